Background: an optimization exercise with open tools, aiming at a short achievable clock period and few clock cycles. Do not read the settings as production practice. Function was checked by simulation only, so behaviour that the tests miss may differ from the original. Order is by start time. A run may have started before the one above it ended, and the first run may already hold edits. Not every run is shown, and edits may drop behaviour that the tests do not exercise. Power figures rest on the tool's default switching activity, not on a simulated workload.

==> flow/config.mk <==
export PLATFORM = sky130hd
export DESIGN_NAME = rv32i
export DESIGN_NICKNAME = rv32i
export VERILOG_FILES = /design/flow/design.v
export SDC_FILE = /design/flow/constraint.sdc
export NUM_CORES = 4
export LEC_CHECK = 0
export CAP_MARGIN = 20
export CORE_MARGIN = 2
export CORE_UTILIZATION = 40
export SLEW_MARGIN = 20
==> flow/constraint.sdc <==
create_clock -name core_clock -period 8.0 [get_ports {clk}]
set_input_delay 1.6000 -clock core_clock [delete_from_list [all_inputs] [get_ports {clk}]]
set_output_delay 1.6000 -clock core_clock [all_outputs]
set_load 0.01 [all_outputs]
==> flow/design.v <==
module rfile #(
    parameter REG_W = -1,
    parameter REG_S = -1,
    parameter DATA_W = -1
)(
    input wire  clk,
    input wire [REG_W-1:0] a1,a2,a3,
    output wire [DATA_W-1:0] rd1,rd2,
    input wire [DATA_W-1:0] wd,
    input wire              we
);
    reg [DATA_W-1:0] rf [0:REG_S-1];
    wire [DATA_W-1:0] x1;
    assign x1 = rf[1];
    assign rd1 = (a1 == 0) ? {DATA_W{1'b0}} : rf[a1];
    assign rd2 = (a2 == 0) ? {DATA_W{1'b0}} : rf[a2];
    always @(posedge clk) begin
        if (we && (a3 != 0)) begin
            rf[a3] <= wd;
        end
    end
endmodule
module alu #(
    parameter DATA_W =32,
    parameter SHAMT_W = 5,
    parameter OP =3
)(
    input wire [DATA_W-1:0] a,
    input wire [DATA_W-1:0] b,
    input wire [OP-1:0]     s,
    input wire              ext,
    output reg [DATA_W-1:0] y
);
    wire [SHAMT_W-1:0] shamt = b[SHAMT_W-1:0];  
    always @(*) begin
        case (s)
        3'b000: y= ext ? (a-b) : (a+b);  
        3'b111: y= a & b;                
        3'b110: y= a | b;                
        3'b100: y= a ^ b;                
        3'b001: y= a << shamt;           
        3'b010: y= {{(DATA_W-1){1'b0}}, ($signed(a) < $signed(b))};  
        3'b011: y= {{(DATA_W-1){1'b0}}, (a < b)};                    
        3'b101:  begin
            if (ext)
                y = $signed(a) >>> shamt;  
            else
                y = a >> shamt;          
        end
        default: y=0;
     endcase
    end
endmodule
module rv32i #(
    parameter   MEMORY_S    =   2**8,
    parameter   OPCODE_W    =   7,
    parameter   SHAMT_W     =   5,
    parameter   OP          =   3,
    parameter   PC_W        =   10,
    parameter   REG_W       =   5,
    parameter   DATA_W      =   32,
    parameter   REG_S       =   32,
    parameter   FUNCT3      =   3,
    parameter   FUNCT7      =   7,
    parameter   IMM         =   32,
    parameter   BYTE        =   8,
    parameter   HALF        =   2*BYTE,
    parameter   WORD        =   4*BYTE,
    parameter   STORE_M     =   2
)(
    input wire                  clk,
    input wire                  n_rst,
    input wire  [DATA_W-1:0]    instruction,
    output wire [PC_W-1:0]      pc,
    input wire  [DATA_W-1:0]    d_in,
    output wire                 wr_en,
    output wire [STORE_M-1:0]   mode,
    output wire [PC_W-1:0]      wr_addr,
    output wire [PC_W-1:0]      rd_addr,
    output wire [DATA_W-1:0]    d_out
);
    reg [PC_W - 1:0]        pc_reg;
    reg [DATA_W - 1:0]      inst;
    reg [PC_W-1:0]          pc_D;     
    wire                    r_we;
    wire [PC_W-1:0]         pc_next;
    reg                     valid_D, valid_E, valid_M, valid_W;
    wire                    pc_write_en;
    wire                    ifid_write_en;
    wire                    stall_pipeline;
    wire                    flush_pipeline;
    assign pc    = pc_reg;
    always @(posedge clk or negedge n_rst) begin
        if (!n_rst) begin
            pc_reg <= 0;
        end else if (pc_write_en) begin
            pc_reg <= pc_next;
        end else begin
            pc_reg <= pc_reg;  
        end
    end
    always @(posedge clk or negedge n_rst) begin
        if (!n_rst) begin
            inst <= 0;
            valid_D <= 0;
            pc_D <= 0;
        end else if (flush_pipeline) begin
            valid_D <= 0;
            inst <= inst;  
            pc_D <= pc_D;  
        end else if (ifid_write_en) begin
            inst <= instruction;
            pc_D <= pc_reg;    
            valid_D <= 1;
        end else begin
            inst <= inst;  
            pc_D <= pc_D;  
            valid_D <= valid_D;
        end
    end
    wire    [REG_W-1:0]     rs1,rs2,rd;
    wire    [DATA_W-1:0]    rdata1,rdata2;
    wire                    aluop;
    wire    [OPCODE_W-1:0]  opcode;
    wire    [FUNCT3-1:0]    funct3;
    wire    [FUNCT7-1:0]    funct7;
    wire    [DATA_W-1:0]    imm_i, imm_s, imm_b, imm_j, imm_u;
    wire    [DATA_W-1:0]    imm_sel;
    reg     [REG_W-1:0]     rd_E;
    reg     [REG_W-1:0]     rs1_E, rs2_E;
    reg     [DATA_W-1:0]    rdata_E1,rdata_E2;
    reg                     aluop_E;
    reg     [OP-1:0]        funct3_E;
    reg     [IMM-1:0]       imm_E;
    reg     [OPCODE_W-1:0]  opcode_E;
    reg     [PC_W-1:0]      pc_E;
    assign funct7   = inst[31:25];
    assign rs2      = inst[24:20];
    assign rs1      = inst[19:15];
    assign funct3   = inst[14:12];
    assign rd       = inst[11:7];
    assign opcode   = inst[6:0];
    assign aluop    = inst[30] && ((opcode == 7'b0110011) ||
                                   (opcode == 7'b0010011 && funct3 == 3'b101));
    assign imm_i = {{20{inst[31]}}, inst[31:20]};
    assign imm_s = {{20{inst[31]}}, inst[31:25], inst[11:7]};
    assign imm_b = {{19{inst[31]}}, inst[31], inst[7], inst[30:25], inst[11:8], 1'b0};
    assign imm_j = {{11{inst[31]}}, inst[31], inst[19:12], inst[20], inst[30:21], 1'b0};
    assign imm_u = {inst[31:12], 12'b0};
    assign imm_sel = (opcode == 7'b0000011   || opcode == 7'b0010011   || opcode == 7'b1100111) ? imm_i :
                     (opcode == 7'b0100011)   ? imm_s :
                     (opcode == 7'b1100011)  ? imm_b :
                     (opcode == 7'b1101111)     ? imm_j :
                     (opcode == 7'b0110111 || opcode == 7'b0010111) ? imm_u :
                     imm_i;
    wire                    id_rs2_used;
    assign id_rs2_used = (opcode == 7'b0110011) || (opcode == 7'b0100011) || (opcode == 7'b1100011);
    wire                    id_writes_rd;
    assign id_writes_rd = (opcode == 7'b0000011) || (opcode == 7'b0110011)  ||
                          (opcode == 7'b0010011)  || (opcode == 7'b1101111) ||
                          (opcode == 7'b1100111) || (opcode == 7'b0110111) ||
                          (opcode == 7'b0010111);
    wire    [DATA_W-1:0]    rdata1_byp, rdata2_byp;
    assign rdata1_byp = (r_we && rd_W != 0 && rd_W == rs1) ? wd : rdata1;
    assign rdata2_byp = (r_we && rd_W != 0 && rd_W == rs2) ? wd : rdata2;
    rfile #(
        .REG_W(REG_W),
        .DATA_W(DATA_W),
        .REG_S(REG_S)
    )rfile(
        .clk(clk),
        .a1(rs1),        
        .a2(rs2),        
        .a3(rd_W),       
        .rd1(rdata1),    
        .rd2(rdata2),    
        .wd(wd),         
        .we(r_we)        
    );
    always @(posedge clk or negedge n_rst) begin
        if (!n_rst) begin
            rdata_E1    <= 0;
            rdata_E2    <= 0;
            rd_E        <= 0;
            rs1_E       <= 0;
            rs2_E       <= 0;
            funct3_E    <= 0;
            aluop_E     <= 0;
            opcode_E    <= 0;
            imm_E       <= 0;
            pc_E        <= 0;
            valid_E     <= 0;
        end else if (flush_pipeline) begin
            rdata_E1    <= 0;
            rdata_E2    <= 0;
            rd_E        <= 0;
            rs1_E       <= 0;
            rs2_E       <= 0;
            funct3_E    <= 0;
            aluop_E     <= 0;
            opcode_E    <= 0;
            imm_E       <= 0;
            pc_E        <= 0;
            valid_E     <= 0;
        end else if (stall_pipeline) begin
            rdata_E1    <= 0;
            rdata_E2    <= 0;
            rd_E        <= 0;
            rs1_E       <= 0;
            rs2_E       <= 0;
            funct3_E    <= 0;
            aluop_E     <= 0;
            opcode_E    <= 0;
            imm_E       <= 0;
            pc_E        <= pc_E;  
            valid_E     <= 0;
        end else begin
            rdata_E1    <= rdata1_byp;
            rdata_E2    <= rdata2_byp;
            rd_E        <= (valid_D && id_writes_rd) ? rd : {REG_W{1'b0}};
            rs1_E       <= rs1;
            rs2_E       <= rs2;
            funct3_E    <= funct3;
            aluop_E     <= aluop;
            opcode_E    <= valid_D ? opcode : {OPCODE_W{1'b0}};
            imm_E       <= imm_sel;
            pc_E        <= pc_D;    
            valid_E     <= valid_D;
        end
    end
    reg     [DATA_W-1:0]    alu_res_M;
    reg     [REG_W-1:0]     rd_M;
    reg     [FUNCT3-1:0]    funct3_M;
    reg     [DATA_W-1:0]    rdata_M1,rdata_M2;
    reg     [OPCODE_W-1:0]  opcode_M;
    reg     [PC_W-1:0]      pc_M;
    wire    [DATA_W-1:0]    alu_res;
    wire    [DATA_W-1:0]    in_a, in_b;
    wire    [DATA_W-1:0]    rs1_fwd, rs2_fwd;
    wire    [FUNCT3-1:0]    s;
    wire                    branch_taken_E;
    wire    [PC_W-1:0]      pc_plus4;
    wire    [PC_W-1:0]      branch_target;
    wire    [PC_W-1:0]      jal_target;
    wire    [PC_W-1:0]      jalr_target;
    wire                    use_imm_E;
    reg     [PC_W-1:0]      pc_next_r;
    wire    [DATA_W-1:0]    branch_sum;
    wire    [DATA_W-1:0]    jal_sum;
    wire    [DATA_W-1:0]    jalr_sum;
    wire                    is_jal_E, is_jalr_E;
    assign s        = (opcode_E == 7'b0110011 || opcode_E == 7'b0010011) ? funct3_E : 0;
    assign use_imm_E= (opcode_E == 7'b0000011)  || (opcode_E == 7'b0100011) ||
                      (opcode_E == 7'b0010011)   || (opcode_E == 7'b1101111)   ||
                      (opcode_E == 7'b1100111)  || (opcode_E == 7'b0110111)   ||
                      (opcode_E == 7'b0010111);
    wire [DATA_W-1:0] wb_result = (opcode_W == 7'b0000011) ? rd_data_W : alu_res_W;
    assign rs1_fwd = (rd_M != 0 && rd_M == rs1_E) ? alu_res_M :
                     (rd_W != 0 && rd_W == rs1_E) ? wb_result : rdata_E1;
    assign rs2_fwd = (rd_M != 0 && rd_M == rs2_E) ? alu_res_M :
                     (rd_W != 0 && rd_W == rs2_E) ? wb_result : rdata_E2;
    assign in_a     = (opcode_E == 7'b0010111) ? pc_E : (opcode_E == 7'b0110111 ? {DATA_W{1'b0}} : rs1_fwd);
    assign in_b     = use_imm_E ? imm_E : rs2_fwd;
    reg                     br_cond_E;
    always @(*) begin
        case (funct3_E)
            3'b000 : br_cond_E = (rs1_fwd == rs2_fwd);
            3'b001 : br_cond_E = (rs1_fwd != rs2_fwd);
            3'b100 : br_cond_E = ($signed(rs1_fwd) <  $signed(rs2_fwd));
            3'b101 : br_cond_E = ($signed(rs1_fwd) >= $signed(rs2_fwd));
            3'b110: br_cond_E = (rs1_fwd <  rs2_fwd);
            3'b111: br_cond_E = (rs1_fwd >= rs2_fwd);
            default : br_cond_E = 1'b0;
        endcase
    end
    assign branch_taken_E = (opcode_E == 7'b1100011) && br_cond_E;
    assign pc_plus4       = pc_reg + 4;
    assign branch_sum     = pc_E + imm_E;
    assign branch_target  = branch_sum[PC_W-1:0];
    assign is_jal_E       = (opcode_E == 7'b1101111);
    assign is_jalr_E      = (opcode_E == 7'b1100111);
    assign jal_sum        = pc_E + imm_E;
    assign jalr_sum       = rs1_fwd + imm_E;
    assign jal_target     = jal_sum[PC_W-1:0];
    assign jalr_target    = {jalr_sum[PC_W-1:1], 1'b0};
    always @(*) begin
        pc_next_r = pc_plus4;
        if (branch_taken_E)  pc_next_r = branch_target;
        else if (is_jal_E)   pc_next_r = jal_target;
        else if (is_jalr_E)  pc_next_r = jalr_target;
    end
    assign pc_next = pc_next_r;
    alu #(
        .DATA_W(DATA_W),
        .SHAMT_W(SHAMT_W),
        .OP(OP)
    )alu(
        .a(in_a),
        .b(in_b),
        .s(s),  
        .ext(aluop_E),
        .y(alu_res)
    );
    wire [DATA_W-1:0] link_E = {{(DATA_W-PC_W){1'b0}}, pc_E} + 4;
    reg [DATA_W-1:0] store_data_M;
    always @(posedge clk or negedge n_rst)begin
        if (!n_rst) begin
            alu_res_M   <= 0;
            rd_M        <= 0;
            funct3_M    <= 0;
            opcode_M    <= 0;
            rdata_M1    <= 0;
            rdata_M2    <= 0;
            pc_M        <= 0;
            valid_M     <= 0;
            store_data_M<= 0;
        end else begin
            alu_res_M   <= (is_jal_E || is_jalr_E) ? link_E : alu_res;
            rd_M        <= rd_E;
            funct3_M    <= funct3_E;
            opcode_M    <= opcode_E;
            rdata_M1    <= rdata_E1;
            rdata_M2    <= rdata_E2;
            pc_M        <= pc_E;
            valid_M     <= valid_E;
            store_data_M<= rs2_fwd;
        end
    end
    wire    [DATA_W-1:0]    rd_data;
    reg     [OPCODE_W-1:0]  opcode_W;
    reg     [DATA_W-1:0]    rd_data_W;
    reg     [DATA_W-1:0]    alu_res_W;
    reg     [REG_W-1:0]     rd_W;
    reg     [PC_W-1:0]      pc_W;
    assign rd_addr  = alu_res_M;
    assign rd_data  = rd_data_sel(funct3_M,d_in);
    function [DATA_W-1:0] rd_data_sel(
        input [FUNCT3-1:0] funct,
        input [DATA_W-1:0] data
    );
        case(funct)
            3'b000 : rd_data_sel = (data[7]) ? {24'hFFFFFF,data[7:0]}:{24'h0,data[7:0]};
            3'b001 : rd_data_sel = (data[15]) ? {16'hFFFF,data[15:0]}:{16'h0,data[15:0]};
            3'b010 : rd_data_sel = data;
            3'b100 : rd_data_sel = {24'h0,data[7:0]};
            3'b101 : rd_data_sel = {16'h0,data[15:0]};
            default: rd_data_sel = 32'h0;
        endcase
    endfunction
    always @(posedge clk or negedge n_rst) begin
        if (!n_rst) begin
            opcode_W    <= 0;
            rd_data_W   <= 0;
            rd_W        <= 0;
            alu_res_W   <= 0;
            pc_W        <= 0;
            valid_W     <= 0;
        end else begin
            opcode_W    <= opcode_M;
            rd_data_W   <= rd_data;
            rd_W        <= rd_M;
            alu_res_W   <= alu_res_M;
            pc_W        <= pc_M;
            valid_W     <= valid_M;
        end
    end
    wire [DATA_W-1:0]   wd;
    wire [DATA_W-1:0]   jal_link;
    assign jal_link  = alu_res_W;
    assign wd        = (opcode_W == 7'b0000011) ? rd_data_W : alu_res_W;
    assign r_we     = valid_W && (
                      (opcode_W == 7'b0000011)  || (opcode_W == 7'b0110011)   ||
                      (opcode_W == 7'b0010011)   || (opcode_W == 7'b1101111)  ||
                      (opcode_W == 7'b1100111)  || (opcode_W == 7'b0110111)  ||
                      (opcode_W == 7'b0010111));
    assign wr_en    = valid_M && (opcode_M == 7'b0100011);
    assign mode     = funct3_M[1:0];
    assign wr_addr  = alu_res_M;
    assign d_out    = store_data_M;
    wire ex_is_load = (opcode_E == 7'b0000011);
    assign stall_pipeline = ex_is_load && (rd_E != 0) &&
                            ( (rd_E == rs1) || (id_rs2_used && (rd_E == rs2)) ) && valid_D;
    assign flush_pipeline = branch_taken_E || is_jal_E || is_jalr_E;
    assign pc_write_en    = ~stall_pipeline;
    assign ifid_write_en  = ~stall_pipeline;
endmodule
==> flow/run.sh <==
#!/bin/bash
# synth_recipe.tcl (not shown) runs the flow's synth.tcl, then flattens the netlist and writes it again
# the make line also repeats each setting of config.mk as NAME=value (left out here)
make -C /OpenROAD-flow-scripts/flow DESIGN_CONFIG=/design/flow/config.mk WORK_HOME=/design/flow/orfs CLKGATE_MAP_FILE= SYNTH_SCRIPT=/design/flow/synth_recipe.tcl finish
==> results of run 1 <==
final timing paths:
check / start / to / slack, ns / depth (start not counted)
min in group asynchronous: n_rst / store_data_M[19] / 0.75 / 1
worst max-delay path: opcode_W[5] / rdata_E1[17] / 0.45 / 20
worst min register to register: valid_E / valid_M / 0.35 / 0
max in group asynchronous: n_rst / inst[16] / 5.70 / 3
worst max register to register: opcode_W[5] / rdata_E1[17] / 0.45 / 20
worst min-delay path: valid_E / valid_M / 0.35 / 0
Yosys cell counts, types with 12 or more instances:
| master | n | area, um^2 |
|---|---|---|
| nand2b_1 | 16 | 100 |
| edfxtp_1 | 1024 | 30700 |
| mux2i_1 | 355 | 3550 |
| o21ai_0 | 174 | 871 |
| o22a_1 | 50 | 438 |
| buf_1 | 70 | 263 |
| a31oi_1 | 27 | 169 |
| o22ai_1 | 27 | 169 |
| and3_1 | 38 | 238 |
| dfrtp_1 | 343 | 8580 |
| o221ai_1 | 33 | 289 |
| nand2_1 | 354 | 1330 |
| xnor2_1 | 57 | 499 |
| inv_1 | 175 | 657 |
| and2_1 | 17 | 106 |
| a221oi_1 | 57 | 499 |
| nand4_1 | 17 | 106 |
| nor2b_1 | 27 | 169 |
| nor3_1 | 63 | 315 |
| clkbuf_1 | 241 | 905 |
| buf_2 | 40 | 200 |
| buf_4 | 27 | 203 |
| mux4_2 | 583 | 13100 |
| ha_1 | 148 | 1850 |
| or3_1 | 12 | 75.1 |
| o211ai_1 | 19 | 143 |
| mux2_2 | 26 | 293 |
| a21o_1 | 58 | 435 |
| nor2_1 | 312 | 1170 |
| nand3_1 | 51 | 255 |
| o21ai_1 | 23 | 115 |
| a21oi_1 | 200 | 1000 |
| xor2_1 | 32 | 280 |
| a22oi_1 | 25 | 188 |
| a211oi_1 | 81 | 608 |
layer usage:
| layer | GRT usage [%] | part of all wire (%) | vias up |
|---|---|---|---|
| li1 | - | - | 19825 |
| met1 | 35.1 | 39 | 24827 |
| met2 | 43.3 | 48 | 2362 |
| met3 | 4.77 | 7.9 | 500 |
| met4 | 13.2 | 5.5 | 2 |
| met5 | 0 | 0.0053 | - |
final cells by class:
cell class                 instances  area (um^2)
multi-input combinational       3099        30600
inverter                         182          698
clock inverter                    68          762
tap                             2355         2950
timing repair inverter             1         5.00
antenna                            1         2.50
sequential                      1367        39400
timing repair buffer             283         2730
clock buffer                     195         4030
fill                           15583        97300
timing repair:
item / CTS / global route
setup endpoints to repair: 0 / 125
setup buffers: 0 / 1
hold buffers: 0 / 0
resized for setup: 0 / 5
power by group through the flow:
stage / clock network, mW / logic, mW / registers, mW
floorplan: 0 / 3.58 / 9.26
global placement: 0 / 5.49 / 9.60
detailed placement: 0 / 5.52 / 9.59
CTS: 6.98 / 5.55 / 9.46
global route: 7.25 / 6.13 / 9.50
finish: 6.89 / 5.72 / 9.47
worst max-delay path: cells and delay by family (launching register included):
kind | cells | cell delay, ns
buffers and inverters | 4 | 1.92
AOI/OAI and AO/OA | 6 | 1.60
and+or+nand+nor | 7 | 1.97
DFF | 1 | 0.37
adders and majority gates | 1 | 0.34
muxes | 2 | 1.11
logic make-up (layout without fill, tap and decap cells):
| kind of cell | Yosys count | count (layout) | share of synthesized area (%) |
|---|---|---|---|
| xor+xnor | 90 | 90 | 1.12 |
| buf+inv | 569 | 729 | 3.27 |
| simple gates | 967 | 967 | 6.09 |
| mux | 964 | 964 | 23.7 |
| flops | 1367 | 1367 | 54.8 |
| other cells | 1 | 33 | 0.00523 |
| compound gates | 894 | 894 | 8.34 |
| fa+ha+maj | 152 | 152 | 2.69 |
cells in the final DEF (no fill, tap or decap), drive strengths merged, types with 25 or more instances in the layout:
cell / synthesis / final
clkdlybuf4s50: 0 / 129
nor3: 66 / 66
a31oi: 27 / 27
o22ai: 27 / 27
and3: 38 / 38
a211oi: 81 / 81
inv: 182 / 185
a221oi: 58 / 58
ha: 148 / 148
xor2: 32 / 32
edfxtp: 1024 / 1024
nand3: 51 / 51
conb: 1 / 32
a21o: 58 / 58
dfrtp: 343 / 343
clkbuf: 242 / 195
buf: 145 / 154
nand2: 354 / 354
xnor2: 57 / 57
a22oi: 25 / 25
a21oi: 200 / 200
clkinv: 0 / 44
o22a: 50 / 50
mux2i: 355 / 355
nor2: 317 / 317
mux2: 26 / 26
o21ai: 203 / 203
nor2b: 27 / 27
o221ai: 33 / 33
mux4: 583 / 583
==> flow_summary.json, run 1 <==
{
  "antenna_found_initial": 5,
  "grt-ovfl-total": 0,
  "regMostFlops": "rfile.rf",
  "fmax_ghz": 0.132,
  "critPathLaunchType": "register",
  "crit_arrival_ns": 8.25,
  "vias": 47516,
  "die_area_mm2": 0.183,
  "synth_cell_types": 98,
  "htreeDepth": 4,
  "via_per_inst": 6.29,
  "outcome": "finished clean",
  "placed_area_mm2": 0.0762,
  "whs_ns": 0.347,
  "cts_made_buffers": 146,
  "port_buffers": 130,
  "io_pins": 131,
  "gr-usage-all-layers_pct": 26.8,
  "setup_viol": 0,
  "clk_pin_slew_ns": 0.06,
  "finalHoldViolCount": 0,
  "timing.slew.headroom_pct": 18.7,
  "p_clk_share_pct": 31.2,
  "syn_avg_cell_area_um2": 14.3,
  "leakage_nw": 29.1,
  "placed_cells_incl_taps": 7281,
  "wirelength_um": 246000,
  "postLayoutCoreUtil_pct": 45.5,
  "drv_cap": 0,
  "rsz0062_at_grt": "false",
  "critPathKind": "register to register",
  "largest_reg_flops": 1024,
  "fin_area_mm2": 0.0811,
  "post_drt_wl_per_cell_um": 32.6,
  "worstPathCellList": "and4bb_2 > nand3b_2 > mux2i_1 > clkinvlp_4 > mux2i_1 > o21ai_0 > ha_1 > a21o_1 > a21o_1 > a21oi_1 > nor3_1 > o31ai_1 > a32o_1 > nor4_1 > or3_1 > buf_4 > inv_1 > nand2_8 > buf_12 > nor2_1",
  "worst_path_largest_cell_delay_ns": 0.67,
  "min_period_ns": 7.55,
  "fin_nets": 5298,
  "drtPass1Iterations": 6,
  "synth_enable_flop_cells": 1024,
  "synth_seq_cells": 1367,
  "seq_power_share_pct": 42.9,
  "critPathSlowestCell": "clkinvlp_4",
  "tritoncts": "done",
  "synthCells": 5004,
  "async_flop_share_pct": 25.1,
  "ys_warn_count": 3,
  "cts.sinks": 1367,
  "hold_class": "register to register",
  "tightest_slew_ns": 1.19,
  "powerDensity_mw_per_mm2": 272,
  "grt_pass1_vias": 47401,
  "chipWidth_um": 428,
  "cp.required_ns": 8.71,
  "synth_area_mm2": 0.0717,
  "row_count": 155,
  "post-dp-hpwl_um": 157000,
  "switching_power_mw": 7.16,
  "p_int_mw": 14.9,
  "fin_ws_ns": 0.452,
  "final.period_utilization_pct": 94.3,
  "area_growth_pct": 13.0,
  "coreArea_mm2": 0.178,
  "p_comb_share_pct": 25.9,
  "grt_pass1_wl_um": 350000,
  "drtAntennaViolNets": 0,
  "drt_iter0_drc": 6339,
  "final_cells": 7551,
  "clock_tree.root_cell": "clkbuf_16",
  "path_max_fanout": 75,
  "finalPower_mw": 22.1,
  "start_util_pct": 40.2,
  "drc": 0,
  "vdd_ir_drop_max_mv": 0.242,
  "final.setup.tns_ns": 0,
  "clock_latency_ns": 0.81,
  "synth_seq_area_share_pct": 54.8,
  "drv_slew": 0,
  "drive_gt1_share_pct": 20.8,
  "clk_path_buf_depth": 3,
  "cp-end-kind": "register",
  "die_y_um": 428,
  "synth_ff_type": "edfxtp_1",
  "grt_max_degree": 172,
  "swShare_pct": 32.4,
  "finalClockSkew_ns": 0.0329,
  "dp_worst_setup_slack_ns": 0.576,
  "place_congestion": 0.985
}
Testbench counts, summed over its fixed seeds: cycles 87,957.
==> run 2: changes to the inputs <==
==> flow/design.v (replaced) <==
module rfile (
    input  wire        clk,
    input  wire [4:0]  a1, a2,
    output wire [31:0] rd1, rd2,
    input  wire [4:0]  a3,
    input  wire [31:0] wd,
    input  wire        we
);
    reg [31:0] rf [1:31];
    assign rd1 = (a1 == 5'd0) ? 32'd0 : rf[a1];
    assign rd2 = (a2 == 5'd0) ? 32'd0 : rf[a2];
    integer k;
    always @(posedge clk) begin
        for (k = 1; k < 32; k = k + 1)
            if (we && a3 == k[4:0]) rf[k] <= wd;
    end
endmodule
module alu (
    input  wire [31:0] a,
    input  wire [31:0] b,
    input  wire        r_add, r_sub, r_sll, r_slt, r_sltu,
    input  wire        r_xor, r_srl, r_sra, r_or, r_and,
    output wire [31:0] y,
    output wire        eq, lt, ltu
);
    wire [31:0] sum  = a + b;
    wire [32:0] diff = {1'b0, a} - {1'b0, b};
    wire [4:0]  sh   = b[4:0];
    assign eq  = (a == b);
    assign ltu = diff[32];
    assign lt  = (a[31] ^ b[31]) ? a[31] : diff[31];
    wire [31:0] y_sll = a << sh;
    wire [31:0] y_srl = a >> sh;
    wire [31:0] y_sra = $signed(a) >>> sh;
    assign y = ({32{r_add}}  & sum)
             | ({32{r_sub}}  & diff[31:0])
             | ({32{r_sll}}  & y_sll)
             | ({32{r_slt}}  & {31'd0, lt})
             | ({32{r_sltu}} & {31'd0, ltu})
             | ({32{r_xor}}  & (a ^ b))
             | ({32{r_srl}}  & y_srl)
             | ({32{r_sra}}  & y_sra)
             | ({32{r_or}}   & (a | b))
             | ({32{r_and}}  & (a & b));
endmodule
module rv32i (
    input  wire        clk,
    input  wire        n_rst,
    input  wire [31:0] instruction,
    output wire [9:0]  pc,
    input  wire [31:0] d_in,
    output wire        wr_en,
    output wire [1:0]  mode,
    output wire [9:0]  wr_addr,
    output wire [9:0]  rd_addr,
    output wire [31:0] d_out
);
    reg  [9:0]  pc_r;
    reg         br_E, jalrnf_E, auipc_E, load_E, store_E, wr_E, pred_E;
    reg         beq_E, bne_E, blt_E, bge_E, bltu_E, bgeu_E;
    reg         r_add_E, r_sub_E, r_sll_E, r_slt_E, r_sltu_E;
    reg         r_xor_E, r_srl_E, r_sra_E, r_or_E, r_and_E, r_pass_E;
    reg         faM_E, faW_E, faR_E;
    reg         fbM_E, fbW_E, fbR_E, fbI_E;
    reg         fsM_E, fsW_E, fsR_E;
    reg  [4:0]  rd_E;
    reg  [2:0]  f3_E;
    reg  [9:0]  alt_E;
    reg  [31:0] pass_E, rfa_E, rfb_E, imm_E;
    reg         wr_M, load_M;
    reg         ldb_M, ldh_M, ldw_M, lds_M;
    reg  [4:0]  rd_M;
    reg  [31:0] res_M;
    reg  [9:0]  rd_addr_r, wr_addr_r;
    reg  [1:0]  mode_r;
    reg         wr_en_r;
    reg  [31:0] d_out_r;
    reg  [31:0] res_W;
    assign pc      = pc_r;
    assign rd_addr = rd_addr_r;
    assign wr_addr = wr_addr_r;
    assign mode    = mode_r;
    assign wr_en   = wr_en_r;
    assign d_out   = d_out_r;
    wire [31:0] i   = instruction;
    wire [4:0]  opc = i[6:2];
    wire [4:0]  rs1 = i[19:15];
    wire [4:0]  rs2 = i[24:20];
    wire [4:0]  rd  = i[11:7];
    wire [2:0]  f3  = i[14:12];
    wire is_lui   = (opc == 5'b01101);
    wire is_auipc = (opc == 5'b00101);
    wire is_jal   = (opc == 5'b11011);
    wire is_jalr  = (opc == 5'b11001);
    wire is_br    = (opc == 5'b11000);
    wire is_load  = (opc == 5'b00000);
    wire is_store = (opc == 5'b01000);
    wire is_opimm = (opc == 5'b00100);
    wire is_op    = (opc == 5'b01100);
    wire use_rs1  = ~(is_lui | is_auipc | is_jal);
    wire use_rs2  = is_op | is_store | is_br;
    wire writes   = (is_lui | is_auipc | is_jal | is_jalr | is_load | is_opimm | is_op)
                    & (rd != 5'd0);
    wire [31:0] imm_i = {{20{i[31]}}, i[31:20]};
    wire [31:0] imm_s = {{20{i[31]}}, i[31:25], i[11:7]};
    wire [31:0] imm_u = {i[31:12], 12'd0};
    wire [31:0] rf_a, rf_b;
    wire [31:0] wd;
    rfile rfile (
        .clk(clk),
        .a1(rs1), .a2(rs2),
        .rd1(rf_a), .rd2(rf_b),
        .a3(rd_M), .wd(wd), .we(wr_M)
    );
    wire a_hitE = wr_E & (rd_E == rs1);
    wire a_hitM = wr_M & (rd_M == rs1);
    wire b_hitE = wr_E & (rd_E == rs2);
    wire b_hitM = wr_M & (rd_M == rs2);
    wire stall = load_E & wr_E & ((use_rs1 & (rd_E == rs1)) | (use_rs2 & (rd_E == rs2)));
    wire is_alu  = is_op | is_opimm;
    wire sub_sra = i[30] & (is_op | (f3 == 3'b101));
    wire f_add   = (is_alu & (f3 == 3'b000) & ~(is_op & i[30])) | is_load | is_store;
    wire f_sub   = is_op & (f3 == 3'b000) & i[30];
    wire f_sll   = is_alu & (f3 == 3'b001);
    wire f_slt   = is_alu & (f3 == 3'b010);
    wire f_sltu  = is_alu & (f3 == 3'b011);
    wire f_xor   = is_alu & (f3 == 3'b100);
    wire f_srl   = is_alu & (f3 == 3'b101) & ~sub_sra;
    wire f_sra   = is_alu & (f3 == 3'b101) & sub_sra;
    wire f_or    = is_alu & (f3 == 3'b110);
    wire f_and   = is_alu & (f3 == 3'b111);
    wire f_pass  = is_lui | is_auipc | is_jal | is_jalr;
    wire [9:0]  pc_plus4 = pc_r + 10'd4;
    wire [10:0] link     = {1'b0, pc_r} + 11'd4;
    wire [9:0]  imm_jb   = is_jal ? {i[29:21], 1'b0} : {i[29:25], i[11:8], 1'b0};
    wire [9:0]  t_jb     = pc_r + imm_jb;
    wire        fuse     = is_jalr & auipc_E & (rd_E == rs1);
    wire [9:0]  t_jr_sum = pass_E[9:0] + i[29:20];
    wire [9:0]  t_jr     = {t_jr_sum[9:1], 1'b0};
    wire        pred_tk  = is_br & i[31];
    wire        jump     = is_jal | pred_tk | fuse;
    wire [31:0] a = ({32{faM_E}} & res_M) | ({32{faW_E}} & res_W) | ({32{faR_E}} & rfa_E);
    wire [31:0] b = ({32{fbM_E}} & res_M) | ({32{fbW_E}} & res_W) | ({32{fbR_E}} & rfb_E)
                  | ({32{fbI_E}} & imm_E);
    wire [31:0] sdata = ({32{fsM_E}} & res_M) | ({32{fsW_E}} & res_W) | ({32{fsR_E}} & rfb_E);
    wire [31:0] alu_y;
    wire        eq, lt, ltu;
    alu alu (
        .a(a), .b(b),
        .r_add(r_add_E), .r_sub(r_sub_E), .r_sll(r_sll_E), .r_slt(r_slt_E), .r_sltu(r_sltu_E),
        .r_xor(r_xor_E), .r_srl(r_srl_E), .r_sra(r_sra_E), .r_or(r_or_E), .r_and(r_and_E),
        .y(alu_y), .eq(eq), .lt(lt), .ltu(ltu)
    );
    wire [31:0] res_E = alu_y | ({32{r_pass_E}} & pass_E);
    wire [9:0]  addr_E = a[9:0] + b[9:0];
    wire taken = (beq_E & eq) | (bne_E & ~eq) | (blt_E & lt) | (bge_E & ~lt)
               | (bltu_E & ltu) | (bgeu_E & ~ltu);
    wire mis   = (br_E & (taken ^ pred_E)) | jalrnf_E;
    wire [9:0] fix = jalrnf_E ? {addr_E[9:1], 1'b0} : alt_E;
    wire [31:0] ld_val = ({32{ldb_M}} & {{24{lds_M & d_in[7]}},  d_in[7:0]})
                       | ({32{ldh_M}} & {{16{lds_M & d_in[15]}}, d_in[15:0]})
                       | ({32{ldw_M}} & d_in);
    assign wd = load_M ? ld_val : res_M;
    wire go = ~mis & ~stall;    
    always @(posedge clk or negedge n_rst) begin
        if (!n_rst) begin
            pc_r <= 10'd0;
        end else if (mis) begin
            pc_r <= fix;
        end else if (!stall) begin
            pc_r <= jump ? (fuse ? t_jr : t_jb) : pc_plus4;
        end
    end
    always @(posedge clk or negedge n_rst) begin
        if (!n_rst) begin
            br_E <= 1'b0; jalrnf_E <= 1'b0; auipc_E <= 1'b0; load_E <= 1'b0;
            store_E <= 1'b0; wr_E <= 1'b0; pred_E <= 1'b0;
            beq_E <= 1'b0; bne_E <= 1'b0; blt_E <= 1'b0; bge_E <= 1'b0;
            bltu_E <= 1'b0; bgeu_E <= 1'b0;
            r_add_E <= 1'b0; r_sub_E <= 1'b0; r_sll_E <= 1'b0; r_slt_E <= 1'b0;
            r_sltu_E <= 1'b0; r_xor_E <= 1'b0; r_srl_E <= 1'b0; r_sra_E <= 1'b0;
            r_or_E <= 1'b0; r_and_E <= 1'b0; r_pass_E <= 1'b0;
            faM_E <= 1'b0; faW_E <= 1'b0; faR_E <= 1'b0;
            fbM_E <= 1'b0; fbW_E <= 1'b0; fbR_E <= 1'b0; fbI_E <= 1'b0;
            fsM_E <= 1'b0; fsW_E <= 1'b0; fsR_E <= 1'b0;
        end else begin
            br_E     <= go & is_br;
            jalrnf_E <= go & is_jalr & ~fuse;
            auipc_E  <= go & is_auipc & (rd != 5'd0);
            load_E   <= go & is_load;
            store_E  <= go & is_store;
            wr_E     <= go & writes;
            pred_E   <= pred_tk;
            beq_E    <= go & is_br & (f3 == 3'b000);
            bne_E    <= go & is_br & (f3 == 3'b001);
            blt_E    <= go & is_br & (f3 == 3'b100);
            bge_E    <= go & is_br & (f3 == 3'b101);
            bltu_E   <= go & is_br & (f3 == 3'b110);
            bgeu_E   <= go & is_br & (f3 == 3'b111);
            r_add_E  <= f_add;
            r_sub_E  <= f_sub;
            r_sll_E  <= f_sll;
            r_slt_E  <= f_slt;
            r_sltu_E <= f_sltu;
            r_xor_E  <= f_xor;
            r_srl_E  <= f_srl;
            r_sra_E  <= f_sra;
            r_or_E   <= f_or;
            r_and_E  <= f_and;
            r_pass_E <= f_pass;
            faM_E    <= a_hitE;
            faW_E    <= ~a_hitE & a_hitM;
            faR_E    <= ~a_hitE & ~a_hitM;
            fbM_E    <= ~(is_opimm | is_load | is_store | is_jalr) & b_hitE;
            fbW_E    <= ~(is_opimm | is_load | is_store | is_jalr) & ~b_hitE & b_hitM;
            fbR_E    <= ~(is_opimm | is_load | is_store | is_jalr) & ~b_hitE & ~b_hitM;
            fbI_E    <= is_opimm | is_load | is_store;
            fsM_E    <= b_hitE;
            fsW_E    <= ~b_hitE & b_hitM;
            fsR_E    <= ~b_hitE & ~b_hitM;
        end
    end
    always @(posedge clk) begin
        rd_E   <= rd;
        f3_E   <= f3;
        alt_E  <= pred_tk ? pc_plus4 : t_jb;
        pass_E <= is_lui   ? imm_u :
                  is_auipc ? {i[31:12], 2'b00, pc_r} :
                             {21'd0, link};
        rfa_E  <= rf_a;
        rfb_E  <= rf_b;
        imm_E  <= is_store ? imm_s : imm_i;
    end
    always @(posedge clk or negedge n_rst) begin
        if (!n_rst) begin
            wr_M    <= 1'b0;
            load_M  <= 1'b0;
            wr_en_r <= 1'b0;
        end else begin
            wr_M    <= wr_E;
            load_M  <= load_E;
            wr_en_r <= store_E;
        end
    end
    always @(posedge clk) begin
        rd_M      <= rd_E;
        res_M     <= res_E;
        ldb_M     <= (f3_E[1:0] == 2'b00);
        ldh_M     <= (f3_E[1:0] == 2'b01);
        ldw_M     <= (f3_E[1:0] == 2'b10);
        lds_M     <= ~f3_E[2];
        rd_addr_r <= addr_E;
        wr_addr_r <= addr_E;
        mode_r    <= f3_E[1:0];
        d_out_r   <= sdata;
        res_W     <= wd;
    end
endmodule
==> run 2 against run 1 <==
- still clean
- non-clock buffer count grew 58
- via count grew 14%
- cell area shrank 14%
- global-route usage grew 10 points
- critical path type unchanged
- critical endpoint is now jalrnf_E
==> flow_summary.json, run 2 <==
{
  "outcome": "finished clean",
  "post_drt_wl_per_cell_um": 40.2,
  "die_area_mm2": 0.154,
  "powerDensity_mw_per_mm2": 263,
  "worstPathCellList": "a222oi_1 > inv_1 > ha_1 > or2_2 > a221oi_1 > o41ai_1 > a21oi_2 > a211oi_1 > buf_4 > o221ai_1 > a21oi_1 > o21bai_1 > a31oi_1 > fa_1 > mux2_2 > a211oi_2 > o31a_2 > a21boi_4 > o31ai_2 > a2111oi_2",
  "drv_slew": 0,
  "cts_resized": 0,
  "ys_warn_count": 35,
  "grt_max_degree": 68,
  "critPathTopFamily": "compound AO/OA/AOI/OAI gates",
  "crit_arrival_ns": 7.37,
  "finalPower_mw": 18.3,
  "grt-ovfl-total": 0,
  "hold_end": "wr_en_r",
  "clock_latency_ns": 0.82,
  "hold_buffers": 0,
  "cp.required_ns": 8.65,
  "post-dp-hpwl_um": 176000,
  "drive_gt1_share_pct": 12.1,
  "vias": 54318,
  "io_pins": 131,
  "drtPass1Iterations": 10,
  "largest_reg_flops": 992,
  "hold_start": "store_E",
  "cts.sinks": 1281,
  "grt_pass1_wl_um": 399000,
  "critPathSlowestCell": "a222oi_1",
  "n_fill_cell": 13640,
  "clk_path_buf_depth": 3,
  "netlist_top_cells_count": "edfxtp_1, a22oi_1, nand2_1",
  "antenna_found_initial": 18,
  "r2r_slack_ns": 1.28,
  "coreArea_mm2": 0.150,
  "final.period_utilization_pct": 84.0,
  "synthCells": 5105,
  "tritoncts": "done",
  "start_util_pct": 40.3,
  "cts_made_buffers": 136,
  "gr-usage-all-layers_pct": 37.0,
  "path_max_fanout": 6,
  "hold_class": "register to register",
  "fmax_ghz": 0.149,
  "r2r_start": "faW_E",
  "row_count": 142,
  "cp-startpoint": "faW_E",
  "synth_area_leaders": "edfxtp_1, dfxtp_1, a22oi_1",
  "rsz0062_at_grt": "false",
  "wirelength_um": 295000,
  "timing.slew.headroom_pct": 4.33,
  "synth.most_common_cell": "edfxtp_1",
  "r2r-end": "jalrnf_E",
  "regMostFlops": "rfile.rf",
  "synth_seq_cells": 1281,
  "critPathLaunchType": "register",
  "critical_path_buf_inv_count": 2,
  "cp-end-kind": "register",
  "critPathKind": "register to register",
  "synth_area_mm2": 0.0605,
  "final.setup.tns_ns": 0,
  "syn_avg_cell_area_um2": 11.8,
  "worst_path_largest_cell_delay_ns": 0.73,
  "finalHoldViolCount": 0,
  "synth_cell_types": 96,
  "reg2reg_depth": 20,
  "die_y_um": 393,
  "post_cts_buffers": 0,
  "clock_tree.root_cell": "clkbuf_16",
  "min_period_ns": 6.72,
  "drt_iter0_drc": 12841,
  "drc": 0,
  "yosysTopAreaCellShare_pct": 49.3,
  "place_congestion": 0.990,
  "yosysTopAreaCell": "edfxtp_1",
  "drtAntennaViolNets": 0,
  "vdd_ir_drop_max_mv": 0.209,
  "clk_pin_slew_ns": 0.06,
  "synth_ff_type": "edfxtp_1",
  "area_growth_pct": 15.4,
  "synth_seq_area_share_pct": 59.2,
  "async_flop_share_pct": 3.67,
  "grt_pass1_vias": 50326,
  "hold_depth": 0,
  "chipWidth_um": 393,
  "synth_enable_flop_cells": 992,
  "fin_nets": 5383,
  "tightest_slew_ns": 1.42,
  "port_buffers": 128,
  "setup_viol": 0,
  "finalClockSkew_ns": 0.0350,
  "mostFrequentLayoutCells": "edfxtp_1, a22oi_1, nand2_1",
  "htreeDepth": 4,
  "via_per_inst": 7.41,
  "layout_commonest_cell": "edfxtp_1",
  "leakage_nw": 24.1,
  "drv_cap": 0
}
run 2: changes by cell type in the layout (fill, tap and decap cells not counted), sizes merged, moves of 55 or more:
cell,change
a211oi,-55
a21oi,+89
a221oi,+208
a222oi,+123
a22o,+248
a22oi,+368
buf,+60
dfrtp,-296
dfxtp,+242
mux2i,-296
mux4,-582
nand3,+114
nand4,+135
nor2,-69
run 2: cell families (layout without fill, tap and decap cells):
logic type	after synthesis	in the layout	share of synthesized area [%]
flops	1281	1281	59.2
xor+xnor	71	71	1.03
fa+ha+maj	120	120	2.55
compound gates	1832	1832	22.9
buf+inv	538	739	3.52
mux	84	84	1.47
other cells	0	13	0
simple gates	1179	1179	9.26
run 2: routing by layer:
layer / vias to the layer above / wire length [um] / global-route usage [%]
met5: - / 620 / 0.861
met4: 24 / 23800 / 22.5
met3: 1560 / 48200 / 16.0
met2: 5639 / 122000 / 53.6
met1: 26286 / 100000 / 45.4
li1: 20809 / - / -
run 2: cell type report:
cell class / instances / area [um^2] / area share (%)
diodes: 13 / 32.5 / 0.0466
flip-flops and latches: 1281 / 35800 / 51.3
clock inverters: 84 / 782 / 1.12
well taps: 2016 / 2520 / 3.62
inverters: 151 / 567 / 0.812
clock buffers: 163 / 3620 / 5.19
multi-input cells: 3286 / 23400 / 33.6
repair buffers: 341 / 3000 / 4.30
run 2: per-stage QoR:
| stage | setup WS (ns) | instance area, um^2 | hold WS [ns] | utilization [%] | std cells |
|---|---|---|---|---|---|
| after floorplan | 2.45 | 60500 | 0.331 | - | 5105 |
| after global placement | 1.54 | 65200 | 0.352 | 43.5 | 7071 |
| after detailed placement | 1.54 | 65200 | 0.355 | 43.5 | 7072 |
| after CTS | 1.52 | 69600 | 0.369 | 46.4 | 7319 |
| after global routing | 0.965 | 69700 | 0.376 | 46.5 | 7324 |
| final | 1.28 | 69800 | 0.365 | 46.5 | 7335 |
run 2: power by group:
part	switching, mW	total (mW)	internal [mW]
Sequential	0.254	7.94	7.68
Clock	2.83	6.35	3.53
Combinational	2.71	4.03	1.32
Total	5.79	18.3	12.5
run 2: worst max path at each step:
| stage | endpoint | slack (ns) | depth (start not counted) |
|---|---|---|---|
| 2_1_floorplan | pc_r[7] | 2.45 | 24 |
| 3_3_place_gp | jalrnf_E | 1.54 | 22 |
| 3_5_place_dp | pc_r[7] | 1.54 | 20 |
| 4_1_cts | jalrnf_E | 1.52 | 18 |
| 5_1_grt | pc_r[7] | 0.97 | 20 |
| 6_report | jalrnf_E | 1.28 | 20 |
Testbench counts for the RTL of run 2, summed over its fixed seeds: cycles 70,019.
==> run 3: changes to the inputs <==
--- a/flow/config.mk
+++ b/flow/config.mk
@@ -7,2 +7,3 @@
 export LEC_CHECK = 0
+export ABC_CLOCK_PERIOD_IN_PS = 2500
 export CAP_MARGIN = 20
@@ -10,2 +11,3 @@
 export CORE_UTILIZATION = 40
+export SETUP_SLACK_MARGIN = 5.0
 export SLEW_MARGIN = 20
==> run 3 against run 2 <==
- hold slack got worse by 0.010 ns
- non-clock buffer count increased by 492
- setup slack improved by 1.3 ns
- synthesized cell count unchanged
- final cell count increased by 6.9%
- combinational power increased by 32%
- first-iteration DRC count decreased by 2.9%
- maximum frequency increased by 25%
- critical path depth increased by 2
- sequential cell count unchanged
- clock power increased by 6.3%
==> flow_summary.json, run 3 <==
{
  "synth_area_leaders": "edfxtp_1, dfxtp_1, a22oi_1",
  "synth_mux_area_share_pct": 1.47,
  "row_count": 142,
  "rsz0062_at_grt": "true",
  "met1_usage_pct": 47.2,
  "drc": 0,
  "critPathSlowestCell": "dfrtp_4",
  "yosys.area_share.simple_pct": 9.26,
  "drv_cap": 0,
  "antenna_found_initial": 15,
  "use_met2_pct": 59.1,
  "powerDensity_mw_per_mm2": 251,
  "fin_nets": 5883,
  "grt_pass1_vias": 53045,
  "finalHoldViolCount": 0,
  "finalClockSkew_ns": 0.0510,
  "clock_latency_ns": 0.81,
  "post_drt_wl_per_cell_um": 41.9,
  "hold_class": "register to register",
  "fmax_ghz": 0.186,
  "grt-ovfl-total": 0,
  "wirelength_um": 328000,
  "worst_path_largest_cell_delay_ns": 0.51,
  "yosysTopAreaCell": "edfxtp_1",
  "port_buffers": 128,
  "tightest_slew_ns": 1.27,
  "synth_top_family_by_area": "compound AO/OA/AOI/OAI gates",
  "netlist_top_cells_count": "edfxtp_1, a22oi_1, nand2_1",
  "whs_ns": 0.355,
  "synth_seq_cells": 1281,
  "final.setup.tns_ns": 0,
  "area_growth_pct": 31.6,
  "path_max_fanout": 8,
  "place_congestion": 1.02,
  "coreArea_mm2": 0.150,
  "drtAntennaViolNets": 0,
  "drtPass1Iterations": 14,
  "layout_commonest_cell": "edfxtp_1",
  "synth_ff_type": "edfxtp_1",
  "critPathLaunchType": "register",
  "crit_arrival_ns": 6.07,
  "post-dp-hpwl_um": 181000,
  "critPathKind": "register to register",
  "drt_iter0_drc": 12473,
  "synth.most_common_cell": "edfxtp_1",
  "synthXorXnorAreaFrac_pct": 1.03,
  "vias": 58120,
  "cp-end-kind": "register",
  "start_util_pct": 40.3,
  "die_y_um": 393,
  "vdd_ir_drop_max_mv": 0.223,
  "synth_fa_ha_area_share_pct": 2.55,
  "regMostFlops": "rfile.rf",
  "fin_area_mm2": 0.0796,
  "syn_avg_cell_area_um2": 11.8,
  "ys_warn_count": 35,
  "synth_seq_area_share_pct": 59.2,
  "postLayoutCoreUtil_pct": 53.1,
  "grt_use_met3_pct": 17.1,
  "drive_gt1_share_pct": 28.9,
  "leakage_nw": 28.5,
  "synth_cell_types": 96,
  "cts_made_buffers": 138,
  "worstPathCellList": "buf_6 > a222oi_1 > buf_4 > inv_2 > ha_4 > nand2b_4 > a21oi_4 > o41ai_4 > a21oi_4 > a211oi_4 > o221ai_4 > a21oi_2 > o21bai_1 > a31oi_2 > fa_2 > mux2_4 > a211oi_4 > o31a_4 > and3b_4 > o31ai_4 > buf_6 > o211a_1",
  "grt_pass1_wl_um": 431000,
  "chipWidth_um": 393,
  "largest_reg_flops": 992,
  "mostFrequentLayoutCells": "edfxtp_1, buf_4, a22oi_1",
  "outcome": "finished clean",
  "final.period_utilization_pct": 67.4,
  "timing.slew.headroom_pct": 15.2,
  "via_per_inst": 7.41,
  "top_usage_layer": "met2",
  "cts.sinks": 1281,
  "grt_max_degree": 67,
  "die_area_mm2": 0.154,
  "drv_slew": 0,
  "critical_path_buf_inv_count": 4,
  "synthCells": 5105,
  "async_flop_share_pct": 3.67,
  "io_pins": 131,
  "critPathTopFamily": "compound AO/OA/AOI/OAI gates",
  "setup_viol": 0,
  "cp.required_ns": 8.68,
  "synth_area_mm2": 0.0605,
  "tritoncts": "done",
  "clk_path_buf_depth": 3,
  "yosysTopAreaCellShare_pct": 49.3,
  "placed_area_mm2": 0.0665,
  "clock_tree.root_cell": "clkbuf_16",
  "gr-usage-all-layers_pct": 40.4,
  "min_period_ns": 5.39,
  "clk_pin_slew_ns": 0.06,
  "htreeDepth": 4,
  "synth_enable_flop_cells": 992,
  "synth-compound-area-share_pct": 22.9
}
[run 3: worst paths after layout]
path                       cells after the start  startpoint       to  slack, ns
setup / recovery                              22       faM_E  pc_r[1]       2.61
hold / removal                                 0     store_E  wr_en_r       0.36
setup reg to reg                              22       faM_E  pc_r[1]       2.61
hold reg to reg                                0     store_E  wr_en_r       0.36
max in group asynchronous                      2       n_rst    faM_E       6.56
min in group asynchronous                      2       n_rst  r_and_E       0.91
[run 3: layer usage]
metal | part of all wire [%] | up-vias
met1 | 32 | 28009
met5 | 0.14 | -
met3 | 17 | 1965
li1 | - | 21830
met4 | 10 | 20
met2 | 41 | 6296
[run 3: where the power goes]
group          total (mW)  leakage [nW]  switching, mW  internal, mW
Sequential           7.89          11.7          0.201          7.69
Combinational        5.32          14.5           3.34          1.99
Clock                6.75          2.29           2.91          3.84
Total                20.0          28.5           6.45          13.5
[run 3: cell families (layout without fill, tap and decap cells)]
logic type | Yosys count | in the layout
xor gates and xnor gates | 71 | 71
and+or+nand+nor | 1179 | 1181
adders and majority gates | 120 | 120
other | 0 | 15
buffers and inverters | 538 | 1237
DFF | 1281 | 1281
AOI/OAI and AO/OA | 1832 | 1836
muxes | 84 | 84
[run 3: what timing repair did]
item / 4_1_cts / 5_1_grt
gates cloned: 15 / 11
pin swaps: 156 / 241
buffers inserted: 276 / 185
hold buffers: 0 / 0
endpoints found under the setup margin: 990 / 317
gates resized for setup: 600 / 425
[run 3: area by class of cell]
type / count / area (um^2)
flip-flops and latches: 1281 / 35800
diodes: 15 / 37.5
clock buffers: 170 / 3640
well taps: 2016 / 2520
multi-input cells: 3292 / 27200
inverters: 151 / 593
repair buffers: 833 / 8680
fillers: 12578 / 70400
clock inverters: 83 / 1060
[run 3: metrics by stage]
stage / setup slack (ns) / power, mW / instances
floorplan: 3.04 / 10.5 / 5105
global placement: 1.64 / 12.1 / 7086
detailed placement: 1.60 / 12.1 / 7086
CTS: 2.71 / 19.2 / 7630
global route: 2.48 / 20.4 / 7827
finish: 2.61 / 20.0 / 7841
[run 3: worst reg2reg max path, delay by kind of cell, from the launching register on]
kind            cells  cell delay (ns)
compound gates     13             2.77
simple gates        2             0.39
mux                 1             0.34
flops               1             0.51
fa+ha+maj           2             0.68
buf+inv             4             0.58
==> run 4: changes to the inputs <==
==> flow/design.v (replaced) <==
module rfile (
    input  wire        clk,
    input  wire [4:0]  a1, a2,
    output wire [31:0] rd1, rd2,
    input  wire [4:0]  a3,
    input  wire [31:0] wd,
    input  wire        we
);
    reg [31:0] rf [1:31];
    assign rd1 = (a1 == 5'd0) ? 32'd0 : rf[a1];
    assign rd2 = (a2 == 5'd0) ? 32'd0 : rf[a2];
    integer k;
    always @(posedge clk) begin
        for (k = 1; k < 32; k = k + 1)
            if (we && a3 == k[4:0]) rf[k] <= wd;
    end
endmodule
module alu (
    input  wire [31:0] a,
    input  wire [31:0] b,
    input  wire        sub,       
    input  wire        sgn,       
    input  wire        r_sll, r_srl, r_sra,
    input  wire        r_xor, r_or, r_and, r_pass,
    input  wire [31:0] pass,
    output wire [31:0] ar,        
    output wire        ltx,       
    output wire        eq,        
    output wire [31:0] ot         
);
    wire [31:0] bx  = b ^ {32{sub}};
    wire [32:0] d33 = {1'b0, a[31] ^ sgn, a[30:0]} + {1'b0, bx[31] ^ sgn, bx[30:0]}
                    + {32'd0, sub};
    assign ar  = d33[31:0];
    assign ltx = ~d33[32];
    assign eq  = (a == b);
    wire [4:0]  s     = b[4:0];
    wire [31:0] y_sll = a << s;
    wire [31:0] y_srl = a >> s;
    wire [31:0] y_sra = $signed(a) >>> s;
    assign ot = ({32{r_sll}}  & y_sll)
              | ({32{r_srl}}  & y_srl)
              | ({32{r_sra}}  & y_sra)
              | ({32{r_xor}}  & (a ^ b))
              | ({32{r_or}}   & (a | b))
              | ({32{r_and}}  & (a & b))
              | ({32{r_pass}} & pass);
endmodule
module rv32i (
    input  wire        clk,
    input  wire        n_rst,
    input  wire [31:0] instruction,
    output wire [9:0]  pc,
    input  wire [31:0] d_in,
    output wire        wr_en,
    output wire [1:0]  mode,
    output wire [9:0]  wr_addr,
    output wire [9:0]  rd_addr,
    output wire [31:0] d_out
);
    reg  [9:0]  pc_r;
    reg  [63:0] flip;        
    reg         br_E, jalrnf_E, auipc_E, load_E, store_E, wr_E;
    reg         pred_E, back_E;
    reg  [5:0]  idx_E;
    reg         beq_E, bne_E, blt_E, bge_E, bltu_E, bgeu_E;
    reg         r_sll_E, r_slt_E, r_sltu_E;
    reg         r_xor_E, r_srl_E, r_sra_E, r_or_E, r_and_E, r_pass_E;
    reg         g_ar_E, g_ot_E, g_slt_E;
    reg  [2:0]  fa_E, fb_E, fs_E;    
    reg         sub_E, sgn_E;
    reg  [4:0]  rd_E;
    reg  [2:0]  f3_E;
    reg  [9:0]  alt_E;
    reg  [31:0] pass_E, a_E, b_E, s_E;
    reg         wr_M, load_M, br_M, jalrnf_M;
    reg         pred_M, back_M, eq_M, ltx_M;
    reg         beq_M, bne_M, blt_M, bge_M;    
    reg  [5:0]  idx_M;
    reg  [9:0]  alt_M, addr_M;
    reg         ldb_M, ldh_M, ldw_M, lds_M;
    reg  [4:0]  rd_M;
    reg         g_ar_M, g_ot_M, g_slt_M;
    reg  [31:0] ar_M, ot_M;
    reg  [9:0]  rd_addr_r, wr_addr_r;
    reg  [1:0]  mode_r;
    reg         wr_en_r;
    reg  [31:0] d_out_r;
    assign pc      = pc_r;
    assign rd_addr = rd_addr_r;
    assign wr_addr = wr_addr_r;
    assign mode    = mode_r;
    assign wr_en   = wr_en_r;
    assign d_out   = d_out_r;
    wire [31:0] ld_val = ({32{ldb_M}} & {{24{lds_M & d_in[7]}},  d_in[7:0]})
                       | ({32{ldh_M}} & {{16{lds_M & d_in[15]}}, d_in[15:0]})
                       | ({32{ldw_M}} & d_in);
    wire [31:0] res_M = ({32{g_ar_M}} & ar_M)
                      | ({32{g_ot_M}} & ot_M)
                      | {31'd0, g_slt_M & ltx_M};
    wire [31:0] wd = load_M ? ld_val : res_M;
    wire taken = (beq_M & eq_M) | (bne_M & ~eq_M) | (blt_M & ltx_M) | (bge_M & ~ltx_M);
    wire mis   = (br_M & (taken ^ pred_M)) | jalrnf_M;
    wire [9:0] fix = jalrnf_M ? {addr_M[9:1], 1'b0} : alt_M;
    wire [31:0] i   = instruction;
    wire [4:0]  opc = i[6:2];
    wire [4:0]  rs1 = i[19:15];
    wire [4:0]  rs2 = i[24:20];
    wire [4:0]  rd  = i[11:7];
    wire [2:0]  f3  = i[14:12];
    wire is_lui   = (opc == 5'b01101);
    wire is_auipc = (opc == 5'b00101);
    wire is_jal   = (opc == 5'b11011);
    wire is_jalr  = (opc == 5'b11001);
    wire is_br    = (opc == 5'b11000);
    wire is_load  = (opc == 5'b00000);
    wire is_store = (opc == 5'b01000);
    wire is_opimm = (opc == 5'b00100);
    wire is_op    = (opc == 5'b01100);
    wire use_rs1  = ~(is_lui | is_auipc | is_jal);
    wire use_rs2  = is_op | is_store | is_br;
    wire use_imm  = is_opimm | is_load | is_store | is_jalr;
    wire writes   = (is_lui | is_auipc | is_jal | is_jalr | is_load | is_opimm | is_op)
                    & (rd != 5'd0);
    wire [31:0] imm_i = {{20{i[31]}}, i[31:20]};
    wire [31:0] imm_s = {{20{i[31]}}, i[31:25], i[11:7]};
    wire [31:0] imm_u = {i[31:12], 12'd0};
    wire [31:0] rf_a, rf_b;
    rfile rfile (
        .clk(clk),
        .a1(rs1), .a2(rs2),
        .rd1(rf_a), .rd2(rf_b),
        .a3(rd_M), .wd(wd), .we(wr_M)
    );
    wire a_hitE = wr_E & (rd_E == rs1);
    wire a_hitM = wr_M & (rd_M == rs1);
    wire b_hitE = wr_E & (rd_E == rs2);
    wire b_hitM = wr_M & (rd_M == rs2);
    wire [31:0] a_val = a_hitE ? 32'd0 : a_hitM ? wd : rf_a;
    wire [31:0] s_val = b_hitE ? 32'd0 : b_hitM ? wd : rf_b;
    wire stall = load_E & wr_E & ((use_rs1 & (rd_E == rs1)) | (use_rs2 & (rd_E == rs2)));
    wire is_alu  = is_op | is_opimm;
    wire sub_sra = i[30] & (is_op | (f3 == 3'b101));
    wire f_add   = is_alu & (f3 == 3'b000) & ~(is_op & i[30]);
    wire f_sub   = is_op & (f3 == 3'b000) & i[30];
    wire f_sll   = is_alu & (f3 == 3'b001);
    wire f_slt   = is_alu & (f3 == 3'b010);
    wire f_sltu  = is_alu & (f3 == 3'b011);
    wire f_xor   = is_alu & (f3 == 3'b100);
    wire f_srl   = is_alu & (f3 == 3'b101) & ~sub_sra;
    wire f_sra   = is_alu & (f3 == 3'b101) & sub_sra;
    wire f_or    = is_alu & (f3 == 3'b110);
    wire f_and   = is_alu & (f3 == 3'b111);
    wire f_pass  = is_lui | is_auipc | is_jal | is_jalr;
    wire [2:0] g_E = {g_slt_E, g_ot_E, g_ar_E};
    wire [9:0]  pc_plus4 = pc_r + 10'd4;
    wire [10:0] link     = {1'b0, pc_r} + 11'd4;
    wire [9:0]  t_j      = pc_r + {i[29:21], 1'b0};
    wire [9:0]  t_b      = pc_r + {i[29:25], i[11:8], 1'b0};
    wire        fuse     = is_jalr & auipc_E & (rd_E == rs1);
    wire [9:0]  t_jr_sum = pass_E[9:0] + i[29:20];
    wire [9:0]  t_jr     = {t_jr_sum[9:1], 1'b0};
    wire        flip_f   = flip[pc_r[7:2]];
    wire        pred_tk  = is_br & (i[31] ^ flip_f);
    wire        jump     = is_jal | pred_tk | fuse;
    wire [31:0] a     = ({32{fa_E[0]}} & ar_M) | ({32{fa_E[1]}} & ot_M)
                      | {31'd0, fa_E[2] & ltx_M} | a_E;
    wire [31:0] b     = ({32{fb_E[0]}} & ar_M) | ({32{fb_E[1]}} & ot_M)
                      | {31'd0, fb_E[2] & ltx_M} | b_E;
    wire [31:0] sdata = ({32{fs_E[0]}} & ar_M) | ({32{fs_E[1]}} & ot_M)
                      | {31'd0, fs_E[2] & ltx_M} | s_E;
    wire [31:0] ar_E, ot_E;
    wire        eq, ltx;
    alu alu (
        .a(a), .b(b), .sub(sub_E), .sgn(sgn_E),
        .r_sll(r_sll_E), .r_srl(r_srl_E), .r_sra(r_sra_E),
        .r_xor(r_xor_E), .r_or(r_or_E), .r_and(r_and_E), .r_pass(r_pass_E),
        .pass(pass_E),
        .ar(ar_E), .ltx(ltx), .eq(eq), .ot(ot_E)
    );
    wire [9:0]  addr_E = a[9:0] + b[9:0];
    wire go = ~mis & ~stall;      
    wire ok = ~mis;               
    always @(posedge clk or negedge n_rst) begin
        if (!n_rst) begin
            pc_r <= 10'd0;
        end else if (mis) begin
            pc_r <= fix;
        end else if (!stall) begin
            pc_r <= ({10{is_jal}}  & t_j)
                  | ({10{pred_tk}} & t_b)
                  | ({10{fuse}}    & t_jr)
                  | ({10{~jump}}   & pc_plus4);
        end
    end
    always @(posedge clk or negedge n_rst) begin
        if (!n_rst) begin
            br_E <= 1'b0; jalrnf_E <= 1'b0; auipc_E <= 1'b0; load_E <= 1'b0;
            store_E <= 1'b0; wr_E <= 1'b0;
        end else begin
            br_E     <= go & is_br;
            jalrnf_E <= go & is_jalr & ~fuse;
            auipc_E  <= go & is_auipc & (rd != 5'd0);
            load_E   <= go & is_load;
            store_E  <= go & is_store;
            wr_E     <= go & writes;
        end
    end
    always @(posedge clk) begin
        pred_E   <= pred_tk;
        back_E   <= i[31];
        idx_E    <= pc_r[7:2];
        beq_E    <= (f3 == 3'b000);
        bne_E    <= (f3 == 3'b001);
        blt_E    <= (f3 == 3'b100);
        bge_E    <= (f3 == 3'b101);
        bltu_E   <= (f3 == 3'b110);
        bgeu_E   <= (f3 == 3'b111);
        r_sll_E  <= f_sll;
        r_slt_E  <= f_slt;
        r_sltu_E <= f_sltu;
        r_xor_E  <= f_xor;
        r_srl_E  <= f_srl;
        r_sra_E  <= f_sra;
        r_or_E   <= f_or;
        r_and_E  <= f_and;
        r_pass_E <= f_pass;
        g_ar_E   <= f_add | f_sub;
        g_ot_E   <= f_sll | f_srl | f_sra | f_xor | f_or | f_and | f_pass;
        g_slt_E  <= f_slt | f_sltu;
        sub_E    <= f_sub | f_slt | f_sltu | is_br;
        sgn_E    <= f_slt | (is_br & ~f3[1]);
        fa_E     <= {3{a_hitE}} & g_E;
        fb_E     <= {3{~use_imm & b_hitE}} & g_E;
        fs_E     <= {3{b_hitE}} & g_E;
        rd_E     <= rd;
        f3_E     <= f3;
        alt_E    <= pred_tk ? pc_plus4 : t_b;
        pass_E   <= is_lui   ? imm_u :
                    is_auipc ? {i[31:12], 2'b00, pc_r} :
                               {21'd0, link};
        a_E      <= a_val;
        b_E      <= use_imm ? (is_store ? imm_s : imm_i) : s_val;
        s_E      <= s_val;
    end
    always @(posedge clk or negedge n_rst) begin
        if (!n_rst) begin
            wr_M     <= 1'b0;
            load_M   <= 1'b0;
            br_M     <= 1'b0;
            jalrnf_M <= 1'b0;
            wr_en_r  <= 1'b0;
        end else begin
            wr_M     <= ok & wr_E;
            load_M   <= ok & load_E;
            br_M     <= ok & br_E;
            jalrnf_M <= ok & jalrnf_E;
            wr_en_r  <= ok & store_E;
        end
    end
    always @(posedge clk) begin
        pred_M    <= pred_E;
        back_M    <= back_E;
        idx_M     <= idx_E;
        eq_M      <= eq;
        ltx_M     <= ltx;
        beq_M     <= beq_E;
        bne_M     <= bne_E;
        blt_M     <= blt_E | bltu_E;
        bge_M     <= bge_E | bgeu_E;
        alt_M     <= alt_E;
        addr_M    <= addr_E;
        rd_M      <= rd_E;
        g_ar_M    <= g_ar_E;
        g_ot_M    <= g_ot_E;
        g_slt_M   <= g_slt_E;
        ar_M      <= ar_E;
        ot_M      <= ot_E;
        ldb_M     <= (f3_E[1:0] == 2'b00);
        ldh_M     <= (f3_E[1:0] == 2'b01);
        ldw_M     <= (f3_E[1:0] == 2'b10);
        lds_M     <= ~f3_E[2];
        rd_addr_r <= addr_E;
        wr_addr_r <= addr_E;
        mode_r    <= f3_E[1:0];
        d_out_r   <= sdata;
    end
    always @(posedge clk or negedge n_rst) begin
        if (!n_rst) begin
            flip <= 64'd0;
        end else if (br_M) begin
            flip[idx_M] <= taken ^ back_M;
        end
    end
endmodule
==> run 4 against run 3 <==
- still clean on timing, DRC and antenna
- final cell count increased by 5.7%
- area after synthesis increased by 6.1%
- non-clock buffer count increased by 139
- critical path depth decreased by 12
- clock skew decreased by 0.0071 ns
==> flow_summary.json, run 4 <==
{
  "cts_made_buffers": 151,
  "area_growth_pct": 36.7,
  "gr-usage-all-layers_pct": 40.5,
  "clock_tree.root_cell": "clkbuf_16",
  "finalHoldViolCount": 0,
  "row_count": 146,
  "largest_reg_flops": 992,
  "synth_mux_area_share_pct": 3.29,
  "yosysTopAreaCell": "edfxtp_1",
  "regMostFlops": "rfile.rf",
  "fin_area_mm2": 0.0876,
  "synth.most_common_cell": "edfxtp_1",
  "final.period_utilization_pct": 46.5,
  "setup_viol": 0,
  "synth_area_mm2": 0.0641,
  "cp.required_ns": 8.65,
  "rsz0062_at_grt": "true",
  "synth_enable_flop_cells": 992,
  "cts.sinks": 1401,
  "cp-end-kind": "register",
  "drv_cap": 0,
  "synth_cell_types": 76,
  "netlist_top_cells_count": "edfxtp_1, a22oi_1, nand2_1",
  "start_util_pct": 40.4,
  "antenna_found_initial": 29,
  "drc": 0,
  "grt-ovfl-total": 0,
  "final_cells": 8285,
  "synth_area_leaders": "edfxtp_1, dfxtp_1, a22oi_1",
  "yosys.area_share.simple_pct": 8.43,
  "die_y_um": 404,
  "place_congestion": 0.978,
  "path_max_fanout": 32,
  "leakage_nw": 31.8,
  "synth_ff_type": "edfxtp_1",
  "drtAntennaViolNets": 0,
  "synthCells": 5327,
  "synth-compound-area-share_pct": 21.0,
  "outcome": "finished clean",
  "io_pins": 131,
  "htreeDepth": 4,
  "grt_pass1_wl_um": 459000,
  "die_area_mm2": 0.164,
  "coreArea_mm2": 0.159,
  "synth_fa_ha_area_share_pct": 2.52,
  "min_period_ns": 3.72,
  "async_flop_share_pct": 6.07,
  "clk_path_buf_depth": 3,
  "placed_cells_incl_taps": 7307,
  "clock_latency_ns": 0.86,
  "powerDensity_mw_per_mm2": 241,
  "grt_max_degree": 64,
  "post-dp-hpwl_um": 176000,
  "port_buffers": 128,
  "yosysTopAreaCellShare_pct": 46.5,
  "drtPass1Iterations": 22,
  "vias": 62787,
  "final.setup.tns_ns": 0,
  "crit_arrival_ns": 4.37,
  "drv_slew": 0,
  "timing.slew.headroom_pct": 10.1,
  "grt_pass1_vias": 56628,
  "wirelength_um": 354000,
  "synth_seq_cells": 1401,
  "chipWidth_um": 404,
  "tightest_slew_ns": 1.35,
  "post_drt_wl_per_cell_um": 42.7,
  "drt_iter0_drc": 14827,
  "layout_commonest_cell": "edfxtp_1",
  "finalClockSkew_ns": 0.0439,
  "synth_top_family_by_area": "compound AO/OA/AOI/OAI gates",
  "synthXorXnorAreaFrac_pct": 1.71,
  "via_per_inst": 7.58,
  "ys_warn_count": 35,
  "critPathKind": "register to register",
  "hold_class": "register to register",
  "fmax_ghz": 0.269,
  "vdd_ir_drop_max_mv": 0.213,
  "clk_pin_slew_ns": 0.06,
  "fin_nets": 6255,
  "critPathLaunchType": "register",
  "tritoncts": "done",
  "syn_avg_cell_area_um2": 12.0,
  "largest_registers": "rfile.rf x992, flip x64",
  "synth_seq_area_share_pct": 59.9,
  "drive_gt1_share_pct": 32.5,
  "mostFrequentLayoutCells": "edfxtp_1, buf_4, nand2_1",
  "placed_area_mm2": 0.0696
}
==> run 4: cell types whose count changed after synthesis, sizes merged, moves of 58 or more <==
| cell | change |
|---|---|
| a222oi | -58 |
| dfxtp | +82 |
| mux2i | +71 |
| nand2 | +62 |
| nand3 | -85 |
| o21ai | +80 |
==> run 4: power by group <==
group          switching [mW]  total [mW]  internal [mW]  leakage (nW)
Clock                    3.18        7.24           4.06          2.43
Sequential              0.377        8.55           8.18          13.1
Combinational            3.09        5.29           2.20          16.3
Total                    6.64        21.1           14.4          31.8
==> run 4: final timing paths <==
check	from	endpoint	slack, ns	depth (start not counted)
worst max-delay path	fa_E[0]	ltx_M	4.28	10
worst min-delay path	beq_E	beq_M	0.32	0
worst max register to register	fa_E[0]	ltx_M	4.28	10
worst min register to register	beq_E	beq_M	0.32	0
max in group asynchronous	n_rst	load_M	6.25	2
min in group asynchronous	n_rst	flip[49]	0.74	1
==> run 4: routing by layer <==
metal / up-vias / global-route usage (%) / wire length (um)
met4: 52 / 31.2 / 39300
met1: 29967 / 47.4 / 113000
li1: 22842 / - / -
met5: - / 3.78 / 1500
met2: 7362 / 55.5 / 136000
met3: 2564 / 20.8 / 63500
==> run 4: kinds of logic (layout without fill, tap and decap cells) <==
| family | Yosys count | after routing |
|---|---|---|
| compound gates | 1828 | 1835 |
| mux | 181 | 181 |
| simple gates | 1154 | 1162 |
| xor+xnor | 125 | 125 |
| fa+ha+maj | 126 | 126 |
| flops | 1401 | 1401 |
| buf+inv | 512 | 1358 |
| other cells | 0 | 25 |
==> run 4: area by class of cell <==
| class | count | area (um^2) |
|---|---|---|
| antenna | 25 | 62.6 |
| clock buffer | 193 | 4080 |
| clock inverter | 85 | 918 |
| fill | 12396 | 71100 |
| inverter | 104 | 432 |
| multi-input combinational | 3429 | 29100 |
| sequential | 1401 | 38400 |
| tap | 2072 | 2590 |
| timing repair buffer | 972 | 11900 |
| timing repair inverter | 4 | 50.0 |
==> run 4: through the flow <==
stage,hold slack (ns),worst slack [ns],util [%],power (mW)
finish,0.325,4.28,55.2,21.1
CTS,0.323,4.32,52.7,20.3
global route,0.332,4.23,55.2,21.5
floorplan,0.310,4.28,-,11.0
detailed placement,0.312,1.97,43.8,12.3
global placement,0.311,1.92,43.8,12.3
==> run 4: what timing repair did <==
action / in CTS / in global routing
gates resized for setup: 1025 / 514
hold buffers: 0 / 0
cloned: 55 / 13
endpoints found under the setup margin: 758 / 247
buffers inserted: 445 / 158
pin swaps: 337 / 361
==> run 4: worst max-delay path, cell delays in order, from the launching register on <==
cell and delay, ns:
dfxtp_1 0.31, buf_6 0.20, a221oi_1 0.75, inv_1 0.32, ha_1 0.45, a21o_1 0.20
o32ai_1 0.27, a21oi_2 0.10, a221oi_2 0.37, o211ai_1 0.13, o211ai_1 0.37
Testbench counts for the RTL of run 4, summed over its fixed seeds: cycles 70,183.
==> run 5: changes to the inputs <==
--- a/flow/design.v
+++ b/flow/design.v
@@ -61,6 +61,7 @@
     reg  [9:0]  pc_r;
-    reg  [63:0] flip;        
+    reg  [9:0]  pc_o;        
+    reg  [15:0] flip;        
     reg         br_E, jalrnf_E, auipc_E, load_E, store_E, wr_E;
     reg         pred_E, back_E;
-    reg  [5:0]  idx_E;
+    reg  [3:0]  idx_E;
     reg         beq_E, bne_E, blt_E, bge_E, bltu_E, bgeu_E;
@@ -69,3 +70,2 @@
     reg         g_ar_E, g_ot_E, g_slt_E;
-    reg  [2:0]  fa_E, fb_E, fs_E;    
     reg         sub_E, sgn_E;
@@ -78,3 +78,3 @@
     reg         beq_M, bne_M, blt_M, bge_M;    
-    reg  [5:0]  idx_M;
+    reg  [3:0]  idx_M;
     reg  [9:0]  alt_M, addr_M;
@@ -88,3 +88,3 @@
     reg  [31:0] d_out_r;
-    assign pc      = pc_r;
+    assign pc      = pc_o;
     assign rd_addr = rd_addr_r;
@@ -138,4 +138,4 @@
     wire b_hitM = wr_M & (rd_M == rs2);
-    wire [31:0] a_val = a_hitE ? 32'd0 : a_hitM ? wd : rf_a;
-    wire [31:0] s_val = b_hitE ? 32'd0 : b_hitM ? wd : rf_b;
+    wire [31:0] a_val = a_hitM ? wd : rf_a;
+    wire [31:0] s_val = b_hitM ? wd : rf_b;
     wire stall = load_E & wr_E & ((use_rs1 & (rd_E == rs1)) | (use_rs2 & (rd_E == rs2)));
@@ -155,2 +155,5 @@
     wire [2:0] g_E = {g_slt_E, g_ot_E, g_ar_E};
+    wire [3:0] ca = {~a_hitE, {3{a_hitE}} & g_E};
+    wire [3:0] cb = {~use_imm & ~b_hitE, {3{~use_imm & b_hitE}} & g_E};
+    wire [3:0] cs = {~b_hitE, {3{b_hitE}} & g_E};
     wire [9:0]  pc_plus4 = pc_r + 10'd4;
@@ -162,11 +165,8 @@
     wire [9:0]  t_jr     = {t_jr_sum[9:1], 1'b0};
-    wire        flip_f   = flip[pc_r[7:2]];
+    wire        flip_f   = flip[pc_r[5:2]];
     wire        pred_tk  = is_br & (i[31] ^ flip_f);
     wire        jump     = is_jal | pred_tk | fuse;
-    wire [31:0] a     = ({32{fa_E[0]}} & ar_M) | ({32{fa_E[1]}} & ot_M)
-                      | {31'd0, fa_E[2] & ltx_M} | a_E;
-    wire [31:0] b     = ({32{fb_E[0]}} & ar_M) | ({32{fb_E[1]}} & ot_M)
-                      | {31'd0, fb_E[2] & ltx_M} | b_E;
-    wire [31:0] sdata = ({32{fs_E[0]}} & ar_M) | ({32{fs_E[1]}} & ot_M)
-                      | {31'd0, fs_E[2] & ltx_M} | s_E;
+    wire [31:0] a     = a_E;
+    wire [31:0] b     = b_E;
+    wire [31:0] sdata = s_E;
     wire [31:0] ar_E, ot_E;
@@ -183,2 +183,8 @@
     wire ok = ~mis;               
+    wire [9:0] pc_next = mis   ? fix :
+                         stall ? pc_r :
+                                 ({10{is_jal}}  & t_j)
+                               | ({10{pred_tk}} & t_b)
+                               | ({10{fuse}}    & t_jr)
+                               | ({10{~jump}}   & pc_plus4);
     always @(posedge clk or negedge n_rst) begin
@@ -186,10 +192,17 @@
             pc_r <= 10'd0;
-        end else if (mis) begin
-            pc_r <= fix;
-        end else if (!stall) begin
-            pc_r <= ({10{is_jal}}  & t_j)
-                  | ({10{pred_tk}} & t_b)
-                  | ({10{fuse}}    & t_jr)
-                  | ({10{~jump}}   & pc_plus4);
-        end
+        end else begin
+            pc_r <= pc_next;
+        end
+    end
+    always @(posedge clk) begin
+        pc_o <= n_rst ? pc_next : 10'd0;
+    end
+    always @(posedge clk) begin
+        if (load_E) rd_addr_r <= addr_E;
+        if (store_E) begin
+            wr_addr_r <= addr_E;
+            mode_r    <= f3_E[1:0];
+            d_out_r   <= sdata;
+        end
+        if (jalrnf_E) addr_M <= addr_E;
     end
@@ -211,3 +224,3 @@
         back_E   <= i[31];
-        idx_E    <= pc_r[7:2];
+        idx_E    <= pc_r[5:2];
         beq_E    <= (f3 == 3'b000);
@@ -232,5 +245,2 @@
         sgn_E    <= f_slt | (is_br & ~f3[1]);
-        fa_E     <= {3{a_hitE}} & g_E;
-        fb_E     <= {3{~use_imm & b_hitE}} & g_E;
-        fs_E     <= {3{b_hitE}} & g_E;
         rd_E     <= rd;
@@ -241,5 +251,9 @@
                                {21'd0, link};
-        a_E      <= a_val;
-        b_E      <= use_imm ? (is_store ? imm_s : imm_i) : s_val;
-        s_E      <= s_val;
+        a_E      <= ({32{ca[0]}} & ar_E) | ({32{ca[1]}} & ot_E)
+                  | {31'd0, ca[2] & ltx} | ({32{ca[3]}} & a_val);
+        b_E      <= ({32{cb[0]}} & ar_E) | ({32{cb[1]}} & ot_E)
+                  | {31'd0, cb[2] & ltx} | ({32{cb[3]}} & s_val)
+                  | ({32{use_imm}} & (is_store ? imm_s : imm_i));
+        s_E      <= ({32{cs[0]}} & ar_E) | ({32{cs[1]}} & ot_E)
+                  | {31'd0, cs[2] & ltx} | ({32{cs[3]}} & s_val);
     end
@@ -271,3 +285,2 @@
         alt_M     <= alt_E;
-        addr_M    <= addr_E;
         rd_M      <= rd_E;
@@ -282,6 +295,2 @@
         lds_M     <= ~f3_E[2];
-        rd_addr_r <= addr_E;
-        wr_addr_r <= addr_E;
-        mode_r    <= f3_E[1:0];
-        d_out_r   <= sdata;
     end
@@ -289,3 +298,3 @@
         if (!n_rst) begin
-            flip <= 64'd0;
+            flip <= 16'd0;
         end else if (br_M) begin
==> run 5 against run 4 <==
- still clean
- area after synthesis grew 0.82%
- count of clock-buffer cells in the layout decreased by 3
- maximum frequency grew 1.0%
- sequential cell count decreased by 32
- die area is 0.81% higher
- register-to-register slack better by 0.24 ns
- setup slack improved by 0.037 ns
- clock skew is 0.024 ns higher
- critical endpoint is now b_E[4]
- largest power group unchanged
==> flow_summary.json, run 5 <==
{
  "tightest_slew_ns": 1.20,
  "r2r_slack_ns": 4.52,
  "clock_tree.root_cell": "clkbuf_16",
  "clock_latency_ns": 0.84,
  "wirelength_um": 372000,
  "start_util_pct": 40.3,
  "drive_gt1_share_pct": 34.1,
  "finalClockSkew_ns": 0.0680,
  "synth_area_mm2": 0.0646,
  "synth_seq_area_share_pct": 59.0,
  "drtAntennaViolNets": 0,
  "critPathLaunchType": "input port",
  "ff_latch_area_mm2": 0.0382,
  "post-dp-hpwl_um": 207000,
  "multi_input_area_mm2": 0.0303,
  "drt_iter0_drc": 14945,
  "grt_max_degree": 47,
  "dp_worst_setup_slack_ns": 1.84,
  "ys_warn_count": 35,
  "regMostFlops": "rfile.rf",
  "netlist_top_cells_count": "edfxtp_1, a22oi_1, nand2_1",
  "vdd_ir_drop_max_mv": 0.234,
  "mostFrequentLayoutCells": "edfxtp_1, a22oi_1, buf_4",
  "async_flop_share_pct": 2.70,
  "whs_ns": 0.320,
  "cts.sinks": 1369,
  "min_period_ns": 3.68,
  "yosysTopAreaCell": "edfxtp_1",
  "post_drt_wl_per_cell_um": 43.6,
  "hold_start": "idx_E[0]",
  "critPathSlowestCell": "nor4_4",
  "antenna_found_initial": 31,
  "syn_avg_cell_area_um2": 11.9,
  "powerDensity_mw_per_mm2": 234,
  "synth_enable_flop_cells": 1055,
  "area_growth_pct": 36.7,
  "finalPower_mw": 20.7,
  "critPathKind": "input port to register",
  "drv_slew": 0,
  "fmax_ghz": 0.272,
  "grt_pass1_wl_um": 482000,
  "largest_reg_flops": 992,
  "n_fill_cell": 12952,
  "final.setup.tns_ns": 0,
  "coreArea_mm2": 0.161,
  "drtPass1Iterations": 19,
  "drv_cap": 0,
  "clk_path_buf_depth": 3,
  "synth_seq_cells": 1369,
  "rsz0062_at_grt": "true",
  "timing.slew.headroom_pct": 19.7,
  "path_max_fanout": 9,
  "grt-ovfl-total": 0,
  "reg2reg_depth": 13,
  "r2r-end": "b_E[0]",
  "via_per_inst": 7.52,
  "outcome": "finished clean",
  "worst_path_largest_cell_delay_ns": 0.80,
  "fin_nets": 6424,
  "synth_cell_types": 91,
  "hold_buffers": 0,
  "hold_depth": 0,
  "yosysTopAreaCellShare_pct": 49.0,
  "cts_made_buffers": 148,
  "clk_pin_slew_ns": 0.06,
  "cp.required_ns": 8.72,
  "place_congestion": 1.04,
  "synthCells": 5419,
  "hold_end": "idx_M[0]",
  "drc": 0,
  "grt_pass1_vias": 58163,
  "vias": 64206,
  "r2r_start": "sub_E",
  "die_area_mm2": 0.165,
  "placed_cells_incl_taps": 7544,
  "synth_ff_type": "edfxtp_1",
  "synth.most_common_cell": "edfxtp_1",
  "gr-usage-all-layers_pct": 42.8,
  "hold_class": "register to register",
  "fin_ws_ns": 4.32,
  "crit_arrival_ns": 4.40,
  "final.period_utilization_pct": 46.0,
  "placed_area_mm2": 0.0705,
  "leakage_nw": 31.8,
  "synth_area_leaders": "edfxtp_1, a22oi_1, dfxtp_1",
  "die_y_um": 406,
  "chipWidth_um": 406,
  "io_pins": 131,
  "cp-end-kind": "register",
  "final_cells": 8535,
  "fin_area_mm2": 0.0884,
  "setup_viol": 0,
  "port_buffers": 128,
  "postLayoutCoreUtil_pct": 55.0,
  "row_count": 147,
  "layout_commonest_cell": "edfxtp_1",
  "htreeDepth": 4,
  "worstPathCellList": "buf_16 > nand3b_1 > buf_12 > buf_4 > nor2_4 > buf_8 > a22oi_1 > nand4_1 > nor4_4 > nor3_2 > a211o_4 > a21o_1",
  "tritoncts": "done",
  "finalHoldViolCount": 0
}
## run 5: area by class of cell
cell class / count / area share [%]
clock buffer: 190 / 4.59
multi-input combinational: 3537 / 34.3
timing repair buffer: 1039 / 13.0
antenna: 23 / 0.0651
sequential: 1369 / 43.2
clock inverter: 81 / 1.15
inverter: 131 / 0.617
tap: 2160 / 3.06
timing repair inverter: 5 / 0.0425
## run 5: repair_timing
action,CTS,global route
setup endpoints to repair,629,222
cloned,38,11
gates resized for setup,1169,451
setup buffers,428,214
hold endpoints to repair,0,0
pin swaps,322,347
## run 5: how the worst max path moves through the flow
stage,startpoint,end
after floorplan,instruction[20],pc_o[8]
after global placement,instruction[22],b_E[6]
after detailed placement,instruction[22],b_E[6]
after CTS,instruction[22],b_E[7]
after global routing,instruction[22],b_E[0]
final,instruction[24],b_E[4]
## run 5: cells by family after synthesis
logic type,share of synthesized area [%]
compound gates,19.2
simple gates,10.7
flops,59.0
buf+inv,3.14
mux,3.87
fa+ha+maj,2.52
xor+xnor,1.56
## run 5: worst max-delay path: cells and delay by family
family,cells,cell delay [ns]
AOI/OAI and AO/OA,3,0.77
buffers and inverters,4,0.58
and+or+nand+nor,5,1.37
## run 5: power breakdown
group,internal (mW),switching [mW]
Clock,4.17,3.12
Combinational,2.01,2.89
Sequential,8.06,0.465
Total,14.2,6.47
## run 5: layer usage
| layer | global-route usage (%) | share of wire [%] | wire length (um) |
|---|---|---|---|
| met2 | 58.9 | 39 | 145000 |
| met5 | 1.78 | 0.39 | 1460 |
| met3 | 22.0 | 17 | 64800 |
| met1 | 48.1 | 31 | 116000 |
| met4 | 37.5 | 12 | 45300 |
Testbench counts for the RTL of run 5, summed over its fixed seeds: cycles 70,661.
==> run 6: changes to the inputs <==
--- a/flow/design.v
+++ b/flow/design.v
@@ -74,3 +74,4 @@
     reg  [9:0]  alt_E;
-    reg  [31:0] pass_E, a_E, b_E, s_E;
+    reg  [31:0] pass_E;
+    reg  [31:0] a_rf_E, b_rf_E, s_rf_E, a_o_E, b_o_E, s_o_E;
     reg         wr_M, load_M, br_M, jalrnf_M;
@@ -138,4 +139,2 @@
     wire b_hitM = wr_M & (rd_M == rs2);
-    wire [31:0] a_val = a_hitM ? wd : rf_a;
-    wire [31:0] s_val = b_hitM ? wd : rf_b;
     wire stall = load_E & wr_E & ((use_rs1 & (rd_E == rs1)) | (use_rs2 & (rd_E == rs2)));
@@ -155,5 +154,8 @@
     wire [2:0] g_E = {g_slt_E, g_ot_E, g_ar_E};
-    wire [3:0] ca = {~a_hitE, {3{a_hitE}} & g_E};
-    wire [3:0] cb = {~use_imm & ~b_hitE, {3{~use_imm & b_hitE}} & g_E};
-    wire [3:0] cs = {~b_hitE, {3{b_hitE}} & g_E};
+    wire [3:0] ca = {~a_hitE & a_hitM, {3{a_hitE}} & g_E};
+    wire [3:0] cb = {~use_imm & ~b_hitE & b_hitM, {3{~use_imm & b_hitE}} & g_E};
+    wire [3:0] cs = {~b_hitE & b_hitM, {3{b_hitE}} & g_E};
+    wire       ca_rf = ~a_hitE & ~a_hitM;
+    wire       cb_rf = ~use_imm & ~b_hitE & ~b_hitM;
+    wire       cs_rf = ~b_hitE & ~b_hitM;
     wire [9:0]  pc_plus4 = pc_r + 10'd4;
@@ -168,5 +170,5 @@
     wire        jump     = is_jal | pred_tk | fuse;
-    wire [31:0] a     = a_E;
-    wire [31:0] b     = b_E;
-    wire [31:0] sdata = s_E;
+    wire [31:0] a     = a_rf_E | a_o_E;
+    wire [31:0] b     = b_rf_E | b_o_E;
+    wire [31:0] sdata = s_rf_E | s_o_E;
     wire [31:0] ar_E, ot_E;
@@ -251,9 +253,12 @@
                                {21'd0, link};
-        a_E      <= ({32{ca[0]}} & ar_E) | ({32{ca[1]}} & ot_E)
-                  | {31'd0, ca[2] & ltx} | ({32{ca[3]}} & a_val);
-        b_E      <= ({32{cb[0]}} & ar_E) | ({32{cb[1]}} & ot_E)
-                  | {31'd0, cb[2] & ltx} | ({32{cb[3]}} & s_val)
+        a_rf_E   <= {32{ca_rf}} & rf_a;
+        b_rf_E   <= {32{cb_rf}} & rf_b;
+        s_rf_E   <= {32{cs_rf}} & rf_b;
+        a_o_E    <= ({32{ca[0]}} & ar_E) | ({32{ca[1]}} & ot_E)
+                  | {31'd0, ca[2] & ltx} | ({32{ca[3]}} & wd);
+        b_o_E    <= ({32{cb[0]}} & ar_E) | ({32{cb[1]}} & ot_E)
+                  | {31'd0, cb[2] & ltx} | ({32{cb[3]}} & wd)
                   | ({32{use_imm}} & (is_store ? imm_s : imm_i));
-        s_E      <= ({32{cs[0]}} & ar_E) | ({32{cs[1]}} & ot_E)
-                  | {31'd0, cs[2] & ltx} | ({32{cs[3]}} & s_val);
+        s_o_E    <= ({32{cs[0]}} & ar_E) | ({32{cs[1]}} & ot_E)
+                  | {31'd0, cs[2] & ltx} | ({32{cs[3]}} & wd);
     end
==> run 6 against run 5 <==
- clock skew shrank 0.012 ns
- setup slack better by 0.38 ns
- wire length decreased by 7.8%
- via count down 4.4%
- die area increased by 2.6%
- count of clock-buffer cells in the layout grew 7
- critical endpoint is now b_o_E[20]
- hold slack gained 0.0039 ns
==> flow_summary.json, run 6 <==
{
  "use_met2_pct": 54.6,
  "fin_ws_ns": 4.70,
  "cts.sinks": 1465,
  "path_max_fanout": 33,
  "synth_enable_flop_cells": 1055,
  "synthCells": 5412,
  "largest_reg_flops": 992,
  "port_buffers": 128,
  "synth_area_mm2": 0.0664,
  "setup_viol": 0,
  "regMostFlops": "rfile.rf",
  "yosysTopAreaCellShare_pct": 47.7,
  "drc": 0,
  "htreeDepth": 4,
  "synth_area_leaders": "edfxtp_1, dfxtp_1, a22oi_1",
  "gr-usage-all-layers_pct": 38.3,
  "whs_ns": 0.324,
  "fin_nets": 6141,
  "netlist_top_cells_count": "edfxtp_1, a22oi_1, dfxtp_1",
  "powerDensity_mw_per_mm2": 251,
  "leakage_nw": 30.6,
  "drv_cap": 0,
  "row_count": 149,
  "clk_path_buf_depth": 3,
  "syn_avg_cell_area_um2": 12.3,
  "min_period_ns": 3.30,
  "finalHoldViolCount": 0,
  "hold_class": "register to register",
  "vias": 61363,
  "layout_commonest_cell": "edfxtp_1",
  "wirelength_um": 343000,
  "post-dp-hpwl_um": 190000,
  "place_congestion": 0.959,
  "via_per_inst": 7.41,
  "ys_warn_count": 35,
  "met1_usage_pct": 46.3,
  "drtAntennaViolNets": 0,
  "clk_pin_slew_ns": 0.06,
  "die_area_mm2": 0.169,
  "grt_pass1_wl_um": 451000,
  "dp_worst_setup_slack_ns": 2.12,
  "rsz0062_at_grt": "true",
  "top_usage_layer": "met2",
  "timing.slew.headroom_pct": 4.55,
  "critPathKind": "input port to register",
  "grt_use_met3_pct": 17.5,
  "synth_ff_type": "edfxtp_1",
  "synth_seq_area_share_pct": 60.4,
  "fin_area_mm2": 0.0862,
  "placed_area_mm2": 0.0726,
  "final.setup.tns_ns": 0,
  "clock_tree.root_cell": "clkbuf_16",
  "drv_slew": 0,
  "synth_seq_cells": 1465,
  "final.period_utilization_pct": 41.3,
  "grt_max_degree": 65,
  "synth.most_common_cell": "edfxtp_1",
  "finalClockSkew_ns": 0.0560,
  "tightest_slew_ns": 1.43,
  "die_y_um": 411,
  "grt_pass1_vias": 55868,
  "clock_latency_ns": 0.84,
  "io_pins": 131,
  "crit_arrival_ns": 4.07,
  "drive_gt1_share_pct": 30.5,
  "cp-end-kind": "register",
  "post_drt_wl_per_cell_um": 41.5,
  "async_flop_share_pct": 2.53,
  "tritoncts": "done",
  "drtPass1Iterations": 14,
  "grt-ovfl-total": 0,
  "fmax_ghz": 0.303,
  "cts_made_buffers": 157,
  "coreArea_mm2": 0.165,
  "critPathLaunchType": "input port",
  "synth_cell_types": 90,
  "mostFrequentLayoutCells": "edfxtp_1, a22oi_1, buf_4",
  "finalPower_mw": 21.6,
  "antenna_found_initial": 15,
  "vdd_ir_drop_max_mv": 0.232,
  "area_growth_pct": 29.9,
  "start_util_pct": 40.3,
  "drt_iter0_drc": 13196,
  "cp.required_ns": 8.77,
  "outcome": "finished clean",
  "yosysTopAreaCell": "edfxtp_1",
  "chipWidth_um": 411
}
[run 6: metal layers]
metal,share of wire [%],up-vias,wire [um]
li1,-,22879,-
met1,33,29738,113000
met2,40,6665,137000
met3,18,2056,60100
met4,9.5,25,32600
met5,0.24,-,836
[run 6: kinds of logic (layout without fill, tap and decap cells)]
group	after synthesis	in the layout	synth area share, %
mux	118	118	3.10
buf+inv	511	1163	2.96
other cells	0	15	0
compound gates	1758	1769	19.7
simple gates	1321	1325	9.92
xor+xnor	114	114	1.50
flops	1465	1465	60.4
fa+ha+maj	125	125	2.40
[run 6: metrics by stage]
| step | cells | util, % |
|---|---|---|
| 2_1_floorplan | 5412 | - |
| 3_3_place_gp | 7545 | 44.1 |
| 3_5_place_dp | 7545 | 44.1 |
| 4_1_cts | 8081 | 49.9 |
| 5_1_grt | 8268 | 52.3 |
| 6_report | 8283 | 52.3 |
[run 6: area by class of cell]
cell class,instances,area [um^2]
Sequential cell,1465,40100
Clock inverter,91,1010
Tap cell,2189,2740
Antenna cell,15,37.5
Inverter,121,538
Timing Repair inverter,5,43.8
Timing Repair Buffer,749,7800
Clock buffer,197,4240
Fill cell,13922,78600
Multi-Input combinational cell,3451,29700
[run 6: worst paths after layout]
check                      startpoint        end  slack (ns)  cells past startpoint
min in group asynchronous       n_rst       br_M        0.88                      2
hold reg to reg                 beq_E      beq_M        0.32                      0
setup / recovery             d_in[15]  b_o_E[20]        4.70                      7
max in group asynchronous       n_rst    pc_r[3]        6.65                      2
hold / removal                  beq_E      beq_M        0.32                      0
setup reg to reg            b_rf_E[2]  b_o_E[20]        4.71                     14
[run 6: what timing repair did]
action | in CTS | in global routing
hold buffers | 0 | 0
endpoints found under the setup margin | 876 | 319
resized for setup | 834 | 404
setup buffers | 221 | 162
pin swaps | 159 | 190
gates cloned | 27 | 18
[run 6: worst max-delay path: stages]
cell and delay (ns):
clkdlybuf4s50_1 0.72, a31oi_4 0.15, buf_12 0.18, a21oi_4 0.79, and2_1 0.23, a221o_1 0.23
o21ba_2 0.17
[run 6: power breakdown]
group	switching [mW]	internal (mW)	total (mW)
sequential	0.318	8.52	8.84
combinational	3.13	2.19	5.33
clock	3.25	4.22	7.47
total	6.70	14.9	21.6
Testbench counts for the RTL of run 6, summed over its fixed seeds: cycles 70,661.
==> run 7: changes to the inputs <==
--- a/flow/design.v
+++ b/flow/design.v
@@ -62,6 +62,6 @@
     reg  [9:0]  pc_o;        
-    reg  [15:0] flip;        
+    reg  [63:0] flip;        
     reg         br_E, jalrnf_E, auipc_E, load_E, store_E, wr_E;
     reg         pred_E, back_E;
-    reg  [3:0]  idx_E;
+    reg  [5:0]  idx_E;
     reg         beq_E, bne_E, blt_E, bge_E, bltu_E, bgeu_E;
@@ -79,3 +79,3 @@
     reg         beq_M, bne_M, blt_M, bge_M;    
-    reg  [3:0]  idx_M;
+    reg  [5:0]  idx_M;
     reg  [9:0]  alt_M, addr_M;
@@ -167,3 +167,3 @@
     wire [9:0]  t_jr     = {t_jr_sum[9:1], 1'b0};
-    wire        flip_f   = flip[pc_r[5:2]];
+    wire        flip_f   = flip[pc_r[7:2]];
     wire        pred_tk  = is_br & (i[31] ^ flip_f);
@@ -226,3 +226,3 @@
         back_E   <= i[31];
-        idx_E    <= pc_r[5:2];
+        idx_E    <= pc_r[7:2];
         beq_E    <= (f3 == 3'b000);
@@ -303,3 +303,3 @@
         if (!n_rst) begin
-            flip <= 16'd0;
+            flip <= 64'd0;
         end else if (br_M) begin
==> run 7 against run 6 <==
- now fails the layout checks on max-slew violations
- critical endpoint is now b_o_E[27]
- clock skew increased by 0.0068 ns
- synthesized cell count is 2.8% higher
- critical path depth increased by 6
- sequential share of layout area is 0.25 points higher
- clock power fell by 0.5%
- power grew 2.0%
- largest power group unchanged
- combinational power is 3% higher
- hold slack about the same
- via count increased by 0.46%
==> flow_summary.json, run 7 <==
{
  "outcome": "complete, but fails checks",
  "so_faults": "max-slew violations",
  "rsz0062_at_grt": "true",
  "async_flop_share_pct": 5.60,
  "layout_commonest_cell": "edfxtp_1",
  "placed_area_mm2": 0.0750,
  "wirelength_um": 347000,
  "critPathSlowestCell": "dfxtp_4",
  "r2r-end": "b_o_E[27]",
  "yosys.area_share.simple_pct": 9.12,
  "cp-end-kind": "register",
  "post_drt_wl_per_cell_um": 40.9,
  "clock_tree.root_cell": "clkbuf_16",
  "synth_seq_cells": 1517,
  "area_growth_pct": 28.8,
  "final_cells": 8482,
  "ys_warn_count": 35,
  "netlist_top_cells_count": "edfxtp_1, a22oi_1, dfxtp_1",
  "post-dp-hpwl_um": 191000,
  "cp.required_ns": 8.74,
  "whs_ns": 0.324,
  "path_max_fanout": 7,
  "synthXorXnorAreaFrac_pct": 1.56,
  "synth_seq_area_share_pct": 60.2,
  "critical_path_buf_inv_count": 2,
  "chipWidth_um": 418,
  "hold_end": "idx_M[3]",
  "fin_ws_ns": 4.60,
  "critPathLaunchType": "register",
  "drtAntennaViolNets": 0,
  "yosysTopAreaCellShare_pct": 46.1,
  "fin_nets": 6300,
  "row_count": 152,
  "yosysTopAreaCell": "edfxtp_1",
  "place_congestion": 0.973,
  "final.period_utilization_pct": 42.5,
  "vdd_ir_drop_max_mv": 0.212,
  "path_depth": 13,
  "coreArea_mm2": 0.171,
  "reg2reg_depth": 13,
  "clock_latency_ns": 0.87,
  "cts.sinks": 1517,
  "io_pins": 131,
  "met2_length_um": 140000,
  "finalHoldViolCount": 0,
  "setup_viol": 0,
  "largest_reg_flops": 992,
  "wl_met1_um": 115000,
  "crit_arrival_ns": 4.14,
  "tightest_slew_ns": 1.55,
  "synth_fa_ha_area_share_pct": 2.35,
  "finalPower_mw": 22.1,
  "top_layer_used": "met5",
  "mostFrequentLayoutCells": "edfxtp_1, buf_4, a22oi_1",
  "grt_max_degree": 73,
  "drv_slew": 2,
  "wl_met3_um": 58300,
  "hold_start": "idx_E[3]",
  "fmax_ghz": 0.294,
  "cts_made_buffers": 161,
  "worst_path_largest_cell_delay_ns": 0.38,
  "min_period_ns": 3.40,
  "r2r_start": "sub_E",
  "tritoncts": "done",
  "syn_avg_cell_area_um2": 12.3,
  "largest_registers": "rfile.rf x992, flip x64",
  "start_util_pct": 40.1,
  "gr-usage-all-layers_pct": 37.5,
  "critPathTopFamily": "compound AO/OA/AOI/OAI gates",
  "die_y_um": 418,
  "placed_cells_incl_taps": 7726,
  "postLayoutCoreUtil_pct": 51.7,
  "drtPass1Iterations": 14,
  "via_per_inst": 7.27,
  "worstPathCellList": "buf_12 > xnor2_1 > ha_1 > a21o_1 > a21o_1 > a211oi_4 > nor3_2 > a211o_4 > a311oi_4 > buf_6 > xnor2_4 > a221o_1 > o21ba_1",
  "synth_area_leaders": "edfxtp_1, dfxtp_1, a22oi_1",
  "leakage_nw": 31.7,
  "synth_cell_types": 107,
  "clk_pin_slew_ns": 0.06,
  "dp_worst_setup_slack_ns": 2.40,
  "synth-compound-area-share_pct": 19.6,
  "regMostFlops": "rfile.rf",
  "critPathKind": "register to register",
  "drc": 0,
  "timing.slew.headroom_pct": -3.45,
  "port_buffers": 128,
  "antenna_found_initial": 16,
  "hold_class": "register to register",
  "synth_enable_flop_cells": 1055,
  "finalClockSkew_ns": 0.0628,
  "final.setup.tns_ns": 0,
  "grt_pass1_wl_um": 456000,
  "cp_common_cell": "a21o_1",
  "grt_pass1_vias": 56678,
  "synth.most_common_cell": "edfxtp_1",
  "synth_top_family_by_area": "compound AO/OA/AOI/OAI gates",
  "synthCells": 5565,
  "synth_area_mm2": 0.0687,
  "drt_iter0_drc": 12743,
  "synth_ff_type": "edfxtp_1",
  "drv_cap": 0,
  "vias": 61644,
  "grt-ovfl-total": 0,
  "r2r_slack_ns": 4.60,
  "drive_gt1_share_pct": 30.7,
  "hold_depth": 0,
  "htreeDepth": 4,
  "powerDensity_mw_per_mm2": 250,
  "die_area_mm2": 0.175,
  "hold_buffers": 0,
  "fin_area_mm2": 0.0884,
  "synth_mux_area_share_pct": 3.95,
  "clk_path_buf_depth": 3
}
run 7: cell count changes after synthesis, sizes merged, moves of 26 or more:
| cell | delta |
|---|---|
| a22oi | -28 |
| o21ai | +82 |
| nor2 | +42 |
| a21oi | -26 |
| nor4 | -28 |
| dfrtp | +48 |
| mux2i | +45 |
run 7: timing repair:
item | CTS | global route
cloned | 30 | 11
buffers inserted | 271 | 134
resized for setup | 829 | 385
endpoints found under the setup margin | 935 | 493
pin swaps | 163 | 231
run 7: layout make-up:
| type | count | area [um^2] |
|---|---|---|
| diodes | 14 | 35.0 |
| clock buffers | 211 | 4410 |
| clock inverters | 79 | 753 |
| fillers | 14378 | 82800 |
| inverters | 137 | 616 |
| multi-input cells | 3529 | 30700 |
| flip-flops and latches | 1517 | 41400 |
| well taps | 2233 | 2790 |
| repair buffers | 752 | 7660 |
| repair inverters | 10 | 109 |
run 7: report_power, final:
part,switching [mW],internal (mW)
logic,3.27,2.21
registers,0.350,8.81
clock network,3.31,4.11
run 7: how the worst max path moves through the flow:
| stage | startpoint | end | slack [ns] |
|---|---|---|---|
| after floorplan | b_rf_E[1] | b_o_E[27] | 4.38 |
| after global placement | instruction[21] | b_rf_E[24] | 2.42 |
| after detailed placement | instruction[21] | b_rf_E[24] | 2.40 |
| after CTS | b_o_E[0] | b_o_E[20] | 4.55 |
| after global routing | sub_E | b_o_E[27] | 4.53 |
| final | sub_E | b_o_E[27] | 4.60 |
run 7: metal layers:
layer | vias to the layer above | track usage [%]
li1 | 23323 | -
met3 | 2046 | 17.0
met4 | 31 | 24.6
met5 | - | 0.861
met2 | 6316 | 53.9
met1 | 29928 | 45.0
run 7: cell families (layout without fill, tap and decap cells):
| family | count (synthesis) | count (layout) |
|---|---|---|
| AOI/OAI and AO/OA | 1797 | 1807 |
| xor gates and xnor gates | 122 | 122 |
| adders and majority gates | 126 | 126 |
| buffers and inverters | 533 | 1189 |
| DFF | 1517 | 1517 |
| muxes | 180 | 180 |
| other | 0 | 14 |
| and+or+nand+nor | 1290 | 1294 |
Testbench counts for the RTL of run 7, summed over its fixed seeds: cycles 70,183.
==> run 8: changes to the inputs <==
--- a/flow/config.mk
+++ b/flow/config.mk
@@ -8,3 +8,3 @@
 export ABC_CLOCK_PERIOD_IN_PS = 2500
-export CAP_MARGIN = 20
+export CAP_MARGIN = 30
 export CORE_MARGIN = 2
@@ -12,2 +12,2 @@
 export SETUP_SLACK_MARGIN = 5.0
-export SLEW_MARGIN = 20
+export SLEW_MARGIN = 30
==> run 8 against run 7 <==
- still fails the layout checks on max-slew violations
- synthesized cell count is the same
- count of clock-buffer cells in the layout shrank 7
- global-route usage grew 0.26 points
- cell area grew 1.1%
- sequential share of layout area shrank 0.53 points
- via count grew 0.73%
==> flow_summary.json, run 8 <==
{
  "setup_viol": 0,
  "regMostFlops": "rfile.rf",
  "largest_reg_flops": 992,
  "rsz0062_at_grt": "true",
  "seq_power_share_pct": 40.7,
  "cp-end-kind": "register",
  "grt_pass1_wl_um": 459000,
  "start_util_pct": 40.1,
  "swShare_pct": 31.3,
  "io_pins": 131,
  "wl_met3_um": 58100,
  "synth_seq_area_share_pct": 60.2,
  "worst_path_largest_cell_delay_ns": 0.51,
  "area_growth_pct": 30.2,
  "drtAntennaViolNets": 0,
  "tightest_slew_ns": 1.54,
  "min_period_ns": 3.50,
  "ys_warn_count": 35,
  "grt_pass1_vias": 56832,
  "netlist_top_cells_count": "edfxtp_1, a22oi_1, dfxtp_1",
  "finalHoldViolCount": 0,
  "yosysTopAreaCell": "edfxtp_1",
  "so_faults": "max-slew violations",
  "chipWidth_um": 418,
  "fin_area_mm2": 0.0894,
  "powerDensity_mw_per_mm2": 251,
  "clk_pin_slew_ns": 0.06,
  "row_count": 152,
  "via_per_inst": 7.28,
  "critPathSlowestCell": "or4_4",
  "timing.slew.headroom_pct": -2.58,
  "top_layer_used": "met5",
  "drv_cap": 0,
  "clock_latency_ns": 0.87,
  "drv_slew": 2,
  "gr-usage-all-layers_pct": 37.7,
  "antenna_found_initial": 24,
  "synthCells": 5565,
  "switching_power_mw": 7.04,
  "cp_common_cell": "buf_12",
  "critPathTopFamily": "simple AND/OR/NAND/NOR gates",
  "synth_area_mm2": 0.0687,
  "p_clk_share_pct": 34.5,
  "final.period_utilization_pct": 43.7,
  "p_int_mw": 15.4,
  "placed_area_mm2": 0.0751,
  "die_area_mm2": 0.175,
  "cts.sinks": 1517,
  "largest_registers": "rfile.rf x992, flip x64",
  "htreeDepth": 4,
  "post-dp-hpwl_um": 191000,
  "synth_cell_types": 107,
  "p_comb_share_pct": 24.8,
  "drc": 0,
  "critPathKind": "register to register",
  "tritoncts": "done",
  "wirelength_um": 349000,
  "vdd_ir_drop_max_mv": 0.191,
  "yosysTopAreaCellShare_pct": 46.1,
  "fmax_ghz": 0.286,
  "critPathLaunchType": "register",
  "drt_iter0_drc": 12897,
  "die_y_um": 418,
  "drtPass1Iterations": 11,
  "path_max_fanout": 7,
  "synth.most_common_cell": "edfxtp_1",
  "place_congestion": 0.973,
  "cts_made_buffers": 162,
  "met2_length_um": 143000,
  "outcome": "complete, but fails checks",
  "vias": 62091,
  "layout_commonest_cell": "edfxtp_1",
  "hold_buffers": 0,
  "syn_avg_cell_area_um2": 12.3,
  "drive_gt1_share_pct": 31.5,
  "cp.required_ns": 8.71,
  "async_flop_share_pct": 5.60,
  "mostFrequentLayoutCells": "edfxtp_1, a22oi_1, buf_4",
  "clk_path_buf_depth": 3,
  "worstPathCellList": "buf_12 > buf_12 > xnor2_2 > ha_4 > and3_1 > and3_1 > nand2b_1 > a211oi_4 > buf_12 > buf_6 > nor4_4 > or4_4 > a32o_2 > a21oi_2 > o21ai_1",
  "synth_enable_flop_cells": 1055,
  "wl_met1_um": 115000,
  "synth_seq_cells": 1517,
  "crit_arrival_ns": 4.21,
  "leakage_nw": 32.1,
  "coreArea_mm2": 0.171,
  "hold_class": "register to register",
  "grt-ovfl-total": 0,
  "critical_path_buf_inv_count": 4,
  "synth_area_leaders": "edfxtp_1, dfxtp_1, a22oi_1",
  "post_drt_wl_per_cell_um": 40.9,
  "clock_tree.root_cell": "clkbuf_16",
  "port_buffers": 128,
  "r2r_slack_ns": 4.50,
  "finalClockSkew_ns": 0.0964,
  "synth_ff_type": "edfxtp_1",
  "fin_nets": 6333,
  "final.setup.tns_ns": 0,
  "grt_max_degree": 73
}
==> run 8: cell counts after synthesis <==
No cell type changed its count.
==> run 8: final timing paths <==
path,start,endpoint,cells past startpoint
max,sub_E,a_o_E[0],15
min,idx_E[3],idx_M[3],0
max reg2reg,sub_E,a_o_E[0],15
min reg2reg,idx_E[3],idx_M[3],0
max in group asynchronous,n_rst,store_E,2
min in group asynchronous,n_rst,br_M,1
==> run 8: layer usage <==
layer | track usage (%) | vias up
met1 | 45.5 | 30240
met3 | 16.5 | 1985
li1 | - | 23406
met2 | 54.2 | 6430
met4 | 25.6 | 30
met5 | 1.03 | -
==> run 8: power by group through the flow <==
stage                     Sequential, mW  Combinational, mW  Clock [mW]
after floorplan                     9.10               2.84           0
after global placement              9.31               3.93           0
after detailed placement            9.32               3.96           0
after CTS                           9.13               4.84        7.75
after global routing                9.20               5.77        8.07
final                               9.16               5.57        7.75
==> run 8: cell families (layout without fill, tap and decap cells) <==
kind of cell,Yosys count,after routing,share of synthesized area (%)
buffers and inverters,533,1227,3.21
xor gates and xnor gates,122,122,1.56
adders and majority gates,126,126,2.35
and+or+nand+nor,1290,1296,9.12
muxes,180,180,3.95
DFF,1517,1517,60.2
AOI/OAI and AO/OA,1797,1807,19.6
other,0,18,0
==> run 8: cell type report <==
| type | instances | area, um^2 |
|---|---|---|
| inverters | 137 | 621 |
| well taps | 2233 | 2790 |
| clock inverters | 94 | 1140 |
| flip-flops and latches | 1517 | 41400 |
| diodes | 18 | 45.0 |
| multi-input cells | 3531 | 30800 |
| repair buffers | 781 | 8210 |
| repair inverters | 11 | 144 |
| fillers | 14214 | 81700 |
| clock buffers | 204 | 4310 |
==> run 8: worst register-to-register path, delay by kind of cell, from the launching register on <==
family | cells | cell delay (ns)
flip-flops | 1 | 0.36
AND/OR/NAND/NOR | 5 | 1.24
adder cells (fa/ha/maj) | 1 | 0.35
AO/OA/AOI/OAI | 4 | 0.72
XOR/XNOR | 1 | 0.15
buffers and inverters | 4 | 0.57
==> run 8: timing repair <==
item	4_1_cts	5_1_grt
setup buffers	274	150
endpoints found under the setup margin	904	355
gates cloned	33	16
pin swaps	177	260
gates resized for setup	826	428
==> run 8: through the flow <==
stage / std cells / power [mW] / utilization [%] / hold WS (ns) / setup slack (ns)
finish: 8526 / 22.5 / 52.2 / 0.324 / 4.50
global placement: 7726 / 13.2 / 43.8 / 0.311 / 2.42
detailed placement: 7729 / 13.3 / 43.9 / 0.312 / 2.45
CTS: 8334 / 21.7 / 50.0 / 0.324 / 4.48
floorplan: 5565 / 11.9 / - / 0.310 / 4.38
global route: 8514 / 23.0 / 52.2 / 0.328 / 4.46

[static timing again, ports no longer ideal]
In the flow no input, the clock included, has a driving cell. The finished layouts below were timed again as built, in two steps.
Step 1, drivers: a clkbuf_16 drives clk and a buf_2 each remaining input, both assumed.
Step 2 also shifts input and output timing later by t, the mid clock arrival at the registers, as if the neighbouring blocks saw the same clock.
Slacks: ideal ports / drivers / drivers and shift; pairs: ideal ports / drivers.
| run | shift t [ns] | slack for setup (ns) | worst data-port slew with drivers (ns) |
|---|---|---|---|
| run 1 | 0.881 | 0.452 / 0.452 / 0.452 | 0.07 |
| run 2 | 0.879 | 1.283 / 1.283 / 1.283 | 0.06 |
| run 3 | 0.865 | 2.610 / 2.610 / 2.610 | 0.28 |
| run 4 | 0.927 | 4.282 / 4.282 / 3.468 | 0.16 |
| run 5 | 0.891 | 4.320 / 4.074 / 3.183 | 0.43 |
| run 6 | 0.901 | 4.700 / 4.712 / 3.848 | 0.09 |
| run 7 | 0.925 | 4.597 / 4.597 / 3.825 | 0.12 |
| run 8 | 0.908 | 4.502 / 4.502 / 3.843 | 0.20 |
For run 5, which loses most, drivers alone change the setup slack by -0.246 ns; drivers and shift together by -1.137 ns.
